This is an optimization exercise on Yosys and OpenROAD, whose aim is small area and a short achievable clock period, not a production implementation. In this exercise RTL edits were held to simulation tests only and were not proved equivalent to the original. The runs stand in the order in which they began. Some may have run side by side, so a run need not build on the results above it, and the first need not be the original design. Some runs may be left out. An edit can pass the tests and still lose a function that they never use. Power is estimated from default activity; no workload was simulated.

==> design.v <==
module AND_gate(A, B, Out);  
  input [31:0] A;
  input [31:0] B;
  output [31:0] Out;
  assign Out = (A & B);
endmodule
module OR_gate(A, B, Out);  
  input [31:0] A;
  input [31:0] B;
  output [31:0] Out;
  assign Out = (A | B);
endmodule
module XOR_gate(A, B, Out);  
  input [31:0] A;
  input [31:0] B;
  output [31:0] Out;
  assign Out = (A ^ B);
endmodule
module NOT_gate(A, Out);  
  input [31:0] A;
  output [31:0] Out;
  assign Out = ~A;
endmodule
module NAND_gate(A, B, Out);  
  input [31:0] A;
  input [31:0] B;
  output [31:0] Out;
  assign Out = ~(A & B);
endmodule
module NOR_gate(A, B, Out);  
  input [31:0] A;
  input [31:0] B;
  output [31:0] Out;
  assign Out = ~(A | B);
endmodule
module XNOR_gate(A, B, Out);  
  input [31:0] A;
  input [31:0] B;
  output [31:0] Out;
  assign Out = ~(A ^ B);
endmodule
module ADD_er(A, B, SUM, Cout);  
  input [31:0] A;
  input [31:0] B;
  output Cout;
  output [31:0] SUM;
  reg [32:0] SUM_local;
  always @(*) begin
    SUM_local = {1'b0, A} + {1'b0, B};
  end
  assign SUM = SUM_local[31:0];  
  assign Cout = SUM_local[32];  
endmodule
module SUB_er(A, B, Out); 
  input [31:0] A;
  input [31:0] B;
  output [31:0] Out;
  reg [32:0] SUB_local;                 
  always @(*) begin
    SUB_local = B-A;
  end
  assign Out = SUB_local[32:0];
endmodule
module MUL_er(A, B, Out);  
  input [31:0] A;
  input [31:0] B;
  output [31:0] Out;
  reg [31:0] MUL_local;
  always @(*) begin
    MUL_local = A*B;
  end
  assign Out = MUL_local[31:0];
endmodule
module DIV_er(A, B, Out, Remainder); 
  input [31:0] A;
  input [31:0] B;
  output [31:0] Out;
  output [31:0] Remainder;
  reg [31:0] DIV_local;
  reg [31:0] REMAIN_local;
  always @(*) begin
    if (A == 32'd0) begin
      DIV_local = 32'hFFFFFFFF;
      REMAIN_local = B;
    end else begin
      DIV_local = B/A;
      REMAIN_local = B%A;
    end
  end
  assign Out = DIV_local[31:0];
  assign Remainder = REMAIN_local[31:0];
endmodule
module SHL_Logic(A, Out);  
  input [31:0] A;
  output [31:0] Out;
  reg [31:0] SHL_local;
  always @(*) begin
    SHL_local = (A << 1);
  end
  assign Out = SHL_local[31:0];
endmodule
module SHR_Logic(A, Out);  
  input [31:0] A;
  output [31:0] Out;
  reg [31:0] SHR_local;
  always @(*) begin
    SHR_local = (A >> 1);
  end
  assign Out = SHR_local[31:0];
endmodule
module DFF(clk, inputA, Out);  
  input clk;
  input inputA;
  output Out;
  reg Out;
  always @(posedge clk) begin
    Out = inputA;
  end
endmodule
module DFF_register(clk, reset, inputA, Out);  
  input clk;
  input reset;
  input [31:0] inputA;
  output [31:0] Out;
  wire [31:0] zeroes;
  assign zeroes = {32{1'b0}};
  reg [31:0] rst;
  always @(posedge clk)
  begin
    rst = inputA;
    if (reset==1) begin
      rst = 0;
    end
  end
  assign Out = rst;
endmodule
module ERROR_Check(clk, rst, add_of, LED); 
  input clk;
  input rst;
  input add_of;
  output LED;
  wire Overflow_ERR;
  assign Overflow_ERR = add_of;
  wire ERROR_wire;
  reg ERROR_value;
  DFF ERROR_CHECKER (clk, Overflow_ERR, ERROR_wire);
  always@(*)
  begin
    ERROR_value = ERROR_wire;
    if (rst == 0)
    begin
      ERROR_value = 0;
    end
  end
  assign LED = ERROR_wire;
endmodule
module MUX(channels, select, Out); 
  input [15:0][31:0] channels;
  input [3:0] select;
  output [31:0] Out;
  assign Out = channels[select];
endmodule
module breadboard(clk,reset,A,B,C,opcode, ERR_out); 
  input clk;
  input reset;
  input [3:0] opcode;
  input [31:0] A;
  input [31:0] B;
  output [31:0] C;
  output ERR_out;
  reg [31:0] curA;
  reg [31:0] curB;
  reg [31:0] curC;
  reg curERROR;
  reg [31:0] nextA;
  reg [31:0] nextB;
  reg [31:0] nextC;
  reg nextERROR;
  wire rst_wire;
  wire clk_wire;
  wire [31:0] inputA_wire;
  wire [31:0] inputB_wire;
  wire [31:0] reg_A_cur_wire;
  wire [31:0] reg_B_cur_wire;
  assign rst_wire = reset;
  assign clk_wire = clk;
  assign inputA_wire = A;
  assign inputB_wire = B;
  wire opcode_s0;
  wire opcode_s1;
  wire opcode_s2;
  wire opcode_s3;
  assign opcode_s0 = opcode[0];
  assign opcode_s1 = opcode[1];
  assign opcode_s2 = opcode[2];
  assign opcode_s3 = opcode[3];
  wire [3:0] opcode_MUX;
  wire [31:0] zeros_wire;
  wire [31:0] ADD_out_wire;
  wire carry_error_wire;
  wire [31:0] SUB_out_wire;
  wire [31:0] MUL_out_wire;
  wire [31:0] DIV_out_wire;
  wire [31:0] remainder_wire;
  wire [31:0] AND_out_wire;
  wire [31:0] OR_out_wire;
  wire [31:0] XOR_out_wire;
  wire [31:0] NOT_out_wire;
  wire [31:0] NAND_out_wire;
  wire [31:0] NOR_out_wire;
  wire [31:0] XNOR_out_wire;
  wire [31:0] SHL_out_wire;
  wire [31:0] SHR_out_wire;
  assign zeros_wire = {32{1'b0}};
  assign opcode_MUX = opcode;
  wire [15:0][31:0] MUX_channels;
  wire [31:0] MUX_out_wire;
  wire [31:0] reg_out_wire;
  assign MUX_channels[0]  = reg_out_wire;
  assign MUX_channels[1]  = ADD_out_wire;
  assign MUX_channels[2]  = SUB_out_wire;
  assign MUX_channels[3]  = MUL_out_wire;
  assign MUX_channels[4]  = DIV_out_wire;
  assign MUX_channels[5]  = remainder_wire;
  assign MUX_channels[6]  = AND_out_wire;
  assign MUX_channels[7]  = OR_out_wire;
  assign MUX_channels[8]  = XOR_out_wire;
  assign MUX_channels[9]  = NOT_out_wire;
  assign MUX_channels[10] = NAND_out_wire;
  assign MUX_channels[11] = NOR_out_wire;
  assign MUX_channels[12] = XNOR_out_wire;
  assign MUX_channels[13] = SHL_out_wire;
  assign MUX_channels[14] = SHR_out_wire;
  assign MUX_channels[15] = zeros_wire;
  wire [31:0] acc_result;
  wire ERROR_result;
  ADD_er        Ch1  (inputA_wire, inputB_wire, ADD_out_wire, carry_error_wire);
  SUB_er        Ch2  (inputA_wire, inputB_wire, SUB_out_wire);
  MUL_er        Ch3  (inputA_wire, inputB_wire, MUL_out_wire);
  DIV_er        Ch4  (inputA_wire, inputB_wire, DIV_out_wire, remainder_wire);
  AND_gate      Ch6  (inputA_wire, inputB_wire, AND_out_wire);
  OR_gate       Ch7  (inputA_wire, inputB_wire, OR_out_wire);
  XOR_gate      Ch8  (inputA_wire, inputB_wire, XOR_out_wire);
  NOT_gate      Ch9  (inputB_wire, NOT_out_wire);
  NAND_gate     Ch10 (inputA_wire, inputB_wire, NAND_out_wire);
  NOR_gate      Ch11 (inputA_wire, inputB_wire, NOR_out_wire);
  XNOR_gate     Ch12 (inputA_wire, inputB_wire, XNOR_out_wire);
  SHL_Logic     Ch13 (inputA_wire, SHL_out_wire);
  SHR_Logic     Ch14 (inputA_wire, SHR_out_wire);
  MUX           CMD (MUX_channels, opcode_MUX, MUX_out_wire);
  DFF_register  ACC (clk_wire, rst_wire, MUX_out_wire, reg_out_wire);
  ERROR_Check   ERR (clk_wire, rst_wire, carry_error_wire, ERROR_result);
  always @(*)
  begin
    curA = reg_A_cur_wire;
    curB = reg_B_cur_wire;
    curC = reg_out_wire;
    curERROR = ERROR_result;
    nextA = inputA_wire;
    nextB = inputB_wire;
    nextC = MUX_out_wire;
    nextERROR = carry_error_wire;
  end
  assign C = reg_out_wire; 
  assign ERR_out = ERROR_result;
endmodule
==> run.sh <==
#!/bin/bash
# synth_recipe.tcl (not shown) runs the flow's synth.tcl, then flattens the netlist and writes it again
# the make line also repeats each setting of config.mk as NAME=value (left out here)
make -C /OpenROAD-flow-scripts/flow DESIGN_CONFIG=/design/flow/config.mk WORK_HOME=/design/flow/orfs CLKGATE_MAP_FILE= SYNTH_SCRIPT=/design/flow/synth_recipe.tcl finish
==> config.mk <==
export PLATFORM = sky130hd
export DESIGN_NAME = breadboard
export DESIGN_NICKNAME = breadboard
export VERILOG_FILES = /design/flow/design.v
export SDC_FILE = /design/flow/constraint.sdc
export NUM_CORES = 4
export LEC_CHECK = 0
export CAP_MARGIN = 20
export CORE_MARGIN = 2
export CORE_UTILIZATION = 40
export SLEW_MARGIN = 20
==> constraint.sdc <==
create_clock -name core_clock -period 80.0 [get_ports {clk}]
set_input_delay 16.0000 -clock core_clock [delete_from_list [all_inputs] [get_ports {clk}]]
set_output_delay 16.0000 -clock core_clock [all_outputs]
set_load 0.01 [all_outputs]
==> impl_metrics.csv, run 1 <==
group,metric,value,unit
timing,post-route-period-util,0.978,
placement,hpwl,246,mm
critical_path,required,80170,ps
run_status,status,"timing/DRC/antenna clean",
critical_path,crit_path_start_kind,"input port",
critical_path,path_class,"in -> reg",
synthesis,synth-edff-count,0,
critical_path,r2r_slack,78290,ps
drt,via_count,70622,
layout,syn_to_final_growth,42.8,%
drt,viasPerCell,6.03,
layout,drive_above_1_share,0.309,
synthesis,synth_area_per_cell,7.02,um2
timing,hold_ws,516,ps
global_routing,grt_max_degree,93,
synthesis,postSynthCellCount,7736,
global_routing,grt_usage,0.426,
die,die_area,139000,um2
drt,dr.pass1.iters,9,
synthesis,synth_top_area_share,0.173,
die,start_util,0.402,
pwr,design_power_total,2.35,mW
clock_network,cts_max_path_buffers,2,
die,io_pins,103,
clock_network,clock_sinks,33,
timing,slew_viol_final,0,
clock_network,cts-hold-fix-buffers,0,
timing,setup_slack,1780,ps
synthesis,synth_top_cells_by_count,"969 x nand2_1, 758 x nor2_1, 749 x ha_1",
clock_network,root_buffer,"clkbuf_16",
critical_path,arrival,78390,ps
synthesis,synth_cell_type_count,106,
global_routing,grt_pass1_wl,441,mm
critical_path,crit_start,"A[26]",
die,row_count,135,
layout,fillers,13171,
flow_run,drv_cap,0,
pwr,vdd_ir_drop_max,0.108,mV
synthesis,yosysSeqAreaShare,0.0122,
layout,nets,11158,
placement,dp_slack,-3860,ps
synthesis,yosysWarnings,10,
synthesis,async_flop_share,0,
min_path,holdPathStages,2,
critical_path,crit_path_end_kind,"register",
critical_path,rr_worst_depth,6,
clock_network,clkTransAtPathRegs,60,ps
pwr,leakage,38.7,nW
critical_path,crit_slowest_cell,"or4b_4",
timing,hold_viol_final,0,
clock_network,cts_tree,"built",
drt,routed_wl,308,mm
synthesis,synth.most_common_cell,"nand2_1",
min_path,hold_path.class,"reg -> reg",
timing,max_freq,0.0128,GHz
global_routing,first_global_vias,67339,
timing,fin_skew,0,ps
drt,drtIter0Drc,7569,
drt,routedWlPerCell,26.3,um
timing,setup_violations,0,
drt,ant_nets,0,
critical_path,slowest_delay,560,ps
critical_path,crit_top_cell,"buf_4",
layout,multiInputGateArea,52000,um2
synthesis,synth_area_leaders,"ha_1 17%, fa_1 15%, nand2_1 6.7%, a21oi_1 5.8%, nor2_1 5.2%",
critical_path,cp_max_fo,14,
timing,fin_crit,78220,ps
synthesis,yosysTopAreaCell,"ha_1",
die,die_x,372,um
drt,drc_errors,0,
placement,port_buffers,102,
die,core,135000,um2
timing,worstMarginPinSlew,1050,ps
synthesis,ys.flop_type,"dfxtp_1",
layout,seq_area,661,um2
synthesis,netlist_area,54300,um2
clock_network,cts_buffers,5,
pwr,p_per_area,30.3,nW/um2
global_routing,antenna_found_initial,15,
clock_network,clk_latency,290,ps
clock_network,h-tree-depth,2,
global_routing,grt_remaining_overflow,0,
timing,maxSlewHeadroom,0.298,
die,dieHeight,372,um
placement,place_congestion,1.04,
synthesis,ys_seq_elements,33,
==> routing by layer <==
metal,track usage,part of all wire,vias up
met4,0.233,0.070,16
met3,0.0819,0.10,911
met2,0.655,0.42,3959
met1,0.560,0.40,33957
li1,-,-,31779
met5,0,0.0010,-
==> repair_timing <==
action,in CTS,in global routing
hold endpoints to repair,0,0
pin swaps,22,185
gates resized for setup,113,433
cloned,0,4
endpoints found under the setup margin,32,32
buffers inserted,21,88
==> logic make-up after synthesis <==
logic type	after synthesis	share of synthesized area
AND/OR/NAND/NOR	2590	0.216
AO/OA/AOI/OAI	2334	0.284
adder cells (fa/ha/maj)	1160	0.324
buffers and inverters	1090	0.0757
XOR/XNOR	441	0.0711
multiplexers	88	0.0179
flip-flops	33	0.0122
==> stage by stage <==
stage	setup TNS (ps)	utilization	cell area, um2	cells
after global placement	-100530	0.549	74200	11589
after global routing	-16120	0.574	77600	11711
after CTS	0	0.554	74900	11618
after floorplan	0	-	54500	7736
final	0	0.574	77600	11716
after detailed placement	-115430	0.549	74200	11589
==> cell usage in the layout, fill, tap and decap left out, drive strengths merged, types with 44 or more instances in the layout <==
cell type,synthesis,routed
nand3,157,157
nor2,760,760
clkdlybuf4s50,0,93
o31ai,65,65
a21oi,629,629
o21a,135,135
fa,411,411
nor2b,59,59
a31oi,105,105
o211ai,88,88
buf,77,2458
xnor2,277,277
ha,749,749
xor2,164,164
inv,715,715
or2,59,59
o22ai,44,44
nor3,179,180
and3,56,56
o21bai,51,51
nand4,47,47
mux2,53,53
nand2,970,970
o21ai,433,433
a21o,217,217
a221oi,44,44
or3,72,72
nand2b,76,76
a211oi,114,114
==> cell type report <==
class                   instances  area share
diodes                          6    0.000194
clock buffers                   5     0.00161
clock inverters                 3    0.000226
inverters                     721      0.0349
multi-input cells            6614       0.671
flip-flops and latches         33     0.00852
well taps                    1781      0.0287
repair buffers               2553       0.255
==> worst max-delay path by stage <==
stage,to
after floorplan,register
final,register
after global placement,register
after detailed placement,register
after global routing,register
after CTS,register
==> critical path, delay by kind of cell <==
kind / cells / cell delay, ps
AOI/OAI and AO/OA: 146 / 29480
and+or+nand+nor: 65 / 12320
buffers and inverters: 58 / 9030
adders and majority gates: 31 / 8610
muxes: 8 / 2700
xor gates and xnor gates: 1 / 90
==> power breakdown <==
| group | leakage (nW) | total, mW | internal, mW | switching (mW) |
|---|---|---|---|---|
| sequential | 0.275 | 0.0348 | 0.0212 | 0.0135 |
| clock | 0.0696 | 0.0202 | 0.0114 | 0.00879 |
| combinational | 38.3 | 2.30 | 0.981 | 1.32 |
| total | 38.7 | 2.35 | 1.01 | 1.34 |
==> run 2: changes to the inputs <==
==> design.v (replaced) <==
module breadboard(clk, reset, A, B, C, opcode, ERR_out);
  input clk;
  input reset;
  input [3:0] opcode;
  input [31:0] A;
  input [31:0] B;
  output [31:0] C;
  output ERR_out;
  reg [31:0] C;
  reg ERR_out;
  wire mul = (opcode == 4'd3);
  wire z16 = ~mul & ~|A[31:16];
  wire [31:0] a1 = z16 ? {A[15:0], 16'b0} : A;
  wire z8 = ~mul & ~|a1[31:24];
  wire [31:0] a2 = z8 ? {a1[23:0], 8'b0} : a1;
  wire z4 = ~mul & ~|a2[31:28];
  wire [31:0] a3 = z4 ? {a2[27:0], 4'b0} : a2;
  wire z2 = ~mul & ~|a3[31:30];
  wire [31:0] a4 = z2 ? {a3[29:0], 2'b0} : a3;
  wire z1 = ~mul & ~a4[31];
  wire [31:0] D = z1 ? {a4[30:0], 1'b0} : a4;
  wire [4:0] sh = {z16, z8, z4, z2, z1};
  wire [62:0] n0 = {31'b0, B & {32{~mul}}};
  wire [62:0] n1 = z16 ? {n0[46:0], 16'b0} : n0;
  wire [62:0] n2 = z8 ? {n1[54:0], 8'b0} : n1;
  wire [62:0] n3 = z4 ? {n2[58:0], 4'b0} : n2;
  wire [62:0] n4 = z2 ? {n3[60:0], 2'b0} : n3;
  wire [62:0] N = z1 ? {n4[61:0], 1'b0} : n4;
  wire [3:0] di = D[30:27];
  wire [6:0] m2 =
    (di == 4'd0) ? 7'h4c :
    (di == 4'd1) ? 7'h4d :
    (di == 4'd2) ? 7'h4d :
    (di == 4'd3) ? 7'h4e :
    (di == 4'd4) ? 7'h4f :
    (di == 4'd5) ? 7'h50 :
    (di == 4'd6) ? 7'h51 :
    (di == 4'd7) ? 7'h52 :
    (di == 4'd8) ? 7'h52 :
    (di == 4'd9) ? 7'h53 :
    (di == 4'd10) ? 7'h54 :
    (di == 4'd11) ? 7'h55 :
    (di == 4'd12) ? 7'h56 :
    (di == 4'd13) ? 7'h57 :
    (di == 4'd14) ? 7'h57 :
    7'h58;
  wire [6:0] m1 =
    (di == 4'd0) ? 7'h44 :
    (di == 4'd1) ? 7'h44 :
    (di == 4'd2) ? 7'h44 :
    (di == 4'd3) ? 7'h45 :
    (di == 4'd4) ? 7'h45 :
    (di == 4'd5) ? 7'h45 :
    (di == 4'd6) ? 7'h46 :
    (di == 4'd7) ? 7'h46 :
    (di == 4'd8) ? 7'h46 :
    (di == 4'd9) ? 7'h47 :
    (di == 4'd10) ? 7'h47 :
    (di == 4'd11) ? 7'h47 :
    (di == 4'd12) ? 7'h48 :
    (di == 4'd13) ? 7'h48 :
    (di == 4'd14) ? 7'h48 :
    7'h49;
  wire [6:0] m0 =
    (di == 4'd0) ? 7'h3c :
    (di == 4'd1) ? 7'h3b :
    (di == 4'd2) ? 7'h3b :
    (di == 4'd3) ? 7'h3b :
    (di == 4'd4) ? 7'h3b :
    (di == 4'd5) ? 7'h3b :
    (di == 4'd6) ? 7'h3b :
    (di == 4'd7) ? 7'h3a :
    (di == 4'd8) ? 7'h3a :
    (di == 4'd9) ? 7'h3a :
    (di == 4'd10) ? 7'h3a :
    (di == 4'd11) ? 7'h3a :
    (di == 4'd12) ? 7'h3a :
    (di == 4'd13) ? 7'h39 :
    (di == 4'd14) ? 7'h39 :
    7'h39;
  wire [6:0] mm1 =
    (di == 4'd0) ? 7'h33 :
    (di == 4'd1) ? 7'h32 :
    (di == 4'd2) ? 7'h32 :
    (di == 4'd3) ? 7'h31 :
    (di == 4'd4) ? 7'h30 :
    (di == 4'd5) ? 7'h30 :
    (di == 4'd6) ? 7'h2f :
    (di == 4'd7) ? 7'h2e :
    (di == 4'd8) ? 7'h2e :
    (di == 4'd9) ? 7'h2d :
    (di == 4'd10) ? 7'h2c :
    (di == 4'd11) ? 7'h2c :
    (di == 4'd12) ? 7'h2b :
    (di == 4'd13) ? 7'h2a :
    (di == 4'd14) ? 7'h2a :
    7'h29;
  wire [32:0] S [0:16];
  wire [32:0] Cy [0:16];
  wire [31:0] Qp;
  wire [31:0] Qn;
  assign S[16] = {2'b0, N[62:32]};
  assign Cy[16] = 33'b0;
  genvar j;
  generate
    for (j = 15; j >= 0; j = j - 1) begin : row
      wire [32:0] s_in = S[j+1];
      wire [32:0] c_in = Cy[j+1];
      wire [6:0] yh = s_in[32:26] + c_in[32:26];
      wire [6:0] yo = {~yh[6], yh[5:0]};
      wire ge2 = yo >= m2;
      wire ge1 = yo >= m1;
      wire ge0 = yo >= m0;
      wire gem1 = yo >= mm1;
      wire [2:0] qs = {ge1, ge2 | ~gem1, (ge1 & ~ge2) | (~ge0 & gem1)};
      wire bh = B[2*j+1];
      wire bl = B[2*j];
      wire bm;
      if (j == 0) begin : b0
        assign bm = 1'b0;
      end else begin : bn
        assign bm = B[2*j-1];
      end
      wire [2:0] bq = {bh & ~(bl & bm), (bh & ~bl & ~bm) | (~bh & bl & bm), bl ^ bm};
      wire [2:0] q = mul ? bq : qs;
      wire sub = q[2];
      wire two = q[1];
      wire one = q[0];
      wire [32:0] mag = ({33{one}} & {1'b0, D}) | ({33{two}} & {D, 1'b0});
      wire [32:0] t = mag ^ {33{sub}};
      wire [32:0] s4 = {s_in[30:0], N[2*j+1], N[2*j]};
      wire [32:0] c4 = {c_in[30:0], 1'b0, sub};
      wire [32:0] mj = (s4 & c4) | (s4 & t) | (c4 & t);
      assign S[j] = s4 ^ c4 ^ t;
      assign Cy[j] = {mj[31:0], 1'b0};
      assign Qp[2*j+1:2*j] = {sub & two, sub & one};
      assign Qn[2*j+1:2*j] = {~sub & two, ~sub & one};
    end
  endgenerate
  wire [32:0] W = S[0] + Cy[0];
  wire neg = W[32];
  wire [32:0] dz = {1'b0, D};
  wire [31:0] x3 = S[0][31:0] ^ Cy[0][31:0] ^ dz[31:0];
  wire [31:0] y3 = (S[0][31:0] & Cy[0][31:0]) | (S[0][31:0] & dz[31:0]) | (Cy[0][31:0] & dz[31:0]);
  wire [31:0] W2 = x3 + {y3[30:0], 1'b0};
  wire [31:0] Rn = neg ? W2 : W[31:0];
  wire [31:0] R = Rn >> sh;
  wire [32:0] qsum = {Qp, ~neg} + {~Qn, ~neg};
  wire [31:0] Qv = qsum[32:1];
  wire a_is0 = (A == 32'd0);
  wire a_is1 = (A == 32'd1);
  wire [31:0] quo = a_is0 ? 32'hFFFFFFFF : (a_is1 ? B : Qv);
  wire [31:0] rem = a_is0 ? B : (a_is1 ? 32'd0 : R);
  wire [31:0] prod = W[31:0];
  wire [32:0] ca;
  wire [32:0] cs;
  wire [31:0] sum;
  wire [31:0] dif;
  assign ca[0] = 1'b0;
  assign cs[0] = 1'b1;
  genvar i;
  generate
    for (i = 0; i < 32; i = i + 1) begin : rc
      wire na = ~A[i];
      assign sum[i] = A[i] ^ B[i] ^ ca[i];
      assign ca[i+1] = (A[i] & B[i]) | (A[i] & ca[i]) | (B[i] & ca[i]);
      assign dif[i] = B[i] ^ na ^ cs[i];
      assign cs[i+1] = (B[i] & na) | (B[i] & cs[i]) | (na & cs[i]);
    end
  endgenerate
  reg [31:0] nxt;
  always @(*) begin
    case (opcode)
      4'd0: nxt = C;
      4'd1: nxt = sum;
      4'd2: nxt = dif;
      4'd3: nxt = prod;
      4'd4: nxt = quo;
      4'd5: nxt = rem;
      4'd6: nxt = A & B;
      4'd7: nxt = A | B;
      4'd8: nxt = A ^ B;
      4'd9: nxt = ~B;
      4'd10: nxt = ~(A & B);
      4'd11: nxt = ~(A | B);
      4'd12: nxt = ~(A ^ B);
      4'd13: nxt = {A[30:0], 1'b0};
      4'd14: nxt = {1'b0, A[31:1]};
      default: nxt = 32'd0;
    endcase
  end
  always @(posedge clk) begin
    if (reset)
      C <= 32'd0;
    else
      C <= nxt;
    ERR_out <= ca[32];
  end
endmodule
==> impl_metrics.csv, run 2 <==
group,metric,value,unit
die,dieHeight,360,um
placement,place_congestion,1.08,
synthesis,synth_top_area_share,0.213,
drt,dr.pass1.iters,6,
synthesis,synth-edff-count,0,
drt,routedWlPerCell,28.8,um
clock_network,clock_sinks,33,
layout,final_area,66800,um2
synthesis,yosysTopAreaCell,"fa_1",
timing,post-route-period-util,1.01,
timing,slew_viol_final,0,
timing,hold_ws,924,ps
die,io_pins,103,
synthesis,ys.flop_type,"dfxtp_1",
timing,rsz0062_at_grt,"yes",
critical_path,required,80220,ps
placement,hpwl,204,mm
flow_run,drv_cap,0,
die,die_area,130000,um2
synthesis,synth_area_leaders,"fa_1 21%, ha_1 14%, xnor2_1 9.3%, a22oi_1 6.6%, inv_1 4.7%",
timing,fin_skew,0,ps
timing,setup_violations,32,
drt,routed_wl,260,mm
global_routing,grt_pass1_wl,375,mm
critical_path,timing.rr.start,"C[27]",
synthesis,synth_cell_type_count,115,
synthesis,netlist_area,50800,um2
die,core,126000,um2
clock_network,clkTransAtPathRegs,80,ps
layout,top_register,"C",
synthesis,yosysSeqAreaShare,0.0130,
clock_network,cts_max_path_buffers,2,
critical_path,rr_worst_depth,10,
layout,largest_register_ffs,32,
critical_path,arrival,80870,ps
drt,via_count,55924,
synthesis,yosysWarnings,1,
placement,port_buffers,102,
global_routing,grt_remaining_overflow,0,
clock_network,h-tree-depth,2,
drt,drc_errors,0,
layout,utilization,0.531,
critical_path,slowest_delay,570,ps
placement,dpl-instance-area,62600,um2
layout,top_regs,"C: 32 flops, ERR_out: 1 flops",
layout,fillers,11983,
clock_network,cts_buffers,5,
timing,setup_slack,-650,ps
drt,drtIter0Drc,6673,
die,die_x,360,um
timing,worstMarginPinSlew,1350,ps
critical_path,cp_max_fo,7,
min_path,hold_path.class,"reg -> reg",
min_path,worstHoldStart,"C[11]",
run_status,status,"finished with violations",
critical_path,crit_path_start_kind,"input port",
global_routing,grt_max_degree,77,
run_status,check-failures,"setup timing",
clock_network,cts_tree,"built",
placement,post-place-cells,8881,
critical_path,crit_slowest_cell,"fa_2",
layout,mostFrequentLayoutCell,"buf_4",
synthesis,synth_area_per_cell,7.90,um2
synthesis,synth_top_cells_by_count,"631 x inv_1, 559 x ha_1, 542 x xnor2_1",
layout,syn_to_final_growth,31.5,%
clock_network,cts-hold-fix-buffers,0,
die,start_util,0.404,
synthesis,synth.most_common_cell,"inv_1",
layout,drive_above_1_share,0.281,
min_path,holdPathStages,4,
drt,viasPerCell,6.19,
global_routing,grt_usage,0.385,
critical_path,path_class,"in -> reg",
critical_path,r2r_slack,76600,ps
synthesis,ys_seq_elements,33,
critical_path,crit_top_cell,"a21oi_2",
min_path,worstHoldEndpoint,"C[11]",
timing,fin_crit,80650,ps
timing,maxSlewHeadroom,0.0922,
die,row_count,130,
synthesis,postSynthCellCount,6429,
timing,hold_viol_final,0,
critical_path,rr_endpoint,"C[27]",
timing,max_freq,0.0124,GHz
critical_path,crit_path_end_kind,"register",
layout,final_cell_count_no_fill,9035,
global_routing,antenna_found_initial,8,
clock_network,clk_latency,310,ps
drt,ant_nets,0,
layout,most-common-layout-cells,"1265 x buf_4, 597 x inv_1, 526 x ha_1",
clock_network,root_buffer,"clkbuf_16",
synthesis,async_flop_share,0,
global_routing,first_global_vias,54849,
layout,nets,8552,
## run 2: critical path, delay by kind of cell
family | cells | cell delay (ps)
mux | 14 | 3690
fa+ha+maj | 50 | 16970
buf+inv | 62 | 6400
simple gates | 51 | 9070
compound gates | 135 | 20890
xor+xnor | 43 | 7650
## run 2: cell families (layout without fill, tap and decap cells)
group	Yosys count	after routing	share of synthesized area
other cells	0	2	0
xor+xnor	731	731	0.129
buf+inv	1124	2078	0.0842
simple gates	1291	1291	0.119
compound gates	1923	1923	0.256
flops	33	33	0.0130
fa+ha+maj	1100	1100	0.351
mux	227	227	0.0479
## run 2: area by class of cell
cell class	instances	area, um2	area share
clock inverter	3	65.1	0.000975
multi-input combinational	5272	50000	0.749
clock buffer	5	125	0.00187
timing repair buffer	1427	11400	0.171
tap	1650	2060	0.0309
antenna	2	5.00	0.0000750
sequential	33	661	0.00990
inverter	643	2430	0.0364
## run 2: metal layers
layer	share of wire	GRT usage
met5	0.00037	0
met4	0.069	0.207
met3	0.097	0.0672
met2	0.44	0.601
met1	0.40	0.506
## run 2: worst max-delay path by stage
stage	end	from	slack [ps]
3_5_place_dp	C[12]	A[17]	-1680
2_1_floorplan	C[6]	opcode[2]	-530
4_1_cts	C[24]	A[27]	0.04
5_1_grt	C[18]	A[17]	-3550
3_3_place_gp	C[12]	A[17]	-650
6_report	C[24]	A[17]	-650
## run 2: through the flow
step | TNS, ps | setup WS [ps]
5_1_grt | -108360 | -3550
6_report | -13630 | -650
4_1_cts | 0 | 0.0355
3_5_place_dp | -46370 | -1680
3_3_place_gp | -12420 | -653
2_1_floorplan | -9350 | -535
## run 2: what timing repair did
item,in CTS,in global routing
setup endpoints to repair,32,32
gates resized for setup,80,501
setup buffers,33,116
gates cloned,0,1
pin swaps,52,363
Power of run 2 is not shown: default switching activity piles up to over one toggle a cycle in this logic, so the estimate is an artifact.
==> run 3: changes to the inputs <==
--- a/design.v
+++ b/design.v
@@ -1,3 +1,33 @@
+module ks_add(a, b, cin, s, cout);
+  parameter W = 32;
+  parameter L = 5;           
+  input [W-1:0] a;
+  input [W-1:0] b;
+  input cin;
+  output [W-1:0] s;
+  output cout;
+  wire [W-1:0] p0 = a ^ b;
+  wire [W-1:0] g [0:L];
+  wire [W-1:0] p [0:L];
+  assign g[0] = (a & b) | {{(W-1){1'b0}}, p0[0] & cin};
+  assign p[0] = p0;
+  genvar l, i;
+  generate
+    for (l = 0; l < L; l = l + 1) begin : lv
+      for (i = 0; i < W; i = i + 1) begin : bt
+        if (i >= (1 << l)) begin : m
+          assign g[l+1][i] = g[l][i] | (p[l][i] & g[l][i-(1<<l)]);
+          assign p[l+1][i] = p[l][i] & p[l][i-(1<<l)];
+        end else begin : k
+          assign g[l+1][i] = g[l][i];
+          assign p[l+1][i] = p[l][i];
+        end
+      end
+    end
+  endgenerate
+  assign s = p0 ^ {g[L][W-2:0], cin};
+  assign cout = g[L][W-1];
+endmodule
 module breadboard(clk, reset, A, B, C, opcode, ERR_out);
   input clk;
   input reset;
@@ -27,74 +57,24 @@
   wire [62:0] n4 = z2 ? {n3[60:0], 2'b0} : n3;
   wire [62:0] N = z1 ? {n4[61:0], 1'b0} : n4;
   wire [3:0] di = D[30:27];
-  wire [6:0] m2 =
-    (di == 4'd0) ? 7'h4c :
-    (di == 4'd1) ? 7'h4d :
-    (di == 4'd2) ? 7'h4d :
-    (di == 4'd3) ? 7'h4e :
-    (di == 4'd4) ? 7'h4f :
-    (di == 4'd5) ? 7'h50 :
-    (di == 4'd6) ? 7'h51 :
-    (di == 4'd7) ? 7'h52 :
-    (di == 4'd8) ? 7'h52 :
-    (di == 4'd9) ? 7'h53 :
-    (di == 4'd10) ? 7'h54 :
-    (di == 4'd11) ? 7'h55 :
-    (di == 4'd12) ? 7'h56 :
-    (di == 4'd13) ? 7'h57 :
-    (di == 4'd14) ? 7'h57 :
-    7'h58;
-  wire [6:0] m1 =
-    (di == 4'd0) ? 7'h44 :
-    (di == 4'd1) ? 7'h44 :
-    (di == 4'd2) ? 7'h44 :
-    (di == 4'd3) ? 7'h45 :
-    (di == 4'd4) ? 7'h45 :
-    (di == 4'd5) ? 7'h45 :
-    (di == 4'd6) ? 7'h46 :
-    (di == 4'd7) ? 7'h46 :
-    (di == 4'd8) ? 7'h46 :
-    (di == 4'd9) ? 7'h47 :
-    (di == 4'd10) ? 7'h47 :
-    (di == 4'd11) ? 7'h47 :
-    (di == 4'd12) ? 7'h48 :
-    (di == 4'd13) ? 7'h48 :
-    (di == 4'd14) ? 7'h48 :
-    7'h49;
-  wire [6:0] m0 =
-    (di == 4'd0) ? 7'h3c :
-    (di == 4'd1) ? 7'h3b :
-    (di == 4'd2) ? 7'h3b :
-    (di == 4'd3) ? 7'h3b :
-    (di == 4'd4) ? 7'h3b :
-    (di == 4'd5) ? 7'h3b :
-    (di == 4'd6) ? 7'h3b :
-    (di == 4'd7) ? 7'h3a :
-    (di == 4'd8) ? 7'h3a :
-    (di == 4'd9) ? 7'h3a :
-    (di == 4'd10) ? 7'h3a :
-    (di == 4'd11) ? 7'h3a :
-    (di == 4'd12) ? 7'h3a :
-    (di == 4'd13) ? 7'h39 :
-    (di == 4'd14) ? 7'h39 :
-    7'h39;
-  wire [6:0] mm1 =
-    (di == 4'd0) ? 7'h33 :
-    (di == 4'd1) ? 7'h32 :
-    (di == 4'd2) ? 7'h32 :
-    (di == 4'd3) ? 7'h31 :
-    (di == 4'd4) ? 7'h30 :
-    (di == 4'd5) ? 7'h30 :
-    (di == 4'd6) ? 7'h2f :
-    (di == 4'd7) ? 7'h2e :
-    (di == 4'd8) ? 7'h2e :
-    (di == 4'd9) ? 7'h2d :
-    (di == 4'd10) ? 7'h2c :
-    (di == 4'd11) ? 7'h2c :
-    (di == 4'd12) ? 7'h2b :
-    (di == 4'd13) ? 7'h2a :
-    (di == 4'd14) ? 7'h2a :
-    7'h29;
+  wire g2_0 = (di >= 4'd0) & (di <= 4'd1);
+  wire g2_1 = (di == 4'd2);
+  wire g2_2 = (di >= 4'd3) & (di <= 4'd4);
+  wire g2_3 = (di >= 4'd5) & (di <= 4'd7);
+  wire g2_4 = (di >= 4'd8) & (di <= 4'd10);
+  wire g2_5 = (di >= 4'd11) & (di <= 4'd14);
+  wire g2_6 = (di == 4'd15);
+  wire g1_0 = (di >= 4'd0) & (di <= 4'd7);
+  wire g1_1 = (di >= 4'd8) & (di <= 4'd15);
+  wire g0_0 = (di >= 4'd0) & (di <= 4'd6);
+  wire g0_1 = (di >= 4'd7) & (di <= 4'd15);
+  wire gm1_0 = (di == 4'd0);
+  wire gm1_1 = (di >= 4'd1) & (di <= 4'd2);
+  wire gm1_2 = (di == 4'd3);
+  wire gm1_3 = (di >= 4'd4) & (di <= 4'd5);
+  wire gm1_4 = (di >= 4'd6) & (di <= 4'd8);
+  wire gm1_5 = (di >= 4'd9) & (di <= 4'd11);
+  wire gm1_6 = (di >= 4'd12) & (di <= 4'd15);
   wire [32:0] S [0:16];
   wire [32:0] Cy [0:16];
   wire [31:0] Qp;
@@ -106,12 +86,32 @@
     for (j = 15; j >= 0; j = j - 1) begin : row
       wire [32:0] s_in = S[j+1];
       wire [32:0] c_in = Cy[j+1];
-      wire [6:0] yh = s_in[32:26] + c_in[32:26];
+      wire [6:0] yh;
+      wire yc;
+      ks_add #(.W(7), .L(3)) est (.a(s_in[32:26]), .b(c_in[32:26]), .cin(1'b0), .s(yh), .cout(yc));
       wire [6:0] yo = {~yh[6], yh[5:0]};
-      wire ge2 = yo >= m2;
-      wire ge1 = yo >= m1;
-      wire ge0 = yo >= m0;
-      wire gem1 = yo >= mm1;
+      wire cg2_0 = yo >= 7'd76;   
+      wire cg2_1 = yo >= 7'd77;   
+      wire cg2_2 = yo >= 7'd78;   
+      wire cg2_3 = yo >= 7'd80;   
+      wire cg2_4 = yo >= 7'd82;   
+      wire cg2_5 = yo >= 7'd85;   
+      wire cg2_6 = yo >= 7'd86;   
+      wire ge2 = (g2_0 & cg2_0) | (g2_1 & cg2_1) | (g2_2 & cg2_2) | (g2_3 & cg2_3) | (g2_4 & cg2_4) | (g2_5 & cg2_5) | (g2_6 & cg2_6);
+      wire cg1_0 = yo >= 7'd68;   
+      wire cg1_1 = yo >= 7'd70;   
+      wire ge1 = (g1_0 & cg1_0) | (g1_1 & cg1_1);
+      wire cg0_0 = yo >= 7'd59;   
+      wire cg0_1 = yo >= 7'd57;   
+      wire ge0 = (g0_0 & cg0_0) | (g0_1 & cg0_1);
+      wire cgm1_0 = yo >= 7'd51;   
+      wire cgm1_1 = yo >= 7'd50;   
+      wire cgm1_2 = yo >= 7'd49;   
+      wire cgm1_3 = yo >= 7'd48;   
+      wire cgm1_4 = yo >= 7'd46;   
+      wire cgm1_5 = yo >= 7'd44;   
+      wire cgm1_6 = yo >= 7'd41;   
+      wire gem1 = (gm1_0 & cgm1_0) | (gm1_1 & cgm1_1) | (gm1_2 & cgm1_2) | (gm1_3 & cgm1_3) | (gm1_4 & cgm1_4) | (gm1_5 & cgm1_5) | (gm1_6 & cgm1_6);
       wire [2:0] qs = {ge1, ge2 | ~gem1, (ge1 & ~ge2) | (~ge0 & gem1)};
       wire bh = B[2*j+1];
       wire bl = B[2*j];
@@ -137,16 +137,21 @@
       assign Qn[2*j+1:2*j] = {~sub & two, ~sub & one};
     end
   endgenerate
-  wire [32:0] W = S[0] + Cy[0];
+  wire [32:0] W;
+  wire wc;
+  ks_add #(.W(33), .L(6)) fin (.a(S[0]), .b(Cy[0]), .cin(1'b0), .s(W), .cout(wc));
   wire neg = W[32];
-  wire [32:0] dz = {1'b0, D};
-  wire [31:0] x3 = S[0][31:0] ^ Cy[0][31:0] ^ dz[31:0];
-  wire [31:0] y3 = (S[0][31:0] & Cy[0][31:0]) | (S[0][31:0] & dz[31:0]) | (Cy[0][31:0] & dz[31:0]);
-  wire [31:0] W2 = x3 + {y3[30:0], 1'b0};
+  wire [31:0] dz = D;
+  wire [31:0] x3 = S[0][31:0] ^ Cy[0][31:0] ^ dz;
+  wire [31:0] y3 = (S[0][31:0] & Cy[0][31:0]) | (S[0][31:0] & dz) | (Cy[0][31:0] & dz);
+  wire [31:0] W2;
+  wire w2c;
+  ks_add #(.W(32), .L(5)) cor (.a(x3), .b({y3[30:0], 1'b0}), .cin(1'b0), .s(W2), .cout(w2c));
   wire [31:0] Rn = neg ? W2 : W[31:0];
   wire [31:0] R = Rn >> sh;
-  wire [32:0] qsum = {Qp, ~neg} + {~Qn, ~neg};
-  wire [31:0] Qv = qsum[32:1];
+  wire [31:0] Qv;
+  wire qc;
+  ks_add #(.W(32), .L(5)) quo_add (.a(Qp), .b(~Qn), .cin(~neg), .s(Qv), .cout(qc));
   wire a_is0 = (A == 32'd0);
   wire a_is1 = (A == 32'd1);
   wire [31:0] quo = a_is0 ? 32'hFFFFFFFF : (a_is1 ? B : Qv);
--- a/config.mk
+++ b/config.mk
@@ -9,3 +9,4 @@
 export CORE_MARGIN = 2
 export CORE_UTILIZATION = 40
 export SLEW_MARGIN = 20
+export SYNTH_HIERARCHICAL = 1
==> impl_metrics.csv, run 3 <==
group,metric,value,unit
timing,setup-tns-final,0,ps
layout,nets,8179,
global_routing,first_global_vias,55813,
layout,largest_register_ffs,32,
layout,mostFrequentLayoutCell,"buf_4",
global_routing,grt_remaining_overflow,0,
run_status,status,"timing/DRC/antenna clean",
die,die_x,363,um
critical_path,crit_slowest_cell,"fa_1",
drt,routed_wl,277,mm
drt,drtIter0Drc,7958,
critical_path,arrival,78620,ps
clock_network,root_buffer,"clkbuf_16",
min_path,holdPathStages,4,
placement,hpwl,213,mm
critical_path,cp_max_fo,26,
layout,top_register,"C",
placement,port_buffers,102,
critical_path,required,80160,ps
critical_path,slowest_delay,610,ps
critical_path,path_class,"in -> reg",
clock_network,cts_tree,"built",
min_path,hold_path.class,"reg -> reg",
critical_path,r2r_slack,77880,ps
timing,post-route-period-util,0.981,
clock_network,cts_max_path_buffers,2,
die,core,128000,um2
global_routing,grt_pass1_wl,393,mm
timing,worstMarginPinSlew,1150,ps
critical_path,rr_worst_depth,4,
critical_path,timing.rr.start,"C[12]",
die,dieHeight,363,um
critical_path,crit_path_end_kind,"register",
timing,setup_violations,0,
layout,most-common-layout-cells,"869 x buf_4, 613 x inv_1, 524 x fa_1",
layout,syn_to_final_growth,20.4,%
min_path,worstHoldStart,"C[15]",
placement,place_congestion,1.08,
synthesis,yosysWarnings,10,
die,row_count,131,
die,io_pins,103,
critical_path,crit_top_cell,"fa_2",
clock_network,h-tree-depth,2,
synthesis,netlist_area,51600,um2
min_path,worstHoldEndpoint,"C[15]",
timing,hold_viol_final,0,
global_routing,antenna_found_initial,9,
critical_path,crit_path_start_kind,"input port",
critical_path,crit_start,"A[23]",
timing,fin_skew,0,ps
drt,routedWlPerCell,31.2,um
drt,via_count,58623,
clock_network,clk_latency,280,ps
critical_path,rr_endpoint,"C[12]",
die,start_util,0.404,
drt,dr.pass1.iters,8,
die,die_area,132000,um2
timing,maxSlewHeadroom,0.228,
global_routing,grt_max_degree,87,
global_routing,grt_usage,0.402,
timing,max_freq,0.0127,GHz
clock_network,cts_buffers,5,
flow_run,drv_cap,0,
timing,slew_viol_final,0,
timing,fin_crit,78460,ps
drt,drc_errors,0,
clock_network,clkTransAtPathRegs,70,ps
layout,drive_above_1_share,0.213,
layout,top_regs,"C: 32 flops, ERR_out: 1 flops",
clock_network,clock_sinks,33,
drt,viasPerCell,6.60,
synthesis,postSynthCellCount,6752,
drt,ant_nets,0,
synthesis,synth_area_per_cell,7.64,um2
==> run 3: cell types whose count changed in the layout (fill, tap and decap cells not counted), moves of 82 or more <==
cell     previous run  this run
buf_4            1265       869
o22ai_1           118       325
a22oi_1           403       151
nand2_1           378       500
nor2_1            354       436
o21ai_0           202       286
ha_1              526       309
==> run 3: metal layers <==
| layer | GRT usage | part of all wire |
|---|---|---|
| met1 | 0.516 | 0.38 |
| met2 | 0.602 | 0.42 |
| met3 | 0.0905 | 0.12 |
| met4 | 0.273 | 0.088 |
| met5 | 0 | 0.000090 |
==> run 3: what timing repair did <==
item                                    4_1_cts  5_1_grt
gates resized for setup                      26      426
setup buffers                                 5      126
pin swaps                                     3      270
hold buffers                                  0        0
endpoints found under the setup margin       32       32
gates cloned                                  0        3
==> run 3: area by class of cell <==
| type | count | area (um2) |
|---|---|---|
| well taps | 1662 | 2080 |
| diodes | 8 | 20.0 |
| fillers | 12607 | 65600 |
| inverters | 645 | 2420 |
| multi-input cells | 5513 | 48500 |
| flip-flops and latches | 33 | 661 |
| repair buffers | 1015 | 8180 |
| clock buffers | 7 | 143 |
| clock inverters | 1 | 30.0 |
==> run 3: stage by stage <==
step	hold WS (ps)	util	cell area (um2)	worst slack, ps	std cells
global route	728	0.486	62000	-715	8877
CTS	667	0.462	59000	1.88	8749
floorplan	640	-	51700	1.23	6781
finish	656	0.486	62100	1540	8884
detailed placement	651	0.459	58600	-1550	8736
global placement	625	0.459	58600	-637	8736
==> run 3: worst max path at each step <==
stage                        to  cells past startpoint
after floorplan           C[30]                    348
after global placement    C[30]                    308
after detailed placement  C[30]                    315
after CTS                 C[30]                    316
after global routing      C[30]                    328
final                     C[30]                    317
==> run 3: critical path: cells and delay by family <==
kind	cells	cell delay, ps
buf+inv	65	7830
fa+ha+maj	45	17810
compound gates	125	21920
xor+xnor	34	6340
simple gates	48	8590
Power of run 3 is left out for the same reason.
==> run 4: changes to the inputs <==
--- a/design.v
+++ b/design.v
@@ -9,7 +9,7 @@
   wire [W-1:0] p0 = a ^ b;
   wire [W-1:0] g [0:L];
   wire [W-1:0] p [0:L];
-  assign g[0] = (a & b) | {{(W-1){1'b0}}, p0[0] & cin};
+  assign g[0] = a & b;
   assign p[0] = p0;
   genvar l, i;
   generate
@@ -25,8 +25,9 @@
       end
     end
   endgenerate
-  assign s = p0 ^ {g[L][W-2:0], cin};
-  assign cout = g[L][W-1];
+  wire [W-1:0] cy = g[L] | (p[L] & {W{cin}});
+  assign s = p0 ^ {cy[W-2:0], cin};
+  assign cout = cy[W-1];
 endmodule
 module breadboard(clk, reset, A, B, C, opcode, ERR_out);
   input clk;
@@ -87,8 +88,12 @@
       wire [32:0] s_in = S[j+1];
       wire [32:0] c_in = Cy[j+1];
       wire [6:0] yh;
-      wire yc;
-      ks_add #(.W(7), .L(3)) est (.a(s_in[32:26]), .b(c_in[32:26]), .cin(1'b0), .s(yh), .cout(yc));
+      if (j == 15) begin : e0
+        assign yh = s_in[32:26];
+      end else begin : en
+        wire yc;
+        ks_add #(.W(7), .L(3)) est (.a(s_in[32:26]), .b(c_in[32:26]), .cin(1'b0), .s(yh), .cout(yc));
+      end
       wire [6:0] yo = {~yh[6], yh[5:0]};
       wire cg2_0 = yo >= 7'd76;   
       wire cg2_1 = yo >= 7'd77;   
==> impl_metrics.csv, run 4 <==
group,metric,value,unit
drt,drtIter0Drc,7119,
timing,post-route-period-util,0.966,
flow_run,drv_cap,0,
timing,maxSlewHeadroom,0.155,
drt,ant_nets,0,
run_status,status,"timing/DRC/antenna clean",
placement,dp_slack,-1570,ps
min_path,worstHoldStart,"C[18]",
clock_network,clkTransAtPathRegs,70,ps
min_path,worstHoldEndpoint,"C[18]",
timing,worstMarginPinSlew,1260,ps
timing,max_freq,0.0129,GHz
die,die_x,362,um
critical_path,path_class,"in -> reg",
critical_path,slowest_delay,660,ps
layout,top_register,"C",
die,start_util,0.402,
die,die_area,131000,um2
critical_path,crit_top_cell,"a21oi_1",
drt,routedWlPerCell,31.5,um
timing,slew_viol_final,0,
synthesis,postSynthCellCount,6718,
layout,most-common-layout-cells,"644 x inv_1, 545 x nand2_1, 540 x fa_1",
critical_path,crit_slowest_cell,"fa_2",
drt,via_count,54940,
critical_path,required,80210,ps
placement,place_congestion,1.08,
global_routing,grt_usage,0.388,
timing,hold_viol_final,0,
drt,viasPerCell,6.56,
global_routing,antenna_found_initial,11,
critical_path,rr_worst_depth,7,
die,row_count,131,
timing,fin_skew,0,ps
layout,largest_register_ffs,32,
layout,drive_above_1_share,0.134,
clock_network,clock_sinks,33,
timing,setup_violations,0,
layout,fillers,12959,
placement,port_buffers,102,
placement,hpwl,205,mm
timing,fin_crit,77290,ps
layout,top_regs,"C: 32 flops, ERR_out: 1 flops",
global_routing,grt_max_degree,88,
critical_path,crit_path_start_kind,"input port",
timing,setup-tns-final,0,ps
critical_path,crit_path_end_kind,"register",
clock_network,cts_max_path_buffers,2,
drt,drc_errors,0,
critical_path,arrival,77510,ps
die,core,127000,um2
critical_path,timing.rr.start,"C[7]",
synthesis,synth_area_per_cell,7.62,um2
clock_network,cts-hold-fix-buffers,0,
die,dieHeight,362,um
critical_path,r2r_slack,78180,ps
clock_network,cts_buffers,5,
critical_path,rr_endpoint,"C[7]",
drt,routed_wl,264,mm
layout,mostFrequentLayoutCell,"inv_1",
clock_network,clk_latency,290,ps
clock_network,cts_tree,"built",
layout,nets,7671,
timing,setup_slack,2710,ps
min_path,holdPathStages,2,
clock_network,root_buffer,"clkbuf_16",
synthesis,netlist_area,51200,um2
die,io_pins,103,
layout,syn_to_final_growth,11.0,%
drt,dr.pass1.iters,6,
critical_path,cp_max_fo,32,
synthesis,yosysWarnings,10,
clock_network,h-tree-depth,2,
global_routing,first_global_vias,52437,
min_path,hold_path.class,"reg -> reg",
global_routing,grt_remaining_overflow,0,
global_routing,grt_pass1_wl,377,mm
## run 4: worst max path at each step
stage               slack, ps  startpoint  cells past startpoint    end
global placement        -1340       A[20]                    268  C[16]
CTS                        40       A[25]                    275  C[15]
detailed placement      -1570       A[25]                    270  C[16]
global route             -330       A[20]                    285  C[29]
finish                   2710       A[26]                    272  C[24]
floorplan                5480       A[24]                    304  C[29]
## run 4: what timing repair did
item | in CTS | in global routing
endpoints found under the hold margin | 0 | 0
pin swaps | 0 | 33
cloned | 0 | 2
gates resized for setup | 14 | 184
setup endpoints to repair | 32 | 32
buffers inserted | 0 | 48
## run 4: critical path, delay by kind of cell
kind | cells | cell delay [ps]
AOI/OAI and AO/OA | 131 | 26200
adders and majority gates | 32 | 14040
and+or+nand+nor | 45 | 10400
xor gates and xnor gates | 31 | 6190
buffers and inverters | 33 | 4560
## run 4: per-stage QoR
step	std cells	hold WS (ps)	util	cell area (um2)
detailed placement	8318	547	0.434	55200
global route	8380	612	0.446	56800
CTS	8326	563	0.436	55500
global placement	8318	558	0.434	55200
floorplan	6755	573	-	51300
finish	8380	568	0.446	56800
## run 4: routing by layer
| metal | part of all wire | vias up | global-route usage |
|---|---|---|---|
| li1 | - | 23565 | - |
| met1 | 0.39 | 26873 | 0.511 |
| met2 | 0.43 | 3605 | 0.588 |
| met3 | 0.11 | 893 | 0.0706 |
| met4 | 0.079 | 4 | 0.239 |
| met5 | 0.000083 | - | 0 |
## run 4: layout make-up
class | instances | area (um2) | share of cell area
Timing Repair Buffer | 539 | 4420 | 0.0778
Inverter | 652 | 2450 | 0.0431
Clock buffer | 5 | 125 | 0.00220
Antenna cell | 4 | 10.0 | 0.000176
Clock inverter | 3 | 17.5 | 0.000308
Sequential cell | 33 | 661 | 0.0116
Multi-Input combinational cell | 5482 | 47100 | 0.828
Tap cell | 1662 | 2080 | 0.0366
Power of run 4 is left out for the same reason.
==> run 5: changes to the inputs <==
--- a/design.v
+++ b/design.v
@@ -29,6 +29,55 @@
   assign s = p0 ^ {cy[W-2:0], cin};
   assign cout = cy[W-1];
 endmodule
+module norm(A, mul, D, sh);
+  input [31:0] A;
+  input mul;
+  output [31:0] D;
+  output [4:0] sh;
+  wire z16 = ~mul & ~|A[31:16];
+  wire [31:0] a1 = z16 ? {A[15:0], 16'b0} : A;
+  wire z8 = ~mul & ~|a1[31:24];
+  wire [31:0] a2 = z8 ? {a1[23:0], 8'b0} : a1;
+  wire z4 = ~mul & ~|a2[31:28];
+  wire [31:0] a3 = z4 ? {a2[27:0], 4'b0} : a2;
+  wire z2 = ~mul & ~|a3[31:30];
+  wire [31:0] a4 = z2 ? {a3[29:0], 2'b0} : a3;
+  wire z1 = ~mul & ~a4[31];
+  assign D = z1 ? {a4[30:0], 1'b0} : a4;
+  assign sh = {z16, z8, z4, z2, z1};
+endmodule
+module qsel(yh, gl, mul, bq, q);
+  input [6:0] yh;
+  input [17:0] gl;
+  input mul;
+  input [2:0] bq;
+  output [2:0] q;
+  wire [6:0] yo = {~yh[6], yh[5:0]};    
+  wire cg2_0 = yo >= 7'd76;   
+  wire cg2_1 = yo >= 7'd77;   
+  wire cg2_2 = yo >= 7'd78;   
+  wire cg2_3 = yo >= 7'd80;   
+  wire cg2_4 = yo >= 7'd82;   
+  wire cg2_5 = yo >= 7'd85;   
+  wire cg2_6 = yo >= 7'd86;   
+  wire ge2 = (gl[0] & cg2_0) | (gl[1] & cg2_1) | (gl[2] & cg2_2) | (gl[3] & cg2_3) | (gl[4] & cg2_4) | (gl[5] & cg2_5) | (gl[6] & cg2_6);
+  wire cg1_0 = yo >= 7'd68;   
+  wire cg1_1 = yo >= 7'd70;   
+  wire ge1 = (gl[7] & cg1_0) | (gl[8] & cg1_1);
+  wire cg0_0 = yo >= 7'd59;   
+  wire cg0_1 = yo >= 7'd57;   
+  wire ge0 = (gl[9] & cg0_0) | (gl[10] & cg0_1);
+  wire cgm1_0 = yo >= 7'd51;   
+  wire cgm1_1 = yo >= 7'd50;   
+  wire cgm1_2 = yo >= 7'd49;   
+  wire cgm1_3 = yo >= 7'd48;   
+  wire cgm1_4 = yo >= 7'd46;   
+  wire cgm1_5 = yo >= 7'd44;   
+  wire cgm1_6 = yo >= 7'd41;   
+  wire gem1 = (gl[11] & cgm1_0) | (gl[12] & cgm1_1) | (gl[13] & cgm1_2) | (gl[14] & cgm1_3) | (gl[15] & cgm1_4) | (gl[16] & cgm1_5) | (gl[17] & cgm1_6);
+  wire [2:0] qs = {ge1, ge2 | ~gem1, (ge1 & ~ge2) | (~ge0 & gem1)};
+  assign q = mul ? bq : qs;
+endmodule
 module breadboard(clk, reset, A, B, C, opcode, ERR_out);
   input clk;
   input reset;
@@ -40,17 +89,14 @@
   reg [31:0] C;
   reg ERR_out;
   wire mul = (opcode == 4'd3);
-  wire z16 = ~mul & ~|A[31:16];
-  wire [31:0] a1 = z16 ? {A[15:0], 16'b0} : A;
-  wire z8 = ~mul & ~|a1[31:24];
-  wire [31:0] a2 = z8 ? {a1[23:0], 8'b0} : a1;
-  wire z4 = ~mul & ~|a2[31:28];
-  wire [31:0] a3 = z4 ? {a2[27:0], 4'b0} : a2;
-  wire z2 = ~mul & ~|a3[31:30];
-  wire [31:0] a4 = z2 ? {a3[29:0], 2'b0} : a3;
-  wire z1 = ~mul & ~a4[31];
-  wire [31:0] D = z1 ? {a4[30:0], 1'b0} : a4;
-  wire [4:0] sh = {z16, z8, z4, z2, z1};
+  wire [31:0] D;
+  wire [4:0] sh;
+  norm nrm (.A(A), .mul(mul), .D(D), .sh(sh));
+  wire z16 = sh[4];
+  wire z8 = sh[3];
+  wire z4 = sh[2];
+  wire z2 = sh[1];
+  wire z1 = sh[0];
   wire [62:0] n0 = {31'b0, B & {32{~mul}}};
   wire [62:0] n1 = z16 ? {n0[46:0], 16'b0} : n0;
   wire [62:0] n2 = z8 ? {n1[54:0], 8'b0} : n1;
@@ -76,6 +122,7 @@
   wire gm1_4 = (di >= 4'd6) & (di <= 4'd8);
   wire gm1_5 = (di >= 4'd9) & (di <= 4'd11);
   wire gm1_6 = (di >= 4'd12) & (di <= 4'd15);
+  wire [17:0] gl = {gm1_6, gm1_5, gm1_4, gm1_3, gm1_2, gm1_1, gm1_0, g0_1, g0_0, g1_1, g1_0, g2_6, g2_5, g2_4, g2_3, g2_2, g2_1, g2_0};
   wire [32:0] S [0:16];
   wire [32:0] Cy [0:16];
   wire [31:0] Qp;
@@ -94,30 +141,6 @@
         wire yc;
         ks_add #(.W(7), .L(3)) est (.a(s_in[32:26]), .b(c_in[32:26]), .cin(1'b0), .s(yh), .cout(yc));
       end
-      wire [6:0] yo = {~yh[6], yh[5:0]};
-      wire cg2_0 = yo >= 7'd76;   
-      wire cg2_1 = yo >= 7'd77;   
-      wire cg2_2 = yo >= 7'd78;   
-      wire cg2_3 = yo >= 7'd80;   
-      wire cg2_4 = yo >= 7'd82;   
-      wire cg2_5 = yo >= 7'd85;   
-      wire cg2_6 = yo >= 7'd86;   
-      wire ge2 = (g2_0 & cg2_0) | (g2_1 & cg2_1) | (g2_2 & cg2_2) | (g2_3 & cg2_3) | (g2_4 & cg2_4) | (g2_5 & cg2_5) | (g2_6 & cg2_6);
-      wire cg1_0 = yo >= 7'd68;   
-      wire cg1_1 = yo >= 7'd70;   
-      wire ge1 = (g1_0 & cg1_0) | (g1_1 & cg1_1);
-      wire cg0_0 = yo >= 7'd59;   
-      wire cg0_1 = yo >= 7'd57;   
-      wire ge0 = (g0_0 & cg0_0) | (g0_1 & cg0_1);
-      wire cgm1_0 = yo >= 7'd51;   
-      wire cgm1_1 = yo >= 7'd50;   
-      wire cgm1_2 = yo >= 7'd49;   
-      wire cgm1_3 = yo >= 7'd48;   
-      wire cgm1_4 = yo >= 7'd46;   
-      wire cgm1_5 = yo >= 7'd44;   
-      wire cgm1_6 = yo >= 7'd41;   
-      wire gem1 = (gm1_0 & cgm1_0) | (gm1_1 & cgm1_1) | (gm1_2 & cgm1_2) | (gm1_3 & cgm1_3) | (gm1_4 & cgm1_4) | (gm1_5 & cgm1_5) | (gm1_6 & cgm1_6);
-      wire [2:0] qs = {ge1, ge2 | ~gem1, (ge1 & ~ge2) | (~ge0 & gem1)};
       wire bh = B[2*j+1];
       wire bl = B[2*j];
       wire bm;
@@ -127,7 +150,8 @@
         assign bm = B[2*j-1];
       end
       wire [2:0] bq = {bh & ~(bl & bm), (bh & ~bl & ~bm) | (~bh & bl & bm), bl ^ bm};
-      wire [2:0] q = mul ? bq : qs;
+      wire [2:0] q;
+      qsel qs (.yh(yh), .gl(gl), .mul(mul), .bq(bq), .q(q));
       wire sub = q[2];
       wire two = q[1];
       wire one = q[0];
--- a/config.mk
+++ b/config.mk
@@ -8,5 +8,6 @@
 export CAP_MARGIN = 20
 export CORE_MARGIN = 2
 export CORE_UTILIZATION = 40
+export SETUP_SLACK_MARGIN = 5
 export SLEW_MARGIN = 20
 export SYNTH_HIERARCHICAL = 1
==> impl_metrics.csv, run 5 <==
group,metric,value,unit
clock_network,cts-hold-fix-buffers,0,
global_routing,grt_usage,0.332,
layout,fillers,11810,
drt,via_count,53518,
die,start_util,0.404,
clock_network,cts_buffers,5,
timing,fin_skew,0,ps
layout,most-common-layout-cells,"507 x buf_4, 499 x fa_1, 496 x inv_1",
placement,dp_slack,-1630,ps
layout,top_regs,"C: 32 flops, ERR_out: 1 flops",
placement,port_buffers,102,
layout,syn_to_final_growth,22.1,%
clock_network,root_buffer,"clkbuf_16",
global_routing,grt_remaining_overflow,0,
timing,slew_viol_final,0,
synthesis,yosysWarnings,10,
layout,mostFrequentLayoutCell,"buf_4",
clock_network,cts_max_path_buffers,2,
drt,dr.pass1.iters,6,
global_routing,first_global_vias,50782,
die,die_x,360,um
critical_path,cpLargestDelayFamily,"compound AO/OA/AOI/OAI gates",
timing,hold_ws,758,ps
flow_run,drv_cap,0,
critical_path,r2r_slack,78110,ps
timing,hold_viol_final,0,
drt,drtIter0Drc,6801,
critical_path,required,80230,ps
layout,multiInputGateArea,50700,um2
layout,drive_above_1_share,0.239,
synthesis,synth_area_per_cell,8.07,um2
clock_network,clk_latency,300,ps
global_routing,antenna_found_initial,3,
critical_path,crit_top_cell,"inv_1",
timing,setup_slack,5580,ps
timing,setup_violations,0,
synthesis,netlist_area,50800,um2
layout,largest_register_ffs,32,
drt,routedWlPerCell,28.8,um
clock_network,h-tree-depth,2,
drt,routed_wl,233,mm
layout,top_register,"C",
run_status,status,"timing/DRC/antenna clean",
placement,place_congestion,1.03,
die,die_area,130000,um2
critical_path,crit_path_start_kind,"input port",
timing,worstMarginPinSlew,1240,ps
critical_path,critPathBufInv,40,
clock_network,cts_tree,"built",
layout,seq_area,661,um2
synthesis,postSynthCellCount,6294,
global_routing,grt_max_degree,93,
min_path,hold_path.class,"reg -> reg",
die,dieHeight,360,um
timing,fin_crit,74420,ps
critical_path,slowest_delay,730,ps
die,core,126000,um2
timing,max_freq,0.0134,GHz
critical_path,crit_path_end_kind,"register",
drt,viasPerCell,6.61,
die,io_pins,103,
placement,hpwl,163,mm
critical_path,cp_max_fo,17,
clock_network,clkTransAtPathRegs,70,ps
critical_path,arrival,74650,ps
clock_network,clock_sinks,33,
critical_path,crit_slowest_cell,"xor2_1",
timing,maxSlewHeadroom,0.171,
drt,ant_nets,0,
drt,drc_errors,0,
critical_path,path_class,"in -> reg",
timing,post-route-period-util,0.930,
layout,nets,7405,
die,row_count,130,
timing,rsz0062_at_grt,"no",
global_routing,grt_pass1_wl,333,mm
==> run 5: worst register-to-register path, cell delays in order (launching register included) <==
cell and delay (ps):
dfxtp_1 360, a22oi_1 180, o211ai_1 130, a2111oi_0 740
o31a_1 270, a21oi_2 70
==> run 5: final timing paths <==
check / cells after the start / startpoint / end
max: 253 / A[22] / C[13]
min: 5 / C[16] / C[16]
max reg2reg: 5 / C[30] / C[30]
min reg2reg: 5 / C[16] / C[16]
==> run 5: layout make-up <==
type	instances	share of cell area
clock inverters	2	0.000161
inverters	539	0.0329
diodes	4	0.000161
clock buffers	6	0.00208
well taps	1650	0.0333
flip-flops and latches	33	0.0106
multi-input cells	5176	0.817
repair buffers	692	0.103
==> run 5: what timing repair did <==
item / 4_1_cts / 5_1_grt
endpoints found under the setup margin: 32 / 32
buffers inserted: 50 / 245
cloned: 7 / 23
pin swaps: 59 / 344
resized for setup: 236 / 625
==> run 5: per-stage QoR <==
step / utilization / setup TNS [ps] / std cells / instance area, um2
3_3_place_gp: 0.431 / -22730 / 7763 / 54200
2_1_floorplan: - / 0 / 6340 / 51600
5_1_grt: 0.493 / 0 / 8098 / 62000
4_1_cts: 0.447 / 0 / 7829 / 56300
6_report: 0.493 / 0 / 8102 / 62100
3_5_place_dp: 0.431 / -44350 / 7764 / 54200
==> run 5: per-layer routing <==
| metal | wire length, um | part of all wire | vias up | track usage |
|---|---|---|---|---|
| li1 | - | - | 22834 | - |
| met1 | 92700 | 0.40 | 26557 | 0.454 |
| met2 | 99400 | 0.43 | 3423 | 0.497 |
| met3 | 26100 | 0.11 | 702 | 0.0700 |
| met4 | 14900 | 0.064 | 2 | 0.157 |
| met5 | 13 | 0.000056 | - | 0 |
Power of run 5 is left out for the same reason.
==> run 6: changes to the inputs <==
--- a/config.mk
+++ b/config.mk
@@ -8,6 +8,5 @@
 export CAP_MARGIN = 20
 export CORE_MARGIN = 2
 export CORE_UTILIZATION = 40
-export SETUP_SLACK_MARGIN = 5
 export SLEW_MARGIN = 20
 export SYNTH_HIERARCHICAL = 1
==> impl_metrics.csv, run 6 <==
group,metric,value,unit
drt,ant_nets,0,
min_path,worstHoldStart,"C[3]",
clock_network,h-tree-depth,2,
die,start_util,0.404,
die,row_count,130,
layout,top_register,"C",
drt,routedWlPerCell,28.8,um
critical_path,required,80230,ps
flow_run,drv_cap,0,
die,die_area,130000,um2
timing,fin_crit,77330,ps
critical_path,cpLargestDelayFamily,"compound AO/OA/AOI/OAI gates",
synthesis,synth_area_per_cell,8.07,um2
timing,hold_viol_final,0,
global_routing,antenna_found_initial,4,
run_status,status,"timing/DRC/antenna clean",
critical_path,crit_slowest_cell,"fa_1",
clock_network,cts-hold-fix-buffers,0,
min_path,hold_path.class,"reg -> reg",
clock_network,cts_tree,"built",
drt,drtIter0Drc,5947,
clock_network,cts_buffers,5,
clock_network,cts_max_path_buffers,2,
die,dieHeight,360,um
timing,post-route-period-util,0.967,
clock_network,clk_latency,320,ps
critical_path,crit_path_end_kind,"register",
min_path,worstHoldEndpoint,"C[3]",
critical_path,critPathBufInv,34,
layout,largest_register_ffs,32,
critical_path,rr_worst_depth,5,
min_path,holdPathStages,4,
clock_network,root_buffer,"clkbuf_16",
critical_path,crit_path_start_kind,"input port",
layout,nets,7154,
critical_path,timing.rr.start,"C[4]",
critical_path,cp_max_fo,34,
layout,top_regs,"C: 32 flops, ERR_out: 1 flops",
clock_network,clock_sinks,33,
timing,setup_violations,0,
die,die_x,360,um
drt,via_count,51498,
drt,dr.pass1.iters,6,
critical_path,r2r_slack,78350,ps
critical_path,arrival,77570,ps
layout,most-common-layout-cells,"557 x a22oi_1, 544 x fa_1, 529 x inv_1",
timing,slew_viol_final,0,
timing,max_freq,0.0129,GHz
synthesis,yosysWarnings,10,
layout,syn_to_final_growth,10.1,%
layout,utilization,0.444,
global_routing,grt_usage,0.334,
critical_path,path_class,"in -> reg",
layout,mostFrequentLayoutCell,"a22oi_1",
placement,place_congestion,1.02,
die,core,126000,um2
die,io_pins,103,
clock_network,clkTransAtPathRegs,80,ps
drt,drc_errors,0,
timing,fin_skew,0,ps
global_routing,grt_pass1_wl,332,mm
synthesis,postSynthCellCount,6294,
placement,port_buffers,102,
synthesis,netlist_area,50800,um2
timing,worstMarginPinSlew,1200,ps
placement,hpwl,167,mm
critical_path,slowest_delay,640,ps
timing,maxSlewHeadroom,0.197,
global_routing,grt_max_degree,81,
drt,routed_wl,226,mm
drt,viasPerCell,6.56,
critical_path,rr_endpoint,"C[4]",
global_routing,grt_remaining_overflow,0,
global_routing,first_global_vias,49694,
layout,drive_above_1_share,0.137,
run 6: cell types whose count changed in the layout (fill, tap and decap cells not counted), sizes merged, moves of 2 or more:
cell           before  now
buf               566  346
clkinv              5    3
clkdlybuf4s50      96   99
dlymetal6s2s        4    0
bufbuf              7    0
xnor2             299  295
clkbuf             24   10
run 6: worst max-delay path by stage:
| stage | to | start | cells after the start |
|---|---|---|---|
| 3_3_place_gp | C[27] | A[22] | 257 |
| 3_5_place_dp | C[27] | A[22] | 255 |
| 6_report | C[27] | A[22] | 250 |
| 4_1_cts | C[27] | A[22] | 248 |
| 2_1_floorplan | C[29] | opcode[0] | 298 |
| 5_1_grt | C[27] | A[22] | 247 |
run 6: timing repair:
item / 4_1_cts / 5_1_grt
gates resized for setup: 39 / 184
buffers inserted: 0 / 41
setup endpoints to repair: 32 / 32
pin swaps: 0 / 41
cloned: 0 / 3
run 6: worst reg2reg max path: cells and delay by family (launching register included):
family             cells  cell delay (ps)
DFF                    1              330
AOI/OAI and AO/OA      3              590
and+or+nand+nor        2              600
run 6: routing by layer:
metal / wire length (um) / global-route usage / vias up
li1: - / - / 22323
met1: 94000 / 0.460 / 25657
met2: 97100 / 0.503 / 3039
met3: 22800 / 0.0639 / 477
met4: 12200 / 0.152 / 2
met5: 30 / 0.00148 / -
run 6: cell type report:
class / instances / area, um2
Antenna cell: 4 / 10.0
Clock buffer: 7 / 143
Clock inverter: 1 / 30.0
Fill cell: 12599 / 69900
Inverter: 539 / 2040
Multi-Input combinational cell: 5169 / 47200
Sequential cell: 33 / 661
Tap cell: 1650 / 2060
Timing Repair Buffer: 448 / 3810
run 6: metrics by stage:
step	std cells	hold slack (ps)	cell area, um2	setup TNS [ps]	setup slack [ps]
after floorplan	6340	666	51000	0	166
after global placement	7795	728	54200	-24720	-1270
final	7851	755	56000	0	2670
after detailed placement	7795	728	54200	-53360	-2190
after CTS	7803	749	54600	0	9.57
after global routing	7848	797	55900	-4070	-381
Power of run 6 is left out for the same reason.
==> run 7: changes to the inputs <==
--- a/design.v
+++ b/design.v
@@ -15,9 +15,9 @@
   generate
     for (l = 0; l < L; l = l + 1) begin : lv
       for (i = 0; i < W; i = i + 1) begin : bt
-        if (i >= (1 << l)) begin : m
-          assign g[l+1][i] = g[l][i] | (p[l][i] & g[l][i-(1<<l)]);
-          assign p[l+1][i] = p[l][i] & p[l][i-(1<<l)];
+        if ((i >> l) & 1) begin : m
+          assign g[l+1][i] = g[l][i] | (p[l][i] & g[l][((i >> l) << l) - 1]);
+          assign p[l+1][i] = p[l][i] & p[l][((i >> l) << l) - 1];
         end else begin : k
           assign g[l+1][i] = g[l][i];
           assign p[l+1][i] = p[l][i];
==> impl_metrics.csv, run 7 <==
group,metric,value,unit
run_status,status,"timing/DRC/antenna clean",
timing,rsz0062_at_grt,"yes",
global_routing,first_global_vias,48230,
global_routing,grt_usage,0.330,
layout,top_regs,"C: 32 flops, ERR_out: 1 flops",
placement,place_congestion,1.02,
critical_path,path_class,"in -> reg",
global_routing,grt_pass1_wl,319,mm
die,die_area,126000,um2
die,die_x,355,um
critical_path,crit_path_start_kind,"input port",
die,dieHeight,355,um
die,core,122000,um2
drt,viasPerCell,6.46,
die,row_count,128,
drt,via_count,50152,
critical_path,crit_top_cell,"buf_4",
timing,setup_slack,2550,ps
drt,ant_nets,0,
timing,worstMarginPinSlew,1170,ps
clock_network,cts-hold-fix-buffers,0,
layout,drive_above_1_share,0.153,
synthesis,yosysWarnings,10,
layout,top_register,"C",
timing,setup_violations,0,
drt,routedWlPerCell,28.1,um
critical_path,timing.rr.start,"C[1]",
layout,fillers,12061,
layout,syn_to_final_growth,13.5,%
placement,hpwl,161,mm
timing,maxSlewHeadroom,0.220,
clock_network,h-tree-depth,2,
clock_network,clkTransAtPathRegs,60,ps
critical_path,crit_start,"A[23]",
min_path,worstHoldEndpoint,"C[8]",
clock_network,cts_buffers,5,
placement,port_buffers,102,
min_path,holdPathStages,4,
critical_path,rr_worst_depth,6,
synthesis,postSynthCellCount,6119,
clock_network,cts_max_path_buffers,2,
global_routing,antenna_found_initial,4,
critical_path,slowest_delay,670,ps
global_routing,grt_max_degree,74,
min_path,hold_path.class,"reg -> reg",
die,start_util,0.403,
die,io_pins,103,
min_path,worstHoldStart,"C[8]",
timing,hold_viol_final,0,
layout,mostFrequentLayoutCell,"fa_1",
timing,setup-tns-final,0,ps
flow_run,drv_cap,0,
timing,fin_skew,0,ps
critical_path,crit_path_end_kind,"register",
drt,routed_wl,218,mm
layout,nets,7089,
critical_path,cp_max_fo,34,
clock_network,clock_sinks,33,
critical_path,arrival,77610,ps
clock_network,cts_tree,"built",
timing,post-route-period-util,0.968,
drt,drc_errors,0,
synthesis,synth_area_per_cell,8.03,um2
drt,dr.pass1.iters,7,
critical_path,crit_slowest_cell,"xnor2_1",
critical_path,rr_endpoint,"C[1]",
critical_path,required,80170,ps
clock_network,root_buffer,"clkbuf_16",
timing,fin_crit,77450,ps
critical_path,r2r_slack,78120,ps
timing,max_freq,0.0129,GHz
layout,largest_register_ffs,32,
drt,drtIter0Drc,5700,
layout,utilization,0.458,
global_routing,grt_remaining_overflow,0,
synthesis,netlist_area,49100,um2
timing,slew_viol_final,0,
layout,most-common-layout-cells,"539 x fa_1, 519 x a22oi_1, 460 x inv_1",
placement,dp_slack,-1160,ps
clock_network,clk_latency,300,ps
run 7: per-layer routing:
layer | GRT usage | vias up | share of wire
li1 | - | 21840 | -
met1 | 0.456 | 25005 | 0.41
met2 | 0.507 | 2805 | 0.44
met3 | 0.0528 | 498 | 0.096
met4 | 0.144 | 4 | 0.053
met5 | 0 | - | 0.00014
run 7: worst max-delay path by stage:
stage / end / depth (start not counted) / slack [ps]
global placement: C[1] / 254 / -140
detailed placement: C[1] / 245 / -1160
floorplan: C[14] / 293 / 110
finish: C[0] / 272 / 2550
CTS: C[1] / 259 / 10
global route: C[14] / 279 / -680
run 7: repair_timing:
| item | 4_1_cts | 5_1_grt |
|---|---|---|
| resized for setup | 22 | 261 |
| pin swaps | 1 | 97 |
| setup buffers | 0 | 127 |
| endpoints found under the setup margin | 32 | 32 |
| cloned | 0 | 13 |
run 7: cell type report:
| type | instances | area (um2) | share of cell area |
|---|---|---|---|
| multi-input cells | 5099 | 46600 | 0.835 |
| repair buffers | 522 | 4580 | 0.0820 |
| well taps | 1625 | 2030 | 0.0364 |
| inverters | 470 | 1780 | 0.0319 |
| flip-flops and latches | 33 | 661 | 0.0118 |
| clock buffers | 6 | 139 | 0.00249 |
| clock inverters | 2 | 37.5 | 0.000673 |
| diodes | 2 | 5.00 | 0.0000897 |
run 7: critical path: cells and delay by family:
family / cells / cell delay [ps]
muxes: 2 / 870
buffers and inverters: 50 / 7780
AOI/OAI and AO/OA: 100 / 21110
xor gates and xnor gates: 31 / 6760
adders and majority gates: 33 / 14210
and+or+nand+nor: 56 / 10730
run 7: through the flow:
stage	cell area (um2)	instances	hold WS (ps)
3_5_place_dp	52900	7609	676
3_3_place_gp	52900	7609	693
5_1_grt	55800	7758	756
6_report	55800	7759	699
2_1_floorplan	49300	6165	649
4_1_cts	53200	7617	692
Power of run 7 is left out for the same reason.
==> run 8: changes to the inputs <==
--- a/design.v
+++ b/design.v
@@ -77,6 +77,15 @@
   wire gem1 = (gl[11] & cgm1_0) | (gl[12] & cgm1_1) | (gl[13] & cgm1_2) | (gl[14] & cgm1_3) | (gl[15] & cgm1_4) | (gl[16] & cgm1_5) | (gl[17] & cgm1_6);
   wire [2:0] qs = {ge1, ge2 | ~gem1, (ge1 & ~ge2) | (~ge0 & gem1)};
   assign q = mul ? bq : qs;
+endmodule
+module fa3(a, b, c, s, co);
+  input a;
+  input b;
+  input c;
+  output s;
+  output co;
+  assign s = a ^ b ^ c;
+  assign co = (a & b) | (a & c) | (b & c);
 endmodule
 module breadboard(clk, reset, A, B, C, opcode, ERR_out);
   input clk;
@@ -155,12 +164,22 @@
       wire sub = q[2];
       wire two = q[1];
       wire one = q[0];
-      wire [32:0] mag = ({33{one}} & {1'b0, D}) | ({33{two}} & {D, 1'b0});
-      wire [32:0] t = mag ^ {33{sub}};
+      wire [32:0] d1 = {1'b0, D};
+      wire [32:0] d2 = {D, 1'b0};
       wire [32:0] s4 = {s_in[30:0], N[2*j+1], N[2*j]};
       wire [32:0] c4 = {c_in[30:0], 1'b0, sub};
-      wire [32:0] mj = (s4 & c4) | (s4 & t) | (c4 & t);
-      assign S[j] = s4 ^ c4 ^ t;
+      wire [32:0] mj;
+      genvar b;
+      for (b = 0; b < 33; b = b + 1) begin : bt
+        if (b == 1 || b == 2 || (j == 15 && b > 2)) begin : h
+          wire t = ((one & d1[b]) | (two & d2[b])) ^ sub;
+          assign S[j][b] = s4[b] ^ t;
+          assign mj[b] = s4[b] & t;
+        end else begin : f
+          wire t = ((one & d1[b]) | (two & d2[b])) ^ sub;
+          fa3 fa (.a(s4[b]), .b(c4[b]), .c(t), .s(S[j][b]), .co(mj[b]));
+        end
+      end
       assign Cy[j] = {mj[31:0], 1'b0};
       assign Qp[2*j+1:2*j] = {sub & two, sub & one};
       assign Qn[2*j+1:2*j] = {~sub & two, ~sub & one};
==> impl_metrics.csv, run 8 <==
group,metric,value,unit
run_status,status,"timing/DRC/antenna clean",
layout,fillers,11936,
drt,drc_errors,0,
min_path,holdPathStages,4,
layout,mostFrequentLayoutCell,"xnor2_1",
timing,fin_crit,76470,ps
placement,place_congestion,1.04,
clock_network,clk_latency,320,ps
timing,post-route-period-util,0.956,
critical_path,arrival,76660,ps
die,row_count,128,
critical_path,path_class,"in -> reg",
die,core,121000,um2
timing,slew_viol_final,0,
clock_network,cts-hold-fix-buffers,0,
die,die_area,125000,um2
timing,setup_violations,0,
timing,hold_ws,770,ps
die,start_util,0.402,
clock_network,root_buffer,"clkbuf_16",
layout,top_register,"C",
critical_path,crit_slowest_cell,"clkdlybuf4s50_1",
drt,drtIter0Drc,5173,
critical_path,slowest_delay,690,ps
timing,fin_skew,0,ps
drt,routedWlPerCell,29.7,um
critical_path,cp_max_fo,34,
critical_path,rr_worst_depth,4,
timing,max_freq,0.0131,GHz
drt,ant_nets,0,
global_routing,grt_max_degree,79,
global_routing,grt_pass1_wl,320,mm
critical_path,crit_top_cell,"xnor2_1",
clock_network,cts_max_path_buffers,2,
die,dieHeight,353,um
critical_path,critPathBufInv,27,
layout,top_regs,"C: 32 flops, ERR_out: 1 flops",
critical_path,required,80180,ps
global_routing,grt_remaining_overflow,0,
drt,dr.pass1.iters,6,
die,io_pins,103,
global_routing,first_global_vias,47413,
clock_network,cts_tree,"built",
layout,nets,6626,
critical_path,r2r_slack,77810,ps
timing,maxSlewHeadroom,0.185,
flow_run,drv_cap,0,
min_path,worstHoldEndpoint,"C[22]",
synthesis,yosysWarnings,10,
timing,hold_viol_final,0,
global_routing,grt_usage,0.337,
synthesis,postSynthCellCount,5694,
clock_network,clock_sinks,33,
layout,drive_above_1_share,0.150,
critical_path,crit_path_start_kind,"input port",
drt,viasPerCell,6.51,
placement,hpwl,164,mm
critical_path,rr_endpoint,"C[15]",
layout,largest_register_ffs,32,
layout,syn_to_final_growth,10.1,%
critical_path,crit_path_end_kind,"register",
layout,most-common-layout-cells,"611 x xnor2_1, 575 x fa_1, 535 x a22oi_1",
synthesis,synth_area_per_cell,8.55,um2
clock_network,clkTransAtPathRegs,70,ps
drt,routed_wl,215,mm
placement,port_buffers,102,
critical_path,cp_num_cells,255,
global_routing,antenna_found_initial,3,
synthesis,netlist_area,48700,um2
critical_path,cpLargestDelayFamily,"compound AO/OA/AOI/OAI gates",
die,die_x,353,um
clock_network,h-tree-depth,2,
min_path,hold_path.class,"reg -> reg",
clock_network,cts_buffers,5,
critical_path,timing.rr.start,"C[15]",
drt,via_count,47256,
timing,worstMarginPinSlew,1210,ps
min_path,worstHoldStart,"C[22]",
[run 8: what timing repair did]
| item | in CTS | in global routing |
|---|---|---|
| setup buffers | 5 | 36 |
| cloned | 1 | 2 |
| pin swaps | 1 | 20 |
| gates resized for setup | 18 | 127 |
| setup endpoints to repair | 22 | 32 |
[run 8: how the worst max path moves through the flow]
stage / from / end / slack (ps)
3_5_place_dp: A[29] / C[28] / -730
4_1_cts: A[29] / C[28] / 90
3_3_place_gp: A[29] / C[28] / 260
2_1_floorplan: opcode[1] / C[28] / 220
5_1_grt: opcode[3] / C[28] / -110
6_report: A[21] / C[28] / 3530
[run 8: layer usage]
layer	GRT usage	part of all wire	up-vias
li1	-	-	20614
met1	0.448	0.41	23710
met2	0.526	0.44	2464
met3	0.0574	0.089	466
met4	0.172	0.062	2
met5	0	0.000042	-
[run 8: worst reg2reg max path, cell delays in order, from the launching register on]
cell and delay (ps):
dfxtp_1 400, a221oi_1 610, o2111ai_1 460, a211oi_1 400
o32ai_1 170
[run 8: area by class of cell]
class	count	area, um2	area share
multi-input combinational	4918	46100	0.859
timing repair buffer	442	3760	0.0701
tap	1625	2030	0.0379
inverter	237	925	0.0172
sequential	33	661	0.0123
clock buffer	7	153	0.00285
clock inverter	1	5.00	0.0000934
antenna	1	2.50	0.0000467
[run 8: stage by stage]
| step | instance area, um2 | setup WS [ps] | std cells | util | setup TNS (ps) |
|---|---|---|---|---|---|
| final | 53600 | 3530 | 7264 | 0.442 | 0 |
| after global routing | 53600 | -112 | 7263 | 0.442 | -184 |
| after CTS | 52700 | 93.4 | 7225 | 0.434 | 0 |
| after detailed placement | 52300 | -731 | 7211 | 0.432 | -9370 |
| after global placement | 52300 | 263 | 7211 | 0.432 | 0 |
| after floorplan | 48900 | 222 | 5739 | - | 0 |
Power of run 8 is left out for the same reason.
==> run 9: changes to the inputs <==
--- a/config.mk
+++ b/config.mk
@@ -7,6 +7,6 @@
 export LEC_CHECK = 0
 export CAP_MARGIN = 20
 export CORE_MARGIN = 2
-export CORE_UTILIZATION = 40
+export CORE_UTILIZATION = 60
 export SLEW_MARGIN = 20
 export SYNTH_HIERARCHICAL = 1
==> impl_metrics.csv, run 9 <==
group,metric,value,unit
run_status,status,"timing/DRC/antenna clean",
layout,utilization,0.659,
die,die_area,83500,um2
placement,port_buffers,102,
global_routing,grt_max_degree,68,
synthesis,synth_area_per_cell,8.55,um2
clock_network,clkTransAtPathRegs,70,ps
critical_path,path_class,"in -> reg",
die,die_x,289,um
drt,ant_nets,0,
clock_network,clk_latency,310,ps
layout,largest_register_ffs,32,
drt,routed_wl,207,mm
global_routing,grt_usage,0.485,
placement,hpwl,154,mm
drt,dr.pass1.iters,7,
layout,drive_above_1_share,0.153,
critical_path,crit_path_end_kind,"register",
clock_network,h-tree-depth,2,
die,core,80400,um2
layout,top_regs,"C: 32 flops, ERR_out: 1 flops",
clock_network,root_buffer,"clkbuf_16",
critical_path,crit_slowest_cell,"clkdlybuf4s50_1",
layout,mostFrequentLayoutCell,"xnor2_1",
timing,fin_crit,77450,ps
drt,routedWlPerCell,31.0,um
synthesis,netlist_area,48700,um2
timing,maxSlewHeadroom,0.135,
flow_run,drv_cap,0,
drt,drc_errors,0,
drt,viasPerCell,7.34,
layout,final_cell_count_no_fill,6700,
die,dieHeight,289,um
timing,setup_violations,0,
global_routing,grt_pass1_wl,304,mm
clock_network,cts-hold-fix-buffers,0,
critical_path,crit_top_cell,"xnor2_1",
timing,setup-tns-final,0,ps
drt,drtIter0Drc,6323,
drt,via_count,49189,
clock_network,cts_tree,"built",
min_path,hold_path.class,"reg -> reg",
timing,fin_skew,0,ps
die,start_util,0.606,
critical_path,required,80170,ps
die,io_pins,103,
timing,max_freq,0.0129,GHz
global_routing,grt_remaining_overflow,0,
critical_path,cp_max_fo,34,
critical_path,arrival,77620,ps
layout,top_register,"C",
layout,most-common-layout-cells,"599 x xnor2_1, 575 x fa_1, 535 x a22oi_1",
layout,nets,6626,
timing,hold_viol_final,0,
layout,fillers,6790,
timing,post-route-period-util,0.968,
critical_path,crit_path_start_kind,"input port",
placement,place_congestion,1.07,
placement,post-place-cells,6636,
timing,worstMarginPinSlew,1290,ps
clock_network,cts_buffers,5,
timing,slew_viol_final,0,
global_routing,first_global_vias,47902,
clock_network,cts_max_path_buffers,2,
synthesis,postSynthCellCount,5694,
synthesis,yosysWarnings,10,
clock_network,clock_sinks,33,
die,row_count,104,
critical_path,slowest_delay,770,ps
global_routing,antenna_found_initial,10,
layout,syn_to_final_growth,8.81,%
## run 9: timing repair
| item | in CTS | in global routing |
|---|---|---|
| setup buffers | 0 | 52 |
| gates resized for setup | 23 | 131 |
| gates cloned | 1 | 1 |
| pin swaps | 1 | 24 |
| setup endpoints to repair | 32 | 32 |
| hold endpoints to repair | 0 | 0 |
## run 9: layout make-up
| class | count | area [um2] | area share |
|---|---|---|---|
| antenna | 2 | 5.00 | 0.0000945 |
| clock buffer | 7 | 153 | 0.00288 |
| clock inverter | 1 | 5.00 | 0.0000945 |
| inverter | 237 | 913 | 0.0172 |
| multi-input combinational | 4918 | 46200 | 0.872 |
| sequential | 33 | 661 | 0.0125 |
| tap | 1060 | 1330 | 0.0250 |
| timing repair buffer | 442 | 3730 | 0.0704 |
## run 9: final timing paths
path	to	slack (ps)	startpoint	depth (start not counted)
worst max-delay path	C[0]	2550	A[29]	248
worst min-delay path	C[23]	710	C[23]	4
worst max register to register	C[4]	77710	C[4]	4
worst min register to register	C[23]	710	C[23]	4
## run 9: layer usage
metal / part of all wire / vias to the layer above / track usage
met5: 0.00032 / - / 0
met4: 0.086 / 8 / 0.336
met1: 0.36 / 23990 / 0.612
met3: 0.13 / 905 / 0.131
met2: 0.42 / 3675 / 0.722
li1: - / 20611 / -
## run 9: per-stage QoR
| stage | hold WS, ps | instance area, um2 | setup WS, ps |
|---|---|---|---|
| floorplan | 657 | 48900 | 222 |
| global placement | 679 | 51500 | 87.3 |
| detailed placement | 696 | 51500 | -1140 |
| CTS | 711 | 51900 | 14.6 |
| global route | 733 | 53000 | -385 |
| finish | 706 | 53000 | 2550 |
## run 9: worst max-delay path: cells and delay by family
| family | cells | cell delay, ps |
|---|---|---|
| xor gates and xnor gates | 32 | 7480 |
| buffers and inverters | 30 | 6750 |
| muxes | 4 | 1340 |
| and+or+nand+nor | 29 | 5420 |
| adders and majority gates | 33 | 14040 |
| AOI/OAI and AO/OA | 120 | 26370 |
Power of run 9 is left out for the same reason.
==> run 10: changes to the inputs <==
--- a/design.v
+++ b/design.v
@@ -86,6 +86,14 @@
   output co;
   assign s = a ^ b ^ c;
   assign co = (a & b) | (a & c) | (b & c);
+endmodule
+module ha2(a, b, s, co);
+  input a;
+  input b;
+  output s;
+  output co;
+  assign s = a ^ b;
+  assign co = a & b;
 endmodule
 module breadboard(clk, reset, A, B, C, opcode, ERR_out);
   input clk;
@@ -173,8 +181,7 @@
       for (b = 0; b < 33; b = b + 1) begin : bt
         if (b == 1 || b == 2 || (j == 15 && b > 2)) begin : h
           wire t = ((one & d1[b]) | (two & d2[b])) ^ sub;
-          assign S[j][b] = s4[b] ^ t;
-          assign mj[b] = s4[b] & t;
+          ha2 ha (.a(s4[b]), .b(t), .s(S[j][b]), .co(mj[b]));
         end else begin : f
           wire t = ((one & d1[b]) | (two & d2[b])) ^ sub;
           fa3 fa (.a(s4[b]), .b(c4[b]), .c(t), .s(S[j][b]), .co(mj[b]));
@@ -190,8 +197,14 @@
   ks_add #(.W(33), .L(6)) fin (.a(S[0]), .b(Cy[0]), .cin(1'b0), .s(W), .cout(wc));
   wire neg = W[32];
   wire [31:0] dz = D;
-  wire [31:0] x3 = S[0][31:0] ^ Cy[0][31:0] ^ dz;
-  wire [31:0] y3 = (S[0][31:0] & Cy[0][31:0]) | (S[0][31:0] & dz) | (Cy[0][31:0] & dz);
+  wire [31:0] x3;
+  wire [31:0] y3;
+  genvar f;
+  generate
+    for (f = 0; f < 32; f = f + 1) begin : csa
+      fa3 fc (.a(S[0][f]), .b(Cy[0][f]), .c(dz[f]), .s(x3[f]), .co(y3[f]));
+    end
+  endgenerate
   wire [31:0] W2;
   wire w2c;
   ks_add #(.W(32), .L(5)) cor (.a(x3), .b({y3[30:0], 1'b0}), .cin(1'b0), .s(W2), .cout(w2c));
@@ -214,11 +227,8 @@
   genvar i;
   generate
     for (i = 0; i < 32; i = i + 1) begin : rc
-      wire na = ~A[i];
-      assign sum[i] = A[i] ^ B[i] ^ ca[i];
-      assign ca[i+1] = (A[i] & B[i]) | (A[i] & ca[i]) | (B[i] & ca[i]);
-      assign dif[i] = B[i] ^ na ^ cs[i];
-      assign cs[i+1] = (B[i] & na) | (B[i] & cs[i]) | (na & cs[i]);
+      fa3 fa (.a(A[i]), .b(B[i]), .c(ca[i]), .s(sum[i]), .co(ca[i+1]));
+      fa3 fs (.a(~A[i]), .b(B[i]), .c(cs[i]), .s(dif[i]), .co(cs[i+1]));
     end
   endgenerate
   reg [31:0] nxt;
==> impl_metrics.csv, run 10 <==
group,metric,value,unit
critical_path,slowest_delay,710,ps
global_routing,grt_usage,0.468,
placement,port_buffers,102,
clock_network,cts_tree,"built",
flow_run,drv_cap,0,
die,dieHeight,290,um
synthesis,yosysWarnings,10,
clock_network,cts-hold-fix-buffers,0,
layout,syn_to_final_growth,8.55,%
synthesis,postSynthCellCount,5704,
timing,fin_skew,0,ps
layout,drive_above_1_share,0.151,
drt,drc_errors,0,
drt,via_count,48521,
timing,slew_viol_final,0,
layout,nets,6619,
timing,max_freq,0.0129,GHz
clock_network,clock_sinks,33,
clock_network,clk_latency,300,ps
layout,final_area,53100,um2
synthesis,synth_area_per_cell,8.58,um2
layout,mostFrequentLayoutCell,"xnor2_1",
timing,post-route-period-util,0.969,
placement,hpwl,149,mm
drt,routedWlPerCell,30.0,um
die,core,80700,um2
timing,fin_crit,77550,ps
critical_path,crit_slowest_cell,"clkdlybuf4s50_1",
layout,most-common-layout-cells,"601 x xnor2_1, 580 x fa_1, 550 x a22oi_1",
timing,setup-tns-final,0,ps
timing,maxSlewHeadroom,0.261,
critical_path,crit_top_cell,"xnor2_1",
die,start_util,0.606,
global_routing,grt_pass1_wl,297,mm
layout,largest_register_ffs,32,
layout,top_register,"C",
clock_network,clkTransAtPathRegs,70,ps
drt,dr.pass1.iters,9,
global_routing,antenna_found_initial,16,
drt,viasPerCell,7.25,
critical_path,required,80150,ps
timing,hold_ws,781,ps
timing,setup_slack,2450,ps
die,io_pins,103,
placement,dp_slack,-1370,ps
timing,worstMarginPinSlew,1100,ps
critical_path,r2r_slack,77500,ps
global_routing,grt_max_degree,87,
die,die_x,290,um
timing,setup_violations,0,
synthesis,netlist_area,48900,um2
drt,drtIter0Drc,5778,
critical_path,arrival,77700,ps
clock_network,cts_max_path_buffers,2,
global_routing,first_global_vias,46643,
critical_path,path_class,"in -> reg",
global_routing,grt_remaining_overflow,0,
clock_network,h-tree-depth,2,
timing,hold_viol_final,0,
die,row_count,104,
layout,top_regs,"C: 32 flops, ERR_out: 1 flops",
critical_path,crit_path_end_kind,"register",
run_status,status,"timing/DRC/antenna clean",
drt,ant_nets,0,
placement,place_congestion,1.06,
clock_network,root_buffer,"clkbuf_16",
placement,dpl-instance-area,51500,um2
critical_path,crit_path_start_kind,"input port",
min_path,hold_path.class,"reg -> reg",
drt,routed_wl,201,mm
critical_path,cp_max_fo,34,
clock_network,cts_buffers,5,
die,die_area,83800,um2
-- run 10: what timing repair did --
| item | 4_1_cts | 5_1_grt |
|---|---|---|
| endpoints found under the setup margin | 32 | 32 |
| gates cloned | 0 | 1 |
| resized for setup | 27 | 136 |
| pin swaps | 0 | 25 |
| buffers inserted | 0 | 66 |
-- run 10: routing by layer --
layer	wire (um)	GRT usage
met1	73200	0.581
met2	86100	0.698
met3	24900	0.144
met4	16500	0.317
met5	127	0.00455
-- run 10: final cells by class --
cell class                 instances  area (um2)
tap                             1060        1330
sequential                        33         661
fill                            6860       27600
timing repair buffer             421        3640
clock buffer                       7         143
antenna                            7        17.5
inverter                         222         868
multi-input combinational       4943       46400
clock inverter                     1        30.0
-- run 10: stage by stage --
stage,instances,util
finish,6694,0.658
global route,6689,0.658
CTS,6619,0.642
detailed placement,6611,0.638
global placement,6611,0.638
floorplan,5751,-
-- run 10: worst max-delay path: cells and delay by family --
| family | cells | cell delay, ps |
|---|---|---|
| AND/OR/NAND/NOR | 37 | 5470 |
| AO/OA/AOI/OAI | 119 | 27720 |
| adder cells (fa/ha/maj) | 32 | 14030 |
| multiplexers | 2 | 400 |
| XOR/XNOR | 33 | 6860 |
| buffers and inverters | 32 | 6990 |
-- run 10: final timing paths --
kind                            endpoint  cells after the start  start
worst max-delay path               C[17]                    255  A[27]
worst min register to register     C[25]                      4  C[25]
worst min-delay path               C[25]                      4  C[25]
worst max register to register      C[0]                      5   C[0]
Power of run 10 is left out for the same reason.

re-timing with driven ports:
Ports are ideal in the flow. The routed layouts listed here were re-timed in OpenROAD. Step 1 assumes that a clkbuf_16 drives the clock port and a buf_2 every other input. Step 2 times the ports against the registers' clock, not the clock port: input delays grow and output delays shrink by t, the midpoint of the rising clock arrivals with the driver on. a / b / c = ideal / step 1 / step 2; a / b = the first two.
run	t (ns)	slack for setup (ns)	pins driven straight from the clock port
run 1	0.340	1.781 / 1.783 / 1.443	1
run 2	0.368	-0.650 / -0.660 / -1.028	1
run 3	0.326	1.540 / 1.552 / 1.226	1
run 4	0.351	2.706 / 2.724 / 2.373	1
run 5	0.347	5.577 / 5.601 / 5.254	1
run 6	0.356	2.666 / 2.678 / 2.322	1
run 7	0.347	2.555 / 2.576 / 2.229	1
run 8	0.362	3.526 / 3.530 / 3.168	1
run 9	0.354	2.551 / 2.576 / 2.221	1
run 10	0.344	2.446 / 2.471 / 2.127	1
The setup slack of run 2, which loses most, moves by -0.010 ns with the drivers and by -0.378 ns with both steps.
